This design comes from an exercise in tuning for small area on the open sky130 flow, not from production work. RTL that was checked went through simulation tests only; none was proved equivalent to the original. Order is by start time. A run may have started before the one above it ended, and the first run may already hold edits. The series may have gaps, and a smaller design here may also do less where the tests do not look. No functional check of the RTL was part of run 1. Power and IR drop assume default switching activity.

### design.v
`timescale 1ns / 1ps
module ALU(
input [2:0]op,
input [31:0]data1,
input [31:0]data2,
output [31:0] result
);
wire [31:0]add_sub,AND_OR,slt;
wire [31:0]t,s,v;
assign s=data1^{32{op[0]}};
assign v=data2^{32{op[0]}};
assign t=(data2^{32{op[2]}});
assign add_sub=data1+t+op[2];
assign AND_OR=(s&v)^{32{op[0]}};
assign slt=(data1<data2)?1:0;
assign result=(op[1]&(~op[0]))?add_sub:((~op[2])&(~op[1])?AND_OR:(op[2]&op[1]&op[0]?slt:0));
endmodule
`timescale 1ns / 1ps
module ALU_control(
input [1:0]ALU_op,
input [5:0]func,
output [2:0]op
);
assign op[0]=(ALU_op[1]&(~ALU_op[0])&((func[3]&(~func[2])&func[1]&(~func[0]))|(func[2]&(~func[3])&func[0]&(~func[1]))));
assign op[1]=(~ALU_op[1])|((ALU_op[1]&(~ALU_op[0]))&(func[1]|(~func[3]))&((~func[2])&(~func[0])));
assign op[2]=((~ALU_op[1])&ALU_op[0])|((~ALU_op[0])&ALU_op[1]&(~func[2])&func[1]&(~func[0]));
endmodule
`timescale 1ns / 1ps
module control_id(
input [5:0]c_input,
output [1:0]ALU_op,
output reg_dst,
output jump,
output Mem_read,
output Mem_write,
output MemtoReg,
output ALU_src,
output Reg_Write,
output branch
    );
   assign jump=c_input[1]&(~c_input[0]);
   assign branch=c_input[2];
   assign Mem_read=c_input[0]&c_input[1]&(~c_input[3]);
   assign MemtoReg=Mem_read;
   assign Mem_write=c_input[0]&c_input[1]&c_input[3];
   assign ALU_op={((~c_input[5])&(~c_input[2])),c_input[2]};
   assign ALU_src=c_input[0]&c_input[1];
   assign Reg_Write=~((c_input[5]^c_input[1])|c_input[3]|c_input[2]);
   assign reg_dst=~c_input[1];
endmodule
`timescale 1ns / 1ps
module forwarding_unit(
input [4:0]ex_mem_rd,
input [4:0]mem_wb_rd,
input [4:0]id_ex_rt,
input [4:0]id_ex_rs,
input mem_wb_regwrite,
input ex_mem_regwrite,
output  [1:0]fa,
output  [1:0]fb
    );
 wire a,b,c,d;
 assign a=(ex_mem_rd==id_ex_rs)?1:0;
 assign b=(ex_mem_rd==id_ex_rt)?1:0;
 assign c=(mem_wb_rd==id_ex_rs)?1:0;
 assign d=(mem_wb_rd==id_ex_rt)?1:0;
 wire z_a,z_b;
 assign z_a=~(ex_mem_rd==0);
 assign z_b=~(mem_wb_rd==0);
 wire A,B,C,D;
 assign A=ex_mem_regwrite&(z_a)&a;
 assign B=ex_mem_regwrite&(z_a)&b;
 assign C=mem_wb_regwrite&(z_b)&c;
 assign D=mem_wb_regwrite&(z_b)&d;
 assign fa=(C)?2'b01:(A?2'b10:2'b00);
 assign fb=(D)?2'b01:(B?2'b10:2'b00);
endmodule
`timescale 1ns / 1ps
module hazard_detection_unit_id(
input id_ex_Mem_read,
input Mem_write,
input [4:0]id_ex_reg_rd,
input [4:0]id_ex_reg_rt,
input [4:0]if_id_reg_rt,
input [4:0]if_id_reg_rs,
output stall
    );
    wire s1,s2;
    assign s1=(id_ex_Mem_read&((id_ex_reg_rt==if_id_reg_rt)|(id_ex_reg_rt==if_id_reg_rs)));
    assign s2=(Mem_write&&((id_ex_reg_rd==if_id_reg_rt)||(id_ex_reg_rd==if_id_reg_rs)));
    assign stall=(s1|s2)?1:0;
endmodule
`timescale 1ns / 1ps
module register_file(
input clk,
input [4:0]r_reg1,
input [4:0]r_reg2,
input [4:0]w_reg,
input [31:0]w_data,
input Reg_Write,
output  [31:0]r_data1,
output  [31:0]r_data2
    );
    reg [31:0]mem[0:31];
    assign r_data1=(Reg_Write&&(w_reg==r_reg1))?w_data:mem[r_reg1];
    assign r_data2=(Reg_Write&&(w_reg==r_reg2))?w_data:mem[r_reg2];
    always@(posedge clk)
     if(Reg_Write) mem[w_reg]<=w_data;
endmodule
`timescale 1ns / 1ps
module info_fetch(
input stall,
input flush,
input PCsrc,
input clk,
input rst,
input [31:0]pc_b,
output reg[63:0]if_id,
output [31:0]imem_addr,
input [31:0]imem_data
    );
reg [31:0]pc,t_pc;
wire [31:0]ins;
assign imem_addr=t_pc;
assign ins=imem_data;
always@(posedge clk or posedge rst)
begin
  if(rst) begin if_id<=0; pc<=0;  end 
  else if(flush) begin if_id<={pc,32'h00000000}; pc<=t_pc; end
  else if(stall) begin if_id<=if_id; pc<=pc; end
  else begin  if_id<={t_pc,ins}; pc<=t_pc; end 
end 
always@(*)
begin
  if(rst) begin t_pc=0; end
  else if(PCsrc) begin t_pc=pc_b; end
  else begin t_pc=pc+1;  end
end 
endmodule
`timescale 1ns / 1ps
module info_decode(
input [63:0]if_id,
input id_ex_Mem_read,
input [4:0]id_ex_reg_rt,
input [4:0]id_ex_reg_rd,
input mem_wb_reg_write,
input [4:0]w_reg,
input [31:0]w_data,
output stall,
output flush,
output PCsrc,
output reg [129:0]id_ex,
input clk,
input rst,
output [31:0]pc_b
);
wire ALU_src;
wire Reg_Write;
wire branch;
wire reg_dst;
wire jump;
wire Mem_read;
wire Mem_write;
wire MemtoReg;
wire [1:0]ALU_op;
wire [5:0]c_input;
assign c_input=if_id[31:26];
control_id ci(.c_input(c_input),.ALU_op(ALU_op),.ALU_src(ALU_src),.Reg_Write(Reg_Write),
.jump(jump),.branch(branch),.reg_dst(reg_dst),.Mem_read(Mem_read),.Mem_write(Mem_write),.MemtoReg(MemtoReg));
wire [4:0]if_id_reg_rt,if_id_reg_rs;
assign if_id_reg_rt=if_id[20:16];
assign if_id_reg_rs=if_id[25:21];
hazard_detection_unit_id hdu(.id_ex_Mem_read(id_ex_Mem_read),.Mem_write(Mem_write),.id_ex_reg_rd(id_ex_reg_rd),.id_ex_reg_rt(id_ex_reg_rt),
.if_id_reg_rt(if_id_reg_rt),.if_id_reg_rs(if_id_reg_rs),
.stall(stall));
wire  [31:0]r_data1;
wire  [31:0]r_data2;
wire [31:0]sign_extend_offset;
register_file rf(.clk(clk),.r_reg1(if_id_reg_rs),.r_reg2(if_id_reg_rt),.w_reg(w_reg),.w_data(w_data),.Reg_Write(mem_wb_reg_write),
.r_data1(r_data1),.r_data2(r_data2));
assign sign_extend_offset={{16{if_id[15]}},if_id[15:0]};
always@(posedge clk or posedge rst)
begin
if(rst) begin id_ex<=0;  end 
else if(stall) begin id_ex<={{8{1'b0}},r_data1,r_data2,if_id[5:0],sign_extend_offset,if_id[25:21],if_id[20:16],if_id[20:16],if_id[15:11]}; end 
else  begin id_ex<={MemtoReg,Reg_Write,Mem_write,Mem_read,reg_dst,ALU_op,ALU_src,r_data1,r_data2,if_id[5:0],sign_extend_offset,if_id[25:21],if_id[20:16],if_id[20:16],if_id[15:11]}; end 
end 
assign pc_b=(branch)?(if_id[63:32]+(sign_extend_offset<<2)):((jump)?{if_id[63:60],(if_id[25:0]<<2)}:0);
assign flush=((r_data1==r_data2)&branch)?1:0;
assign PCsrc=(((r_data1==r_data2)&branch)|jump)?1:0;
endmodule
`timescale 1ns / 1ps
module execution(
input [129:0]id_ex,
output reg [72:0]ex_mem,
input [4:0]ex_mem_rd,
input [4:0]mem_wb_rd,
input mem_wb_regwrite,
input ex_mem_regwrite,
output id_ex_memread,
input [31:0]ex_mem_data,
input [31:0]mem_wb_data,
output [4:0]id_ex_reg_rt,
output [4:0]id_ex_reg_rd,
input clk,
input rst
);
assign id_ex_reg_rt=id_ex[9:5];
assign id_ex_reg_rd=id_ex[4:0];
wire [2:0]op;
wire [4:0]t_id_ex_rs,t_id_ex_rt;
wire [31:0] result;
wire [31:0]data1,data2p,data2;
wire [1:0]fa; 
wire [1:0]fb;
wire [4:0]dest;
wire [31:0]w_data;
assign t_id_ex_rs=id_ex[19:15];
assign t_id_ex_rt=id_ex[14:10];
ALU_control ac(.ALU_op(id_ex[124:123]),.func(id_ex[57:52]),.op(op));
forwarding_unit fu(.ex_mem_rd(ex_mem_rd),.mem_wb_rd(mem_wb_rd),.id_ex_rs(t_id_ex_rs),
.id_ex_rt(t_id_ex_rt),.mem_wb_regwrite(mem_wb_regwrite),.ex_mem_regwrite(ex_mem_regwrite),
.fa(fa),.fb(fb)
);
assign id_ex_memread=id_ex[126];
assign data1=(fa==2)?ex_mem_data:((fa==1)?mem_wb_data:id_ex[121:90]);
assign data2p=(fb==2)?ex_mem_data:((fb==1)?mem_wb_data:id_ex[89:58]);
assign data2=id_ex[122]?id_ex[51:20]:data2p;
ALU a(.op(op),.data1(data1),.data2(data2),.result(result));
assign dest=id_ex[125]?id_ex[4:0]:id_ex[9:5];
assign w_data=((t_id_ex_rt==mem_wb_rd)&id_ex[127])?mem_wb_data:id_ex[89:58];
always@(posedge clk or posedge rst)
begin
if(rst) ex_mem<=0;
else ex_mem<={id_ex[129:126],result,w_data,dest};
end
endmodule
`timescale 1ns / 1ps
module memory(
input [72:0]ex_mem,
output reg [70:0]mem_wb,
output [4:0]ex_mem_rd,
output [31:0]ex_mem_data,
output ex_mem_regwrite,
output [31:0]dmem_addr,
output [31:0]dmem_wdata,
output dmem_we,
output dmem_re,
input [31:0]dmem_rdata,
input clk,
input rst
    );
assign ex_mem_rd=ex_mem[4:0];
assign ex_mem_data=ex_mem[68:37];
assign ex_mem_regwrite=ex_mem[71];
wire [31:0]t_data1,t_data2,rd_data;
assign t_data1=ex_mem[68:37];
assign t_data2=ex_mem[36:5];
wire write,read;
assign write=ex_mem[70];
assign read=ex_mem[69];
assign dmem_addr=t_data1;
assign dmem_wdata=t_data2;
assign dmem_we=write;
assign dmem_re=read;
assign rd_data=read?dmem_rdata:0;
always@(posedge clk or posedge rst)
begin
if(rst) mem_wb<=0;
else mem_wb<={ex_mem[72:71],rd_data,t_data1,ex_mem_rd};
end   
endmodule
`timescale 1ns / 1ps
module write_back(
input [70:0]mem_wb,
output [4:0]w_reg,
output [31:0]w_data,
output reg_write,
output [31:0]mem_wb_data,
output [4:0]mem_wb_rd
    );
wire [31:0]data1,data2;
assign w_reg=mem_wb[4:0];
assign data1=mem_wb[36:5];
assign data2=mem_wb[68:37];
assign w_data=mem_wb[70]?data2:data1;
assign reg_write=mem_wb[69];
assign mem_wb_data=w_data;  
assign mem_wb_rd=mem_wb[4:0];  
endmodule
`timescale 1ns / 1ps
module risc_cpu(
input clk,
input rst,
output [31:0]imem_addr,
input [31:0]imem_data,
output [31:0]dmem_addr,
output [31:0]dmem_wdata,
output dmem_we,
output dmem_re,
input [31:0]dmem_rdata
);
wire stall,flush,PCsrc;
wire [31:0]pc_b;
wire [63:0]if_id;
wire [129:0]id_ex;
wire [72:0]ex_mem;
wire [70:0]mem_wb;
wire id_ex_memread;
wire [4:0]id_ex_reg_rt,id_ex_reg_rd;
wire [4:0]ex_mem_rd,mem_wb_rd,w_reg;
wire [31:0]ex_mem_data,mem_wb_data,w_data;
wire ex_mem_regwrite,reg_write;
info_fetch f(.stall(stall),.flush(flush),.PCsrc(PCsrc),.clk(clk),.rst(rst),.pc_b(pc_b),
.if_id(if_id),.imem_addr(imem_addr),.imem_data(imem_data));
info_decode d(.if_id(if_id),.id_ex_Mem_read(id_ex_memread),.id_ex_reg_rt(id_ex_reg_rt),
.id_ex_reg_rd(id_ex_reg_rd),.mem_wb_reg_write(reg_write),.w_reg(w_reg),.w_data(w_data),
.stall(stall),.flush(flush),.PCsrc(PCsrc),.id_ex(id_ex),.clk(clk),.rst(rst),.pc_b(pc_b));
execution e(.id_ex(id_ex),.ex_mem(ex_mem),.ex_mem_rd(ex_mem_rd),.mem_wb_rd(mem_wb_rd),
.mem_wb_regwrite(reg_write),.ex_mem_regwrite(ex_mem_regwrite),.id_ex_memread(id_ex_memread),
.ex_mem_data(ex_mem_data),.mem_wb_data(mem_wb_data),.id_ex_reg_rt(id_ex_reg_rt),
.id_ex_reg_rd(id_ex_reg_rd),.clk(clk),.rst(rst));
memory m(.ex_mem(ex_mem),.mem_wb(mem_wb),.ex_mem_rd(ex_mem_rd),.ex_mem_data(ex_mem_data),
.ex_mem_regwrite(ex_mem_regwrite),.dmem_addr(dmem_addr),.dmem_wdata(dmem_wdata),
.dmem_we(dmem_we),.dmem_re(dmem_re),.dmem_rdata(dmem_rdata),.clk(clk),.rst(rst));
write_back w(.mem_wb(mem_wb),.w_reg(w_reg),.w_data(w_data),.reg_write(reg_write),
.mem_wb_data(mem_wb_data),.mem_wb_rd(mem_wb_rd));
endmodule
### run.sh
#!/bin/bash
# synth_recipe.tcl (not shown) runs the flow's synth.tcl, then flattens the netlist and writes it again
# the make line also repeats each setting of config.mk as NAME=value (left out here)
make -C /OpenROAD-flow-scripts/flow DESIGN_CONFIG=/design/flow/config.mk WORK_HOME=/design/flow/orfs CLKGATE_MAP_FILE= SYNTH_SCRIPT=/design/flow/synth_recipe.tcl finish
### config.mk
export PLATFORM = sky130hd
export DESIGN_NAME = risc_cpu
export DESIGN_NICKNAME = risc_cpu
export VERILOG_FILES = /design/flow/design.v
export SDC_FILE = /design/flow/constraint.sdc
export NUM_CORES = 4
export LEC_CHECK = 0
export CAP_MARGIN = 20
export CORE_MARGIN = 2
export CORE_UTILIZATION = 40
export PLACE_DENSITY = 0.6
export SLEW_MARGIN = 20
### constraint.sdc
create_clock -name core_clock -period 10.0 [get_ports {clk}]
set_input_delay 2.0000 -clock core_clock [delete_from_list [all_inputs] [get_ports {clk}]]
set_output_delay 2.0000 -clock core_clock [all_outputs]
set_load 0.01 [all_outputs]
==> results.cfg, run 1 <==
[status]
status = complete, no violations

[routing]
drtPass1Iterations = 7
dr_total_vias = 42880
via_per_inst = 6.225
drt_iter0_markers = 5137
wirelength_um = 223400
drc = 0
ant_nets = 0
wl_per_cell_um = 32.43

[clock_network]
clock_sinks = 1359
numCtsBuffers = 144
cts_root_buffer = clkbuf_16
cts_tree = built
post_cts_buffers = 0
cts_max_level = 4
path_clk_slew_ns = 0.06
cts_buffer_depth = 3
hold_buffers = 0
clk-insertion-delay-late_ns = 0.83
ctsResizeCount = 0

[hold_path]
whs_path_depth = 0
min-delay-path-class = register to register

[placement]
dp_cells = 6621
routabilityCongestion = 0.9316
port_buffers = 162
dpl.hpwl_um = 136700
postPlaceCellArea_um2 = 72150

[sta]
worst_slew_pin_slew_ns = 1.130
skew_ns = 0.05537
fmax_ghz = 0.1088
setup_violations = 0
fin_crit_sh = 0.9194
fin_setup_tns_ns = 0
rsz0062_at_grt = no
period_minus_slack_ns = 9.194
relSlewSlack = 0.2447
slew_violations = 0
hold_viol_final = 0

[setup_path]
slowest_delay_ns = 0.94
cp-start-kind = register
cp_slowest_cell = dfrtp_4
required_ns = 8.00
crit_chain = buf_12 -> buf_4 -> mux4_2 -> mux2i_1 -> a22oi_1 -> a31oi_1 -> xor2_1 -> nor4_1 -> buf_4 -> o2111a_1 -> nand3_4 -> and2_4 -> nand2b_1 -> o21ai_1 -> and2_1 -> clkdlybuf4s50_1
worstPathBufferInverterCount = 4
crit_arrival_ns = 7.19
cp.depth = 16
end_kind = output pin
rr_startpoint = m.mem_wb[2]$_DFF_PP0_
cp_max_fo = 49
ff2ff_path_depth = 22
cp-startpoint = f.if_id[16]$_DFFE_PP0P_
critPathCapture = imem_addr[23]
timing.critical_path.mode_cell = buf_4
r2r-end = e.ex_mem[68]$_DFF_PP0_
r2r_slack_ns = 2.55
critical-path-top-delay-family = simple AND/OR/NAND/NOR gates
crit_type = register to output pin

[power]
power.density_nw_per_um2 = 212.0
p_sw_frac = 0.3074
comb_power_share = 0.217
pwr-share-seq = 0.448
power.switching_mw = 5.021
clockPowerShare = 0.335
p_int_mw = 11.31
power_mw = 16.33
leakagePower_nw = 26.86
peakVddDrop_mv = 0.2297

[die]
core_um2 = 168900
die_h_um = 416.0
rows = 151
dieArea_um2 = 173000
initial_core_util = 0.4019
fp.dieW_um = 416.0
pin_count = 164

[finish]
fin_area_um2 = 77040
drive_gt1_frac = 0.2197
syn_to_final_growth_pct = 13.47
fin_nets = 4711
final_cells = 6888
post-route-util = 0.4561

[synthesis]
synth_nets = 4627
yosys_warnings = 5
synthMuxAreaShare = 0.2220
synthCells = 4468
synth_xor_xnor_area_share = 0.02490
synth_top_family_by_area = multiplexers
synth-async-reset-ratio = 0.2465
synth_seq_area_share = 0.5764
synth_cell_type_count = 82
synth.avg_cell_area_um2 = 15.19
synth-compound-area-share = 0.06900
synth_edf_count = 1024
ys.flop_type = edfxtp_1
yosysMostFrequentCell = edfxtp_1
synthSimpleGateAreaFrac = 0.05123
synthTopCellsByArea = edfxtp_1 (45%), mux4_2 (18%), dfrtp_1 (12%), mux2i_1 (4.2%), ha_1 (1.7%)
yosys-top-cells-count = edfxtp_1 (1024), mux4_2 (528), dfrtp_1 (335), nand2_1 (286), mux2i_1 (284)
yosys.area.top_type_share = 0.4529
syn_area_um2 = 67890
ys_ff_latch = 1359
yosys.area.top_type = edfxtp_1
synth-adder-area-share = 0.02164

[global_route]
grt_max_degree = 98
grt_use_met3 = 0.04039
grt_pass1_vias = 42580
grt_overflow = 0
antenna_found_initial = 5
grtUsageMet2 = 0.4197
grt.busiest_layer = met2
grt_pass1_wl_um = 315500
grtUsageTotal = 0.2568
grtUsageMet1 = 0.3392

[flow_run]
cap_violations = 0
==> stage by stage <==
| stage | hold WS [ns] | setup WS, ns |
|---|---|---|
| after floorplan | 0.3312 | 1.294 |
| after global placement | 0.3366 | 1.774 |
| after detailed placement | 0.3469 | 1.710 |
| after CTS | 0.3562 | 0.7894 |
| after global routing | 0.3651 | 0.4983 |
| final | 0.3584 | 0.8063 |
==> area by class of cell <==
type	instances	area (µm²)
timing repair buffer	310	3038
inverter	120	471.7
sequential	1359	39160
fill	14660	91870
clock buffer	175	3810
tap	2218	2775
multi-input combinational	2617	26780
antenna	1	2.502
clock inverter	88	1002
==> state kept, by name, indices dropped and copies added, names as in the netlist <==
signal and flops:
d.rf.mem 1024, d.id_ex 97, e.ex_mem 72, m.mem_wb 71, f.if_id 63, f.pc 32
==> kinds of logic (layout without fill, tap and decap cells) <==
family                     count (synthesis)  after routing
DFF                                     1359           1359
muxes                                    842            842
and+or+nand+nor                          763            763
AOI/OAI and AO/OA                        697            697
buffers and inverters                    492            693
xor gates and xnor gates                 193            193
adders and majority gates                122            122
other                                      0              1
==> power by group through the flow <==
| stage | clock, mW | combinational [mW] | sequential (mW) |
|---|---|---|---|
| finish | 5.48 | 3.55 | 7.31 |
| global route | 5.77 | 3.78 | 7.33 |
| CTS | 5.55 | 3.49 | 7.31 |
| detailed placement | 0 | 3.47 | 7.43 |
| global placement | 0 | 3.45 | 7.42 |
| floorplan | 0 | 2.32 | 7.17 |
==> how the worst min path moves through the flow <==
stage	startpoint	endpoint	slack [ns]
2_1_floorplan	d.id_ex[128]$_DFF_PP0_	e.ex_mem[71]$_DFF_PP0_	0.33
3_3_place_gp	d.id_ex[128]$_DFF_PP0_	e.ex_mem[71]$_DFF_PP0_	0.34
3_5_place_dp	d.id_ex[128]$_DFF_PP0_	e.ex_mem[71]$_DFF_PP0_	0.35
4_1_cts	d.id_ex[128]$_DFF_PP0_	e.ex_mem[71]$_DFF_PP0_	0.36
5_1_grt	d.id_ex[128]$_DFF_PP0_	e.ex_mem[71]$_DFF_PP0_	0.37
6_report	d.id_ex[128]$_DFF_PP0_	e.ex_mem[71]$_DFF_PP0_	0.36
==> per-layer routing <==
layer	wire length, µm	part of all wire	up-vias
met3	18300	0.082	422
met1	86000	0.38	22600
met2	108100	0.48	2123
met5	13	0.000058	-
met4	10960	0.049	2
li1	-	-	17730
==> layout by cell type (no fill, tap or decap), types with 19 or more instances in the layout <==
| master | count |
|---|---|
| nor2_4 | 35 |
| xor2_1 | 64 |
| inv_1 | 114 |
| o22ai_1 | 27 |
| nor3_1 | 80 |
| a22oi_1 | 62 |
| a21oi_1 | 193 |
| o21ai_0 | 72 |
| nand2_1 | 284 |
| nor2_1 | 160 |
| nand3_1 | 33 |
| a32oi_1 | 56 |
| xnor2_1 | 129 |
| edfxtp_1 | 1024 |
| maj3_1 | 29 |
| clkbuf_16 | 144 |
| nand4_1 | 23 |
| buf_4 | 125 |
| mux2i_1 | 284 |
| mux2_2 | 29 |
| ha_1 | 91 |
| clkinv_1 | 25 |
| a21o_1 | 37 |
| a211oi_1 | 21 |
| clkinv_2 | 27 |
| a21boi_0 | 31 |
| o21a_1 | 42 |
| clkbuf_1 | 22 |
| a31oi_1 | 47 |
| and2_1 | 47 |
| dfrtp_1 | 327 |
| mux4_2 | 528 |
| clkdlybuf4s50_1 | 162 |
| buf_12 | 19 |
==> inputs of run 2 (changes only) <==
==> design.v (replaced) <==
module alu_dp(
input [31:0]an,
input [31:0]b,
input sub,
input s_a,input s_a_n,
input s_l,input s_l_n,
input s_or,input s_or_n,
output [31:0]r,
output co
);
wire [32:0]c;             
assign c[0]=sub;
genvar i;
generate for(i=0;i<32;i=i+1) begin:bt
  wire xn;                
  g_xnor2 ux(.a(b[i]),.b(sub),.y(xn));
  if(i%2==0) begin:e
    wire p,g,sn,ln;
    g_xor2 up(.a(an[i]),.b(xn),.y(p));
    g_nor2 ug(.a(an[i]),.b(xn),.y(g));
    g_a21oi uc(.a1(p),.a2(c[i]),.b1(g),.y(c[i+1]));
    g_xnor2 us(.a(p),.b(c[i]),.y(sn));
    g_a21oi ul(.a1(p),.a2(s_or),.b1(g),.y(ln));
    g_o22ai ur(.a1(sn),.a2(s_a_n),.b1(ln),.b2(s_l_n),.y(r[i]));
  end else begin:o
    wire pn,gn,s,l;
    g_xnor2 up(.a(an[i]),.b(xn),.y(pn));
    g_or2 ug(.a(an[i]),.b(xn),.y(gn));
    g_o21ai uc(.a1(pn),.a2(c[i]),.b1(gn),.y(c[i+1]));
    g_xor2 us(.a(pn),.b(c[i]),.y(s));
    g_o21ai ul(.a1(pn),.a2(s_or_n),.b1(gn),.y(l));
    g_ao22 ur(.a(s),.sa(s_a),.b(l),.sb(s_l),.y(r[i]));
  end
end endgenerate
assign co=c[32];
endmodule
module add30(
input [29:0]a,
input [15:0]imm,
output [29:0]s
);
wire [29:0]bb={{14{imm[15]}},imm};
wire [30:0]c;             
g_ha u0(.a(a[0]),.b(bb[0]),.s(s[0]),.co(c[1]));
genvar i;
generate for(i=1;i<30;i=i+1) begin:b
  if(i%2==1) begin:t
    wire p,gn;
    g_xor2 up(.a(a[i]),.b(bb[i]),.y(p));
    g_nand2 ug(.a(a[i]),.b(bb[i]),.y(gn));
    g_a21boi uc(.a1(p),.a2(c[i]),.b1n(gn),.y(c[i+1]));
    g_xor2 us(.a(p),.b(c[i]),.y(s[i]));
  end else begin:n
    wire pn,gn;
    g_xnor2 up(.a(a[i]),.b(bb[i]),.y(pn));
    g_nand2 ug(.a(a[i]),.b(bb[i]),.y(gn));
    g_o21ai uc(.a1(pn),.a2(c[i]),.b1(gn),.y(c[i+1]));
    g_xor2 us(.a(pn),.b(c[i]),.y(s[i]));
  end
end endgenerate
endmodule
module inc32(
input [31:0]a,
output [31:0]s
);
wire [31:0]c;
assign s[0]=~a[0];
assign c[1]=a[0];
genvar i;
generate for(i=1;i<31;i=i+1) begin:b
  g_ha u(.a(a[i]),.b(c[i]),.s(s[i]),.co(c[i+1]));
end endgenerate
g_xor2 ut(.a(a[31]),.b(c[31]),.y(s[31]));
endmodule
module g_ao22(input a,input sa,input b,input sb,output y);
assign y=(a&sa)|(b&sb);
endmodule
module g_aoi222(input a,input sa,input b,input sb,input c,input sc,output y);
assign y=~((a&sa)|(b&sb)|(c&sc));
endmodule
module g_a21boi(input a1,input a2,input b1n,output y);
assign y=~((a1&a2)|~b1n);
endmodule
module g_a21oi(input a1,input a2,input b1,output y);
assign y=~((a1&a2)|b1);
endmodule
module g_o21ai(input a1,input a2,input b1,output y);
assign y=~((a1|a2)&b1);
endmodule
module g_o22ai(input a1,input a2,input b1,input b2,output y);
assign y=~((a1|a2)&(b1|b2));
endmodule
module g_xor2(input a,input b,output y);
assign y=a^b;
endmodule
module g_xnor2(input a,input b,output y);
assign y=~(a^b);
endmodule
module g_nor2(input a,input b,output y);
assign y=~(a|b);
endmodule
module g_nand2(input a,input b,output y);
assign y=~(a&b);
endmodule
module g_or2(input a,input b,output y);
assign y=a|b;
endmodule
module g_inv(input a,output y);
assign y=~a;
endmodule
module g_ha(input a,input b,output s,output co);
assign s=a^b;
assign co=a&b;
endmodule
module rf_wmux(input s,input sn,input a,input b,output y);
assign y=(s&a)|(sn&b);
endmodule
module rf_aoi222(input a0,input s0,input a1,input s1,input a2,input s2,output y);
assign y=~((a0&s0)|(a1&s1)|(a2&s2));
endmodule
module rf_or11n(input [10:0]n,output y);
assign y=~&n;
endmodule
module rf_rd33(input [32:0]x,input [32:0]s,output y);
wire [10:0]n;
genvar k;
generate for(k=0;k<11;k=k+1) begin:g
  rf_aoi222 a(.a0(x[3*k]),.s0(s[3*k]),.a1(x[3*k+1]),.s1(s[3*k+1]),.a2(x[3*k+2]),.s2(s[3*k+2]),.y(n[k]));
end endgenerate
rf_or11n o(.n(n),.y(y));
endmodule
module risc_cpu(
input clk,
input rst,
output [31:0]imem_addr,
input [31:0]imem_data,
output [31:0]dmem_addr,
output [31:0]dmem_wdata,
output dmem_we,
output dmem_re,
input [31:0]dmem_rdata
);
reg [31:0]pc;             
reg [31:0]ir;             
reg e_regwrite,e_memwrite,e_memread,e_regdst,e_alusrc;
reg e_fa_m,e_fa_x,e_fa_r,e_sb_m,e_sb_x,e_sb_r,e_sfw;  
reg [2:0]e_op;
reg [31:0]e_a,e_b;
reg [15:0]e_imm;
reg [4:0]e_rt;
reg x_regwrite,x_memwrite,x_memread;
reg [31:0]x_res,x_wd;
reg [4:0]x_rd;
reg m_regwrite;
reg [31:0]m_data;
reg [4:0]m_rd;
wire c0=ir[26],c1=ir[27],c2=ir[28],c3=ir[29],c5=ir[31];
wire d_jump=c1&~c0;
wire d_memread=c0&c1&~c3;
wire d_memwrite=c0&c1&c3;
wire d_alusrc=c0&c1;
wire d_regwrite=~((c5^c1)|c3|c2);
wire d_regdst=~c1;
wire [1:0]aluop={~c5&~c2,c2};
wire [5:0]fn=ir[5:0];
wire [2:0]d_op;
assign d_op[0]=aluop[1]&~aluop[0]&((fn[3]&~fn[2]&fn[1]&~fn[0])|(fn[2]&~fn[3]&fn[0]&~fn[1]));
assign d_op[1]=~aluop[1]|(aluop[1]&~aluop[0]&(fn[1]|~fn[3])&~fn[2]&~fn[0]);
assign d_op[2]=(~aluop[1]&aluop[0])|(~aluop[0]&aluop[1]&~fn[2]&fn[1]&~fn[0]);
wire [4:0]rs=ir[25:21],rt=ir[20:16];
wire [4:0]e_rd=e_imm[15:11];
wire stall=(e_memread&((e_rt==rt)|(e_rt==rs)))|(d_memwrite&((e_rd==rt)|(e_rd==rs)));
wire rf_we=m_regwrite&~rst;
wire [31:0]rd1,rd2;
wire [31:0]q[0:31];
wire [31:0]s1,s2;
wire byp1=m_regwrite&(m_rd==rs);    
wire byp2=m_regwrite&(m_rd==rt);
genvar i,j;
generate for(i=0;i<32;i=i+1) begin:r
  reg [31:0]v;
  wire wen=rf_we&(m_rd==i);
  wire wn=~wen;
  wire [31:0]d;
  for(j=0;j<32;j=j+1) begin:b
    rf_wmux m(.s(wen),.sn(wn),.a(m_data[j]),.b(v[j]),.y(d[j]));
  end
  always@(posedge clk) v<=d;
  assign q[i]=v;
  assign s1[i]=~byp1&(rs==i);
  assign s2[i]=~byp2&(rt==i);
end endgenerate
generate for(j=0;j<32;j=j+1) begin:c
  wire [32:0]x;
  for(i=0;i<32;i=i+1) begin:e
    assign x[i]=q[i][j];
  end
  assign x[32]=m_data[j];
  rf_rd33 p1(.x(x),.s({byp1,s1}),.y(rd1[j]));
  rf_rd33 p2(.x(x),.s({byp2,s2}),.y(rd2[j]));
end endgenerate
wire flush=(rd1==rd2)&c2;
wire pcsrc=flush|d_jump;
wire [31:0]inc,npc;
wire [29:0]pcb;
inc32 ui(.a(pc),.s(inc));
add30 ub(.a(pc[31:2]),.imm(ir[15:0]),.s(pcb));
wire s_inc=~pcsrc;
wire s_br=pcsrc&c2;
wire s_j=pcsrc&~c2;
wire [31:0]jt={2'b00,pc[31:28],ir[23:0],2'b00};
genvar k;
generate for(k=0;k<32;k=k+1) begin:n
  if(k<2) begin:lo
    g_ao22 u(.a(inc[k]),.sa(s_inc),.b(pc[k]),.sb(s_br),.y(npc[k]));
  end else if(k>=30) begin:hi
    g_ao22 u(.a(inc[k]),.sa(s_inc),.b(pcb[k-2]),.sb(s_br),.y(npc[k]));
  end else begin:mid
    wire nn;
    g_aoi222 u(.a(inc[k]),.sa(s_inc),.b(pcb[k-2]),.sb(s_br),.c(jt[k]),.sc(s_j),.y(nn));
    g_inv v(.a(nn),.y(npc[k]));
  end
end endgenerate
assign imem_addr=npc;
wire f_hold=~rst&stall&~flush;
wire f_ldpc=~rst&~(stall&~flush);
wire f_ldir=~rst&~stall&~flush;
wire [31:0]pc_d,ir_d;
generate for(k=0;k<32;k=k+1) begin:f
  g_ao22 up(.a(pc[k]),.sa(f_hold),.b(npc[k]),.sb(f_ldpc),.y(pc_d[k]));
  g_ao22 ui(.a(ir[k]),.sa(f_hold),.b(imem_data[k]),.sb(f_ldir),.y(ir_d[k]));
end endgenerate
always@(posedge clk) begin pc<=pc_d; ir<=ir_d; end
always@(posedge clk)
  if(rst) begin
    e_regwrite<=0; e_memwrite<=0; e_memread<=0; e_regdst<=0; e_rt<=0;
  end else begin
    e_regwrite<=d_regwrite&~stall;
    e_memwrite<=d_memwrite&~stall;
    e_memread<=d_memread&~stall;
    e_regdst<=d_regdst&~stall;
    e_rt<=rt;
  end
always@(posedge clk) begin
  e_alusrc<=alusrc_d;
  e_op<=stall?3'b010:d_op;
  e_a<=rd1;
  e_b<=rd2;
  e_imm<=ir[15:0];
end
wire [4:0]dest=e_regdst?e_rd:e_rt;
wire fa_m_d=x_regwrite&(x_rd!=0)&(x_rd==rs);
wire fa_x_d=~fa_m_d&e_regwrite&(dest!=0)&(dest==rs);
wire fb_m_d=x_regwrite&(x_rd!=0)&(x_rd==rt);
wire fb_x_d=~fb_m_d&e_regwrite&(dest!=0)&(dest==rt);
wire alusrc_d=d_alusrc&~stall;
always@(posedge clk) begin
  e_fa_m<=fa_m_d;
  e_fa_x<=fa_x_d;
  e_fa_r<=~fa_m_d&~fa_x_d;
  e_sb_m<=fb_m_d&~alusrc_d;
  e_sb_x<=fb_x_d&~alusrc_d;
  e_sb_r<=~fb_m_d&~fb_x_d&~alusrc_d;
  e_sfw<=(rt==x_rd);
end
wire [31:0]da_n,db;
wire kn=~(e_imm[15]&e_alusrc);
generate for(k=0;k<32;k=k+1) begin:x
  wire t,u;
  g_aoi222 ua(.a(m_data[k]),.sa(e_fa_m),.b(x_res[k]),.sb(e_fa_x),.c(e_a[k]),.sc(e_fa_r),.y(da_n[k]));
  g_aoi222 ub(.a(m_data[k]),.sa(e_sb_m),.b(x_res[k]),.sb(e_sb_x),.c(e_b[k]),.sc(e_sb_r),.y(t));
  if(k<16) begin:lo
    g_nand2 uc(.a(e_imm[k]),.b(e_alusrc),.y(u));
  end else begin:hi
    assign u=kn;
  end
  g_nand2 ud(.a(t),.b(u),.y(db[k]));
end endgenerate
wire sub=e_op[2];
wire s_a=e_op[1]&~e_op[0];
wire s_l=~e_op[2]&~e_op[1];
wire s_or=~e_op[2]&~e_op[1]&e_op[0];
wire s_slt=&e_op;
wire [31:0]ar;
wire co;
alu_dp ua(.an(da_n),.b(db),.sub(sub),.s_a(s_a),.s_a_n(~s_a),.s_l(s_l),.s_l_n(~s_l),
  .s_or(s_or),.s_or_n(~s_or),.r(ar),.co(co));
wire [31:0]result={ar[31:1],ar[0]|(s_slt&~co)};
wire [31:0]wdata;
generate for(k=0;k<32;k=k+1) begin:w
  g_ao22 u(.a(m_data[k]),.sa(e_sfw),.b(e_b[k]),.sb(~e_sfw),.y(wdata[k]));
end endgenerate
always@(posedge clk)
  if(rst) begin x_regwrite<=0; x_memwrite<=0; x_memread<=0; end
  else begin x_regwrite<=e_regwrite; x_memwrite<=e_memwrite; x_memread<=e_memread; end
always@(posedge clk) begin
  x_res<=result;
  x_wd<=wdata;
  x_rd<=dest;
end
assign dmem_addr=x_res;
assign dmem_wdata=x_wd;
assign dmem_we=x_memwrite;
assign dmem_re=x_memread;
always@(posedge clk)
  if(rst) m_regwrite<=0;
  else m_regwrite<=x_regwrite;
wire [31:0]m_data_d;
generate for(k=0;k<32;k=k+1) begin:m
  g_ao22 u(.a(dmem_rdata[k]),.sa(x_memread),.b(x_res[k]),.sb(~x_memread),.y(m_data_d[k]));
end endgenerate
always@(posedge clk) begin
  m_data<=m_data_d;
  m_rd<=x_rd;
end
endmodule
==> flow/run.sh (new file) <==
#!/bin/bash
# Layout: the standard flow (standard.sh) unchanged, except that
#  - the port buffers are sky130_fd_sc_hd__buf_1 (buffer_ports -buffer_cell);
#  - clock tree synthesis inserts no dummy loads (-dont_use_dummy_load).
# Each step's output goes to its own log file here.
set -euo pipefail
bash standard.sh synth > run_synth.log 2>&1
cat >> config.mk <<'CFG'
export BUFFER_PORTS_ARGS = -buffer_cell sky130_fd_sc_hd__buf_1
export CTS_ARGS = -sink_clustering_enable -repair_clock_nets -buf_list sky130_fd_sc_hd__clkbuf_8 -sink_clustering_size 14 -sink_clustering_max_diameter 60 -dont_use_dummy_load
CFG
bash standard.sh finish > run_layout.log 2>&1
==> standard.sh (new file) <==
#!/bin/bash
# synth_recipe.tcl (not shown) runs the flow's synth.tcl, then flattens the netlist and writes it again
# the make line also repeats each setting of config.mk as NAME=value (left out here)
make -C /OpenROAD-flow-scripts/flow DESIGN_CONFIG=/design/flow/config.mk WORK_HOME=/design/flow/orfs CLKGATE_MAP_FILE= SYNTH_SCRIPT=/design/flow/synth_recipe.tcl "${@:-finish}"
--- a/config.mk
+++ b/config.mk
@@ -10,3 +10,9 @@
 export CORE_UTILIZATION = 40
+export CTS_BUF_LIST = sky130_fd_sc_hd__clkbuf_8
+export CTS_CLUSTER_DIAMETER = 60
+export CTS_CLUSTER_SIZE = 14
 export PLACE_DENSITY = 0.6
 export SLEW_MARGIN = 20
+export SYNTH_HIERARCHICAL = 1
+export BUFFER_PORTS_ARGS = -buffer_cell sky130_fd_sc_hd__buf_1
+export CTS_ARGS = -sink_clustering_enable -repair_clock_nets -buf_list sky130_fd_sc_hd__clkbuf_8 -sink_clustering_size 14 -sink_clustering_max_diameter 60 -dont_use_dummy_load
removed: run.sh
==> results.cfg, run 2 <==
[placement]
port_buffers = 162
dp_cells = 6350
routabilityCongestion = 1.012
dpl.hpwl_um = 146500

[clock_network]
numCtsBuffers = 113
clk-insertion-delay-late_ns = 0.92
cts_max_level = 3
path_clk_slew_ns = 0.09
hold_buffers = 0
cts_root_buffer = clkbuf_8
post_cts_buffers = 0
clock_sinks = 1297
ctsResizeCount = 0
cts_tree = built
cts_buffer_depth = 3

[power]
p_int_mw = 7.471
power.density_nw_per_um2 = 208.2
pwr-share-seq = 0.501
clockPowerShare = 0.233
comb_power_share = 0.265
peakVddDrop_mv = 0.1501
leakagePower_nw = 21.43
p_sw_frac = 0.3745
power.switching_mw = 4.474

[synthesis]
synth_nets = 4431
synthTopCellsByArea = dfxtp_1 (51%), a22o_1 (20%), a222oi_1 (16%), xor2_1 (2.3%), xnor2_1 (1.8%)
syn_area_um2 = 51070
ys.flop_type = dfxtp_1
yosys.area.top_type = dfxtp_1
synth-async-reset-ratio = 0
yosysMostFrequentCell = dfxtp_1
yosys_warnings = 7
yosys-top-cells-count = dfxtp_1 (1297), a22o_1 (1171), a222oi_1 (796), xor2_1 (135), nand4_1 (130)
ys_ff_latch = 1297
synth_edf_count = 0
synth_cell_type_count = 49
yosys.area.top_type_share = 0.5084
synth.avg_cell_area_um2 = 11.78
synth_seq_area_share = 0.5084
synthCells = 4334

[finish]
seqCellArea_um2 = 25970
drive_gt1_frac = 0.1035
syn_to_final_growth_pct = 12.35
regMostFlops = r.v
largest_reg_flops = 1024
final_cells = 6482
fin_nets = 4900
fill_cells = 11820
final_cell_mix = dfxtp_1 (1290), a22o_1 (1171), a222oi_1 (796), buf_4 (214), buf_1 (162)
multi_input_area_um2 = 25160
final_common_cell = dfxtp_1

[die]
pin_count = 164
dieArea_um2 = 130500
core_um2 = 127200
rows = 131
initial_core_util = 0.4015
fp.dieW_um = 361.3
die_h_um = 361.3

[sta]
slew_violations = 0
fmax_ghz = 0.1027
rsz0062_at_grt = no
relSlewSlack = 0.1692
worst_slew_pin_slew_ns = 1.244
hold_viol_final = 0
setup_violations = 0
skew_ns = 0.1209
fin_setup_tns_ns = 0
period_minus_slack_ns = 9.733
fin_crit_sh = 0.9733

[setup_path]
cp_max_fo = 26
required_ns = 8.00
cp-start-kind = register
crit_type = register to output pin
crit_arrival_ns = 7.73
end_kind = output pin
ff2ff_path_depth = 40
r2r_slack_ns = 0.51

[global_route]
grt_pass1_vias = 46840
antenna_found_initial = 18
grt_max_degree = 64
grt_overflow = 0
grtUsageTotal = 0.3522
grt_pass1_wl_um = 338300

[routing]
via_per_inst = 7.698
dr_total_vias = 49900
drtPass1Iterations = 17
wirelength_um = 242600
wl_per_cell_um = 37.43
drt_iter0_markers = 11550
ant_nets = 0
drc = 0

[flow_run]
cap_violations = 0

[hold_path]
min-delay-path-class = register to register
whs_path_depth = 0

[status]
status = complete, no violations
-- run 2: modules after synthesis, one instance, submodules excluded, excerpt --
module / copies in the design / cells inside / flops+latches / area, µm²
risc_cpu: 1 / 1680 / 1297 / 28250
g_ha: 31 / 1 / 0 / 12.51
g_xor2: 77 / 1 / 0 / 8.758
g_nor2: 16 / 1 / 0 / 3.754
rf_aoi222: 704 / 1 / 0 / 10.01
g_a21boi: 14 / 1 / 0 / 11.26
g_o21ai: 46 / 1 / 0 / 5.005
g_ao22: 147 / 1 / 0 / 8.758
g_or2: 16 / 1 / 0 / 6.256
g_xnor2: 78 / 1 / 0 / 8.758
inc32: 1 / 1 / 0 / 3.754
rf_wmux: 1024 / 1 / 0 / 8.758
-- run 2: metrics by stage --
step           utilization  instance area, µm²  hold WS (ns)  setup slack, ns  power, mW
6_report            0.4511               57380        0.3720           0.2667      11.95
5_1_grt             0.4510               57360        0.3893         0.004794      12.22
4_1_cts             0.4506               57310        0.3785           0.2128      11.75
3_5_place_dp        0.4383               55750        0.3959            1.186      9.062
3_3_place_gp        0.4383               55750        0.3976            1.179      9.022
2_1_floorplan            -               51070        0.3801            2.111      7.636
-- run 2: logic make-up after synthesis --
family,Yosys count,share of synthesized area
compound gates,2089,0.3748
xor+xnor,238,0.04082
fa+ha+maj,31,0.007595
buf+inv,101,0.008110
flops,1297,0.5084
mux,5,0.001225
simple gates,573,0.05902
-- run 2: worst max-delay path, stage by stage (launching register included) --
cell	delay, ns
dfxtp_1	0.54
xor2_1	0.13
nor4_1	0.31
nand3_1	0.24
inv_2	0.50
or3_2	0.55
nor2_4	0.29
buf_4	0.29
a222oi_1	0.33
nand4_1	0.51
or3_1	0.56
xor2_1	0.27
nor3_1	0.58
nand3_1	0.23
nor3_2	0.16
buf_4	0.24
a21oi_2	0.14
buf_4	0.29
a222oi_1	0.40
inv_1	0.13
buf_1	0.15
-- run 2: metal layers --
layer  share of wire  wire (µm)  up-vias  track usage
li1                -          -    20160            -
met1            0.38      91640    24340       0.4568
met2            0.39      95000     4517       0.4793
met3            0.16      38470      864       0.1457
met4           0.072      17430       10       0.2196
met5         0.00027         66        -      0.01147
-- run 2: power by group through the flow --
| stage | clock network [mW] | registers (mW) | logic [mW] |
|---|---|---|---|
| 6_report | 2.79 | 5.99 | 3.17 |
| 5_1_grt | 2.96 | 6.02 | 3.24 |
| 4_1_cts | 2.79 | 5.96 | 2.99 |
| 3_5_place_dp | 0 | 6.08 | 2.99 |
| 3_3_place_gp | 0 | 6.07 | 2.95 |
| 2_1_floorplan | 0 | 6.30 | 1.34 |
-- run 2: worst paths after layout --
check / from / to
worst min-delay path: ir[7]$_DFF_P_ / e_imm[7]$_DFF_P_
worst max register to register: e_sb_r$_DFF_P_ / x_res[0]$_DFF_P_
worst max-delay path: m_rd[3]$_DFF_P_ / imem_addr[6]
worst min register to register: ir[7]$_DFF_P_ / e_imm[7]$_DFF_P_
-- run 2: layout make-up --
cell class | count | area share
repair buffers | 379 | 0.03965
diodes | 19 | 0.0008287
flip-flops and latches | 1297 | 0.4527
well taps | 1662 | 0.03624
clock buffers | 113 | 0.02711
multi-input cells | 2936 | 0.4385
inverters | 76 | 0.004972
==> inputs of run 3 (changes only) <==
--- a/design.v
+++ b/design.v
@@ -10,4 +10,7 @@
 );
-wire [32:0]c;             
+wire [32:0]c;
+wire [31:0]pq,gq,gx;
+wire [8:0]cl;             
 assign c[0]=sub;
+assign cl[0]=sub;
 genvar i;
@@ -17,16 +20,24 @@
   if(i%2==0) begin:e
-    wire p,g,sn,ln;
-    g_xor2 up(.a(an[i]),.b(xn),.y(p));
-    g_nor2 ug(.a(an[i]),.b(xn),.y(g));
-    g_a21oi uc(.a1(p),.a2(c[i]),.b1(g),.y(c[i+1]));
-    g_xnor2 us(.a(p),.b(c[i]),.y(sn));
-    g_a21oi ul(.a1(p),.a2(s_or),.b1(g),.y(ln));
+    wire sn,ln;
+    g_xor2 up(.a(an[i]),.b(xn),.y(pq[i]));
+    g_nor2 ug(.a(an[i]),.b(xn),.y(gq[i]));
+    g_a21oi uc(.a1(pq[i]),.a2(c[i]),.b1(gq[i]),.y(c[i+1]));
+    g_xnor2 us(.a(pq[i]),.b(c[i]),.y(sn));
+    g_a21oi ul(.a1(pq[i]),.a2(s_or),.b1(gq[i]),.y(ln));
     g_o22ai ur(.a1(sn),.a2(s_a_n),.b1(ln),.b2(s_l_n),.y(r[i]));
+    if(i>=4) begin:k
+      g_or2 uh(.a(an[i]),.b(xn),.y(gx[i]));
+    end else begin:z
+      assign gx[i]=1'b0;
+    end
   end else begin:o
-    wire pn,gn,s,l;
-    g_xnor2 up(.a(an[i]),.b(xn),.y(pn));
-    g_or2 ug(.a(an[i]),.b(xn),.y(gn));
-    g_o21ai uc(.a1(pn),.a2(c[i]),.b1(gn),.y(c[i+1]));
-    g_xor2 us(.a(pn),.b(c[i]),.y(s));
-    g_o21ai ul(.a1(pn),.a2(s_or_n),.b1(gn),.y(l));
+    wire s,l;
+    g_xnor2 up(.a(an[i]),.b(xn),.y(pq[i]));
+    g_or2 ug(.a(an[i]),.b(xn),.y(gq[i]));
+    assign gx[i]=1'b0;
+    if(i%4!=3) begin:u
+      g_o21ai uc(.a1(pq[i]),.a2(c[i]),.b1(gq[i]),.y(c[i+1]));
+    end
+    g_xor2 us(.a(pq[i]),.b(c[i]),.y(s));
+    g_o21ai ul(.a1(pq[i]),.a2(s_or_n),.b1(gq[i]),.y(l));
     g_ao22 ur(.a(s),.sa(s_a),.b(l),.sb(s_l),.y(r[i]));
@@ -34,3 +45,18 @@
 end endgenerate
-assign co=c[32];
+g_o21ai ub0(.a1(pq[3]),.a2(c[3]),.b1(gq[3]),.y(cl[1]));
+genvar k;
+generate for(k=1;k<8;k=k+1) begin:la
+  wire g01,g23,p01,p23,gg,pp;
+  g_o21ai u1(.a1(pq[4*k+1]),.a2(gx[4*k]),.b1(gq[4*k+1]),.y(g01));
+  g_nor2b u2(.a(pq[4*k+1]),.bn(pq[4*k]),.y(p01));
+  g_o21ai u3(.a1(pq[4*k+3]),.a2(gx[4*k+2]),.b1(gq[4*k+3]),.y(g23));
+  g_nor2b u4(.a(pq[4*k+3]),.bn(pq[4*k+2]),.y(p23));
+  g_a21o u5(.a1(p23),.a2(g01),.b1(g23),.y(gg));
+  g_and2 u6(.a(p23),.b(p01),.y(pp));
+  g_a21o u7(.a1(pp),.a2(cl[k]),.b1(gg),.y(cl[k+1]));
+end endgenerate
+generate for(k=1;k<=8;k=k+1) begin:cb
+  assign c[4*k]=cl[k];
+end endgenerate
+assign co=cl[8];
 endmodule
@@ -114,2 +140,11 @@
 endmodule
+module g_a21o(input a1,input a2,input b1,output y);
+assign y=(a1&a2)|b1;
+endmodule
+module g_and2(input a,input b,output y);
+assign y=a&b;
+endmodule
+module g_nor2b(input a,input bn,output y);
+assign y=~(a|~bn);
+endmodule
 module rf_wmux(input s,input sn,input a,input b,output y);
@@ -176,4 +211,8 @@
 wire [31:0]s1,s2;
-wire byp1=m_regwrite&(m_rd==rs);    
-wire byp2=m_regwrite&(m_rd==rt);
+reg byp1,byp2;
+wire [31:0]ir_d;
+always@(posedge clk) begin
+  byp1<=~rst&x_regwrite&(x_rd==ir_d[25:21]);
+  byp2<=~rst&x_regwrite&(x_rd==ir_d[20:16]);
+end
 genvar i,j;
@@ -227,3 +266,3 @@
 wire f_ldir=~rst&~stall&~flush;
-wire [31:0]pc_d,ir_d;
+wire [31:0]pc_d;
 generate for(k=0;k<32;k=k+1) begin:f
==> results.cfg, run 3 <==
[clock_network]
hold_buffers = 0
clock_sinks = 1299
post_cts_buffers = 0
cts_max_level = 3
cts_root_buffer = clkbuf_8
path_clk_slew_ns = 0.09
cts_buffer_depth = 3
clk-insertion-delay-late_ns = 0.91
numCtsBuffers = 116
ctsResizeCount = 0
cts_tree = built

[synthesis]
synth-adder-area-share = 0.007521
synth_top_family_by_area = compound AO/OA/AOI/OAI gates
synthCells = 4412
yosys_warnings = 7
synth_cell_type_count = 51
ys_ff_latch = 1299
synthSimpleGateAreaFrac = 0.06570
synth_seq_area_share = 0.5042
synth_xor_xnor_area_share = 0.04042
yosys.area.top_type = dfxtp_1
synthTopCellsByArea = dfxtp_1 (50%), a22o_1 (20%), a222oi_1 (15%), xor2_1 (2.2%), xnor2_1 (1.8%)
ys.flop_type = dfxtp_1
yosys.area.top_type_share = 0.5042
synth-compound-area-share = 0.3728
synth.avg_cell_area_um2 = 11.69
syn_area_um2 = 51570
synthMuxAreaShare = 0.0009704
synth_edf_count = 0
yosys-top-cells-count = dfxtp_1 (1299), a22o_1 (1171), a222oi_1 (796), nand4_1 (135), xor2_1 (132)
synth-async-reset-ratio = 0
synth_nets = 4509
yosysMostFrequentCell = dfxtp_1

[sta]
period_minus_slack_ns = 9.416
rsz0062_at_grt = no
skew_ns = 0.1009
fmax_ghz = 0.1062
setup_violations = 0
fin_setup_tns_ns = 0
hold_viol_final = 0
fin_crit_sh = 0.9416
slew_violations = 0
relSlewSlack = 0.2370
worst_slew_pin_slew_ns = 1.143

[setup_path]
cp_max_fo = 4
required_ns = 8.00
slowest_delay_ns = 0.34
critical-path-top-delay-family = adder cells
r2r_slack_ns = 3.09
ff2ff_path_depth = 16
worstPathBufferInverterCount = 1
end_kind = output pin
crit_type = register to output pin
cp.depth = 33
crit_arrival_ns = 7.42
timing.critical_path.mode_cell = ha_1
cp_slowest_cell = dfxtp_1
cp-start-kind = register

[hold_path]
whs_path_depth = 0
min-delay-path-class = register to register

[global_route]
grt_pass1_vias = 45780
grt_overflow = 0
antenna_found_initial = 28
grtUsageTotal = 0.3396
grt_pass1_wl_um = 331200
grt_max_degree = 38

[placement]
routabilityCongestion = 0.9559
port_buffers = 162
dpl.hpwl_um = 143800

[power]
power.density_nw_per_um2 = 209.0
power_mw = 12.07
peakVddDrop_mv = 0.1874
leakagePower_nw = 21.61

[routing]
dr_total_vias = 49130
wl_per_cell_um = 36.17
drt_iter0_markers = 11490
ant_nets = 0
wirelength_um = 236200
drc = 0
via_per_inst = 7.522
drtPass1Iterations = 14

[finish]
drive_gt1_frac = 0.09879
final_common_cell = dfxtp_1
fin_nets = 4958
largest_reg_flops = 1024
regMostFlops = r.v
final_cell_mix = dfxtp_1 (1277), a22o_1 (1171), a222oi_1 (796), buf_4 (197), buf_1 (162)
fill_cells = 11870
syn_to_final_growth_pct = 11.93

[die]
core_um2 = 127700
pin_count = 164
dieArea_um2 = 131800
fp.dieW_um = 363.1
rows = 131
die_h_um = 363.1
initial_core_util = 0.4039

[flow_run]
cap_violations = 0

[status]
status = complete, no violations
run 3: changes by cell type after synthesis, moves of 8 or more:
cell      change
nand2b_1      +8
or2_1        +14
nor3_1       +10
buf_2        -10
a21o_1       +14
clkbuf_1      +8
nor2b_4      +14
run 3: kinds of logic after synthesis:
kind of cell    count (synthesis)
compound gates               2109
flops                        1299
simple gates                  626
xor+xnor                      238
buf+inv                       104
fa+ha+maj                      31
mux                             5
run 3: power by group:
| part | switching, mW | internal [mW] | leakage [nW] |
|---|---|---|---|
| clock | 1.78 | 1.02 | 0.834 |
| sequential | 0.455 | 5.59 | 10.5 |
| combinational | 2.33 | 0.879 | 10.3 |
run 3: Yosys stat by module (local to each module, per instance), excerpt:
module    area, µm²  times used  cells inside
inc32         3.754           1             1
rf_wmux       8.758        1024             1
g_xor2        8.758          77             1
g_nand2       3.754          76             1
g_ao22        8.758         147             1
risc_cpu      28300           1          1702
g_aoi222      10.01          92             1
g_and2        6.256           7             1
g_a21oi       8.758          32             1
g_a21boi      11.26          14             1
g_inv         3.754          28             1
g_o21ai       5.005          53             1
run 3: worst register-to-register path, stage by stage, from the launching register on:
cell and delay (ns):
dfxtp_1 0.92, nand2b_1 0.82, nor2_4 0.36, buf_4 0.34, a222oi_1 0.35, nand4_1 0.43, or3_1 0.52, xor2_1 0.17
nor4_1 0.66, nand4_1 0.31, nor3_1 0.61, nor3_2 0.12, buf_4 0.27, a22o_1 0.30, xnor2_1 0.19, nand4_1 0.13
nor3_1 0.32
run 3: worst paths after layout:
check | start | endpoint
min reg2reg | ir[8]$_DFF_P_ | e_imm[8]$_DFF_P_
min | ir[8]$_DFF_P_ | e_imm[8]$_DFF_P_
max reg2reg | ir[22]$_DFF_P_ | byp2$_DFF_P_
max | pc[0]$_DFF_P_ | imem_addr[31]
run 3: final cells by class:
cell class / count / area, µm² / share of cell area
antenna: 11 / 27.53 / 0.0004769
clock buffer: 116 / 1597 / 0.02766
inverter: 75 / 281.5 / 0.004877
multi-input combinational: 3009 / 25590 / 0.4434
sequential: 1299 / 26030 / 0.4510
tap: 1662 / 2079 / 0.03602
timing repair buffer: 360 / 2115 / 0.03663
run 3: per-stage QoR:
step	cells	hold slack [ns]	setup slack (ns)	utilization	area, µm²
final	6532	0.4190	0.5843	0.4521	57730
after global routing	6525	0.4334	0.1542	0.4520	57710
after CTS	6520	0.4281	0.5829	0.4517	57670
after detailed placement	6404	0.4071	1.630	0.4392	56070
after global placement	6404	0.4020	1.567	0.4392	56070
after floorplan	4412	0.3290	2.111	-	51570
run 3: layer usage:
metal | track usage | wire, µm
met3 | 0.1107 | 32760
met1 | 0.4294 | 87390
met5 | 0.005084 | 173
met4 | 0.2162 | 16970
met2 | 0.4965 | 98940
==> inputs of run 4 (changes only) <==
--- a/flow/run.sh
+++ b/flow/run.sh
@@ -9,3 +9,3 @@
 export BUFFER_PORTS_ARGS = -buffer_cell sky130_fd_sc_hd__buf_1
-export CTS_ARGS = -sink_clustering_enable -repair_clock_nets -buf_list sky130_fd_sc_hd__clkbuf_8 -sink_clustering_size 14 -sink_clustering_max_diameter 60 -dont_use_dummy_load
+export CTS_ARGS = -sink_clustering_enable -repair_clock_nets -buf_list sky130_fd_sc_hd__clkbuf_8 -sink_clustering_size 18 -sink_clustering_max_diameter 70 -dont_use_dummy_load
 CFG
--- a/config.mk
+++ b/config.mk
@@ -11,4 +11,4 @@
 export CTS_BUF_LIST = sky130_fd_sc_hd__clkbuf_8
-export CTS_CLUSTER_DIAMETER = 60
-export CTS_CLUSTER_SIZE = 14
+export CTS_CLUSTER_DIAMETER = 70
+export CTS_CLUSTER_SIZE = 18
 export PLACE_DENSITY = 0.6
@@ -17,2 +17,2 @@
 export BUFFER_PORTS_ARGS = -buffer_cell sky130_fd_sc_hd__buf_1
-export CTS_ARGS = -sink_clustering_enable -repair_clock_nets -buf_list sky130_fd_sc_hd__clkbuf_8 -sink_clustering_size 14 -sink_clustering_max_diameter 60 -dont_use_dummy_load
+export CTS_ARGS = -sink_clustering_enable -repair_clock_nets -buf_list sky130_fd_sc_hd__clkbuf_8 -sink_clustering_size 18 -sink_clustering_max_diameter 70 -dont_use_dummy_load
==> results.cfg, run 4 <==
[finish]
regMostFlops = r.v
largest_reg_flops = 1024
final_cell_mix = dfxtp_1 (1277), a22o_1 (1171), a222oi_1 (796), buf_4 (197), buf_1 (162)
fin_nets = 4934
drive_gt1_frac = 0.09431
syn_to_final_growth_pct = 11.29
final_common_cell = dfxtp_1
final_cells = 6509
fill_cells = 11890
post-route-util = 0.4495

[synthesis]
synth-async-reset-ratio = 0
synth_nets = 4509
synth_cell_type_count = 51
synthSimpleGateAreaFrac = 0.06570
synthCells = 4412
synth-compound-area-share = 0.3728
yosysMostFrequentCell = dfxtp_1
synth_edf_count = 0
ys_ff_latch = 1299
yosys-top-cells-count = dfxtp_1 (1299), a22o_1 (1171), a222oi_1 (796), nand4_1 (135), xor2_1 (132)
synth_xor_xnor_area_share = 0.04042
synth_top_family_by_area = compound AO/OA/AOI/OAI gates
yosys.area.top_type = dfxtp_1
synth.avg_cell_area_um2 = 11.69
synth-adder-area-share = 0.007521
synth_seq_area_share = 0.5042
yosys.area.top_type_share = 0.5042
synthMuxAreaShare = 0.0009704
ys.flop_type = dfxtp_1
syn_area_um2 = 51570
synthTopCellsByArea = dfxtp_1 (50%), a22o_1 (20%), a222oi_1 (15%), xor2_1 (2.2%), xnor2_1 (1.8%)
yosys_warnings = 7

[status]
status = complete, no violations

[setup_path]
crit_chain = nand2b_1 -> nor2_4 -> buf_4 -> a222oi_1 -> nand4_1 -> or3_1 -> xor2_1 -> nor4_1 -> nand4_1 -> nor3_1 -> o21a_1 -> buf_4 -> a222oi_1 -> inv_1 -> buf_1
worstPathBufferInverterCount = 4
slowest_delay_ns = 0.99
critical-path-top-delay-family = simple AND/OR/NAND/NOR gates
crit_arrival_ns = 7.44
cp-start-kind = register
cp_max_fo = 32
required_ns = 8.00
crit_type = register to output pin
end_kind = output pin
cp_slowest_cell = dfxtp_1

[clock_network]
numCtsBuffers = 92
cts_root_buffer = clkbuf_8
hold_buffers = 0
path_clk_slew_ns = 0.11
post_cts_buffers = 0
clock_sinks = 1299
clk-insertion-delay-late_ns = 0.87
ctsResizeCount = 0
cts_max_level = 3
cts_tree = built
cts_buffer_depth = 3

[global_route]
grt_overflow = 0
grtUsageTotal = 0.3394
grt_max_degree = 38
antenna_found_initial = 30
grt_pass1_wl_um = 331000
grt_pass1_vias = 45720

[sta]
skew_ns = 0.1031
fmax_ghz = 0.1060
rsz0062_at_grt = no
slew_violations = 0
fin_crit_sh = 0.9436
relSlewSlack = 0.2226
worst_slew_pin_slew_ns = 1.165
setup_violations = 0
period_minus_slack_ns = 9.436
fin_setup_tns_ns = 0
hold_viol_final = 0

[routing]
wl_met3_um = 32050
dr_total_vias = 49110
drt_iter0_markers = 11660
ant_nets = 0
wl_per_cell_um = 36.32
wirelength_um = 236400
dr.max_layer_used = met5
drc = 0
met1_length_um = 87580
drtPass1Iterations = 13
wl_met2_um = 99900
via_per_inst = 7.545

[power]
leakagePower_nw = 21.43
power.density_nw_per_um2 = 205.8
peakVddDrop_mv = 0.1824
power_mw = 11.81

[die]
core_um2 = 127700
pin_count = 164
fp.dieW_um = 363.1
dieArea_um2 = 131800
initial_core_util = 0.4039
rows = 131
die_h_um = 363.1

[hold_path]
min-delay-path-class = register to register

[placement]
dpl.hpwl_um = 143800
dp_cells = 6404
port_buffers = 162
routabilityCongestion = 0.9559

[flow_run]
cap_violations = 0
run 4: cell counts after synthesis:
No cell type changed its count.
run 4: Yosys stat by module, one instance, submodules excluded, a selection:
module | flip-flops and latches | copies in the design | cell area (µm²) | cells inside
g_and2 | 0 | 7 | 6.256 | 1
g_ao22 | 0 | 147 | 8.758 | 1
g_xnor2 | 0 | 78 | 8.758 | 1
g_a21oi | 0 | 32 | 8.758 | 1
rf_or11n | 0 | 64 | 23.77 | 4
g_aoi222 | 0 | 92 | 10.01 | 1
rf_wmux | 0 | 1024 | 8.758 | 1
g_o21ai | 0 | 53 | 5.005 | 1
inc32 | 0 | 1 | 3.754 | 1
g_nor2b | 0 | 14 | 13.76 | 1
run 4: cell type report:
cell class                      count  area (µm²)  area share
Tap cell                         1662        2079     0.03623
Clock buffer                       92        1266     0.02206
Multi-Input combinational cell   3009       25590      0.4459
Antenna cell                       12       30.03   0.0005232
Timing Repair Buffer              360        2115     0.03684
Inverter                           75       281.5    0.004905
Sequential cell                  1299       26030      0.4535
run 4: cells by family (layout without fill, tap and decap cells):
| group | Yosys count | in the layout |
|---|---|---|
| AOI/OAI and AO/OA | 2109 | 2109 |
| xor gates and xnor gates | 238 | 238 |
| adders and majority gates | 31 | 31 |
| buffers and inverters | 104 | 527 |
| DFF | 1299 | 1299 |
| muxes | 5 | 5 |
| other | 0 | 12 |
| and+or+nand+nor | 626 | 626 |
run 4: path summary, 6_finish.rpt:
check / from / to / slack (ns) / depth (start not counted)
setup / recovery: ir[22]$_DFF_P_ / imem_addr[23] / 0.56 / 15
hold / removal: ir[11]$_DFF_P_ / e_imm[11]$_DFF_P_ / 0.41 / 0
setup reg to reg: ir[22]$_DFF_P_ / byp2$_DFF_P_ / 2.98 / 16
hold reg to reg: ir[11]$_DFF_P_ / e_imm[11]$_DFF_P_ / 0.41 / 0
run 4: through the flow:
| stage | hold WS, ns | worst slack [ns] | area [µm²] |
|---|---|---|---|
| global placement | 0.4020 | 1.567 | 56070 |
| detailed placement | 0.4071 | 1.630 | 56070 |
| floorplan | 0.3290 | 2.111 | 51570 |
| CTS | 0.4095 | 0.6227 | 57340 |
| global route | 0.4162 | 0.2224 | 57380 |
| finish | 0.4104 | 0.5639 | 57400 |
run 4: metal layers:
| metal | vias up | GRT usage |
|---|---|---|
| met4 | 24 | 0.2122 |
| met5 | - | 0.005084 |
| met3 | 742 | 0.1099 |
| li1 | 20290 | - |
| met1 | 24200 | 0.4280 |
| met2 | 3851 | 0.5000 |
run 4: power by group:
| part | internal (mW) | switching (mW) |
|---|---|---|
| clock network | 0.825 | 1.72 |
| registers | 5.59 | 0.458 |
| logic | 0.879 | 2.34 |
| total | 7.29 | 4.52 |
==> inputs of run 5 (changes only) <==
--- a/flow/run.sh
+++ b/flow/run.sh
@@ -3,3 +3,4 @@
 #  - the port buffers are sky130_fd_sc_hd__buf_1 (buffer_ports -buffer_cell);
-#  - clock tree synthesis inserts no dummy loads (-dont_use_dummy_load).
+#  - clock tree synthesis inserts no dummy loads (-dont_use_dummy_load);
+#  - the resizer may change a cell's footprint when it sizes it (MATCH_CELL_FOOTPRINT 0).
 # Each step's output goes to its own log file here.
@@ -11,2 +12,2 @@
 CFG
-bash standard.sh finish > run_layout.log 2>&1
+bash standard.sh MATCH_CELL_FOOTPRINT=0 finish > run_layout.log 2>&1
==> results.cfg, run 5 <==
[flow_run]
cap_violations = 0

[synthesis]
ys.flop_type = dfxtp_1
syn_area_um2 = 51570
synth-async-reset-ratio = 0
yosys_warnings = 7
yosys-top-cells-count = dfxtp_1 (1299), a22o_1 (1171), a222oi_1 (796), nand4_1 (135), xor2_1 (132)
synth_cell_type_count = 51
yosys.area.top_type = dfxtp_1
yosys.area.top_type_share = 0.5042
synth_edf_count = 0
yosysMostFrequentCell = dfxtp_1
ys_ff_latch = 1299
synth_seq_area_share = 0.5042
synthCells = 4412
synth.avg_cell_area_um2 = 11.69
synthTopCellsByArea = dfxtp_1 (50%), a22o_1 (20%), a222oi_1 (15%), xor2_1 (2.2%), xnor2_1 (1.8%)
synth_nets = 4509

[routing]
wirelength_um = 236700
ant_nets = 0
via_per_inst = 7.557
drc = 0
drtPass1Iterations = 15
dr_total_vias = 49200
drt_iter0_markers = 11800
wl_per_cell_um = 36.36

[sta]
fin_crit_sh = 0.9360
relSlewSlack = 0.2293
skew_ns = 0.09706
fmax_ghz = 0.1068
hold_viol_final = 0
setup_violations = 0
fin_setup_tns_ns = 0
rsz0062_at_grt = no
period_minus_slack_ns = 9.360
slew_violations = 0
worst_slew_pin_slew_ns = 1.154

[setup_path]
cp-start-kind = register
timing.critical_path.mode_cell = ha_1
slowest_delay_ns = 0.35
required_ns = 8.00
crit_arrival_ns = 7.36
end_kind = output pin
cp_slowest_cell = dfxtp_1
crit_type = register to output pin
cp-startpoint = pc[0]$_DFF_P_
cp_max_fo = 4
rr_startpoint = ir[22]$_DFF_P_

[finish]
syn_to_final_growth_pct = 11.32
fin_nets = 4935
final_cell_mix = dfxtp_1 (1277), a22o_1 (1171), a222oi_1 (796), buf_4 (197), buf_1 (162)
largest_reg_flops = 1024
final_common_cell = dfxtp_1
post-route-util = 0.4496
drive_gt1_frac = 0.09429
regMostFlops = r.v

[die]
rows = 131
pin_count = 164
dieArea_um2 = 131800
initial_core_util = 0.4039
core_um2 = 127700
fp.dieW_um = 363.1
die_h_um = 363.1

[global_route]
grt_pass1_vias = 45720
antenna_found_initial = 30
grt_pass1_wl_um = 331000
grtUsageTotal = 0.3394
grt_max_degree = 38
grt_overflow = 0

[hold_path]
min_from = ir[11]$_DFF_P_
min-delay-path-class = register to register

[placement]
routabilityCongestion = 0.9559
dpl.hpwl_um = 143800
port_buffers = 162

[clock_network]
cts_max_level = 3
clk-insertion-delay-late_ns = 0.86
numCtsBuffers = 92
ctsResizeCount = 0
cts_root_buffer = clkbuf_8
post_cts_buffers = 0
cts_buffer_depth = 3
clock_sinks = 1299
cts_tree = built
path_clk_slew_ns = 0.11
hold_buffers = 0

[power]
leakagePower_nw = 21.44
power.density_nw_per_um2 = 205.8
peakVddDrop_mv = 0.1821

[status]
status = complete, no violations
## run 5: cell counts after synthesis
Identical to the previous run, type by type.
## run 5: stage by stage
step	total power [mW]	instance area, µm²	hold slack (ns)	setup WS, ns	std cells
floorplan	7.690	51570	0.3290	2.111	4412
global placement	9.188	56070	0.4020	1.567	6404
detailed placement	9.219	56070	0.4071	1.630	6404
CTS	11.66	57340	0.4095	0.6227	6496
global route	12.11	57400	0.4162	0.2224	6504
finish	11.82	57410	0.4110	0.6399	6510
## run 5: critical path, delay by kind of cell (launching register included)
family / cells / cell delay, ns
fa+ha+maj: 30 / 5.64
buf+inv: 1 / 0.13
flops: 1 / 0.35
xor+xnor: 1 / 0.16
compound gates: 1 / 0.25
## run 5: modules after synthesis, one instance, submodules excluded, excerpt
module / flops+latches / cells
rf_aoi222: 0 / 1
rf_or11n: 0 / 4
g_ao22: 0 / 1
g_nor2: 0 / 1
g_nand2: 0 / 1
inc32: 0 / 1
g_and2: 0 / 1
g_inv: 0 / 1
g_a21o: 0 / 1
g_nor2b: 0 / 1
g_o22ai: 0 / 1
g_a21oi: 0 / 1
g_a21boi: 0 / 1
g_aoi222: 0 / 1
g_or2: 0 / 1
g_xor2: 0 / 1
## run 5: final cells by class
class / count / area (µm²)
well taps: 1662 / 2079
fillers: 11890 / 70270
repair buffers: 361 / 2130
flip-flops and latches: 1299 / 26030
multi-input cells: 3009 / 25590
inverters: 75 / 281.5
clock buffers: 92 / 1266
diodes: 12 / 30.03
## run 5: cell families (layout without fill, tap and decap cells)
family / Yosys count / count (layout) / share of synthesized area
AO/OA/AOI/OAI: 2109 / 2109 / 0.3728
XOR/XNOR: 238 / 238 / 0.04042
adder cells (fa/ha/maj): 31 / 31 / 0.007521
buffers and inverters: 104 / 528 / 0.008370
flip-flops: 1299 / 1299 / 0.5042
multiplexers: 5 / 5 / 0.0009705
other: 0 / 12 / 0
AND/OR/NAND/NOR: 626 / 626 / 0.06570
## run 5: worst paths after layout
kind                  endpoint  slack [ns]  cells past startpoint
min reg2reg  e_imm[11]$_DFF_P_        0.41                      0
max reg2reg       byp2$_DFF_P_        3.11                     16
max              imem_addr[31]        0.64                     33
min          e_imm[11]$_DFF_P_        0.41                      0
## run 5: routing by layer
layer / vias to the layer above / global-route usage / wire (µm)
met3: 753 / 0.1099 / 31990
met5: - / 0.005084 / 305
met2: 3947 / 0.5000 / 100100
met1: 24180 / 0.4280 / 87760
li1: 20300 / - / -
met4: 24 / 0.2122 / 16520
## run 5: power by group
group,leakage (nW),total (mW),switching [mW],internal (mW)
Combinational,10.3,3.22,2.34,0.879
Sequential,10.5,6.05,0.458,5.59
Clock,0.662,2.55,1.72,0.825
==> inputs of run 6 (changes only) <==
--- a/design.v
+++ b/design.v
@@ -10,7 +10,4 @@
 );
-wire [32:0]c;
-wire [31:0]pq,gq,gx;
-wire [8:0]cl;             
+wire [32:0]c;             
 assign c[0]=sub;
-assign cl[0]=sub;
 genvar i;
@@ -20,24 +17,16 @@
   if(i%2==0) begin:e
-    wire sn,ln;
-    g_xor2 up(.a(an[i]),.b(xn),.y(pq[i]));
-    g_nor2 ug(.a(an[i]),.b(xn),.y(gq[i]));
-    g_a21oi uc(.a1(pq[i]),.a2(c[i]),.b1(gq[i]),.y(c[i+1]));
-    g_xnor2 us(.a(pq[i]),.b(c[i]),.y(sn));
-    g_a21oi ul(.a1(pq[i]),.a2(s_or),.b1(gq[i]),.y(ln));
+    wire p,g,sn,ln;
+    g_xor2 up(.a(an[i]),.b(xn),.y(p));
+    g_nor2 ug(.a(an[i]),.b(xn),.y(g));
+    g_a21oi uc(.a1(p),.a2(c[i]),.b1(g),.y(c[i+1]));
+    g_xnor2 us(.a(p),.b(c[i]),.y(sn));
+    g_a21oi ul(.a1(p),.a2(s_or),.b1(g),.y(ln));
     g_o22ai ur(.a1(sn),.a2(s_a_n),.b1(ln),.b2(s_l_n),.y(r[i]));
-    if(i>=4) begin:k
-      g_or2 uh(.a(an[i]),.b(xn),.y(gx[i]));
-    end else begin:z
-      assign gx[i]=1'b0;
-    end
   end else begin:o
-    wire s,l;
-    g_xnor2 up(.a(an[i]),.b(xn),.y(pq[i]));
-    g_or2 ug(.a(an[i]),.b(xn),.y(gq[i]));
-    assign gx[i]=1'b0;
-    if(i%4!=3) begin:u
-      g_o21ai uc(.a1(pq[i]),.a2(c[i]),.b1(gq[i]),.y(c[i+1]));
-    end
-    g_xor2 us(.a(pq[i]),.b(c[i]),.y(s));
-    g_o21ai ul(.a1(pq[i]),.a2(s_or_n),.b1(gq[i]),.y(l));
+    wire pn,gn,s,l;
+    g_xnor2 up(.a(an[i]),.b(xn),.y(pn));
+    g_or2 ug(.a(an[i]),.b(xn),.y(gn));
+    g_o21ai uc(.a1(pn),.a2(c[i]),.b1(gn),.y(c[i+1]));
+    g_xor2 us(.a(pn),.b(c[i]),.y(s));
+    g_o21ai ul(.a1(pn),.a2(s_or_n),.b1(gn),.y(l));
     g_ao22 ur(.a(s),.sa(s_a),.b(l),.sb(s_l),.y(r[i]));
@@ -45,18 +34,3 @@
 end endgenerate
-g_o21ai ub0(.a1(pq[3]),.a2(c[3]),.b1(gq[3]),.y(cl[1]));
-genvar k;
-generate for(k=1;k<8;k=k+1) begin:la
-  wire g01,g23,p01,p23,gg,pp;
-  g_o21ai u1(.a1(pq[4*k+1]),.a2(gx[4*k]),.b1(gq[4*k+1]),.y(g01));
-  g_nor2b u2(.a(pq[4*k+1]),.bn(pq[4*k]),.y(p01));
-  g_o21ai u3(.a1(pq[4*k+3]),.a2(gx[4*k+2]),.b1(gq[4*k+3]),.y(g23));
-  g_nor2b u4(.a(pq[4*k+3]),.bn(pq[4*k+2]),.y(p23));
-  g_a21o u5(.a1(p23),.a2(g01),.b1(g23),.y(gg));
-  g_and2 u6(.a(p23),.b(p01),.y(pp));
-  g_a21o u7(.a1(pp),.a2(cl[k]),.b1(gg),.y(cl[k+1]));
-end endgenerate
-generate for(k=1;k<=8;k=k+1) begin:cb
-  assign c[4*k]=cl[k];
-end endgenerate
-assign co=cl[8];
+assign co=c[32];
 endmodule
@@ -140,11 +114,2 @@
 endmodule
-module g_a21o(input a1,input a2,input b1,output y);
-assign y=(a1&a2)|b1;
-endmodule
-module g_and2(input a,input b,output y);
-assign y=a&b;
-endmodule
-module g_nor2b(input a,input bn,output y);
-assign y=~(a|~bn);
-endmodule
 module rf_wmux(input s,input sn,input a,input b,output y);
==> flow/run.sh (replaced) <==
#!/bin/bash
# Layout: the standard flow (standard.sh) unchanged, except that
#  - the port buffers are sky130_fd_sc_hd__buf_1 (buffer_ports -buffer_cell);
#  - clock tree synthesis inserts no dummy loads (-dont_use_dummy_load).
# Each step's output goes to its own log file here.
set -euo pipefail
bash standard.sh synth > run_synth.log 2>&1
cat >> config.mk <<'CFG'
export BUFFER_PORTS_ARGS = -buffer_cell sky130_fd_sc_hd__buf_1
export CTS_ARGS = -sink_clustering_enable -repair_clock_nets -buf_list sky130_fd_sc_hd__clkbuf_8 -sink_clustering_size 16 -sink_clustering_max_diameter 65 -dont_use_dummy_load
CFG
bash standard.sh finish > run_layout.log 2>&1
--- a/config.mk
+++ b/config.mk
@@ -11,4 +11,4 @@
 export CTS_BUF_LIST = sky130_fd_sc_hd__clkbuf_8
-export CTS_CLUSTER_DIAMETER = 70
-export CTS_CLUSTER_SIZE = 18
+export CTS_CLUSTER_DIAMETER = 65
+export CTS_CLUSTER_SIZE = 16
 export PLACE_DENSITY = 0.6
@@ -17,2 +17,2 @@
 export BUFFER_PORTS_ARGS = -buffer_cell sky130_fd_sc_hd__buf_1
-export CTS_ARGS = -sink_clustering_enable -repair_clock_nets -buf_list sky130_fd_sc_hd__clkbuf_8 -sink_clustering_size 18 -sink_clustering_max_diameter 70 -dont_use_dummy_load
+export CTS_ARGS = -sink_clustering_enable -repair_clock_nets -buf_list sky130_fd_sc_hd__clkbuf_8 -sink_clustering_size 16 -sink_clustering_max_diameter 65 -dont_use_dummy_load
==> results.cfg, run 6 <==
[placement]
dp_cells = 6353
dp_slack_ns = 1.475
dpl.hpwl_um = 141400
port_buffers = 162
postPlaceCellArea_um2 = 55690
routabilityCongestion = 0.9483

[sta]
setup_violations = 0
fin_setup_tns_ns = 0
hold_viol_final = 0
fin_ws_ns = 0.4306
period_minus_slack_ns = 9.569
relSlewSlack = 0.1985
rsz0062_at_grt = no
fmax_ghz = 0.1045
worst_slew_pin_slew_ns = 1.199
skew_ns = 0.1216
timing.hold.ws_ns = 0.4213
slew_violations = 0
fin_crit_sh = 0.9569

[synthesis]
yosys.area.top_type_share = 0.5088
synth_cell_type_count = 49
synthTopCellsByArea = dfxtp_1 (51%), a22o_1 (20%), a222oi_1 (16%), xor2_1 (2.3%), xnor2_1 (1.8%)
ys_ff_latch = 1299
ys.flop_type = dfxtp_1
synth.avg_cell_area_um2 = 11.73
synth-async-reset-ratio = 0
yosys_warnings = 7
synthCells = 4356
synth_nets = 4453
yosys.area.top_type = dfxtp_1
synth_edf_count = 0
yosysMostFrequentCell = dfxtp_1
yosys-top-cells-count = dfxtp_1 (1299), a22o_1 (1171), a222oi_1 (796), nand4_1 (135), xor2_1 (132)
syn_area_um2 = 51110
synth_seq_area_share = 0.5088

[global_route]
grt_max_degree = 64
grtUsageMet1 = 0.4526
grtUsageMet2 = 0.4713
grt_overflow = 0
grt.busiest_layer = met2
grt_pass1_vias = 45720
antenna_found_initial = 14
grtUsageTotal = 0.3355
grt_pass1_wl_um = 326100
grt_use_met3 = 0.09909

[die]
dieArea_um2 = 130600
initial_core_util = 0.4018
fp.dieW_um = 361.5
rows = 131
pin_count = 164
core_um2 = 127200
die_h_um = 361.5

[hold_path]
min_to = e_imm[14]$_DFF_P_
min-delay-path-class = register to register
whs_path_depth = 0
min_from = ir[14]$_DFF_P_

[setup_path]
r2r-end = x_res[0]$_DFF_P_
end_kind = output pin
required_ns = 8.00
crit_type = register to output pin
timing.critical_path.mode_cell = buf_4
rr_startpoint = e_sb_m$_DFF_P_
r2r_slack_ns = 0.95
slowest_delay_ns = 0.91
worstPathBufferInverterCount = 5
crit_arrival_ns = 7.57
cp_slowest_cell = nor4_1
cp-start-kind = register
ff2ff_path_depth = 38
cp_max_fo = 18
crit_chain = nand2b_1 -> nor2_4 -> buf_4 -> a222oi_1 -> nand4_1 -> or3_1 -> xor2_1 -> nor4_1 -> nand4_1 -> nor3_1 -> buf_4 -> nor2_2 -> buf_4 -> a222oi_1 -> inv_1 -> buf_1
critical-path-top-delay-family = simple AND/OR/NAND/NOR gates

[clock_network]
cts_max_level = 3
ctsResizeCount = 0
hold_buffers = 0
cts_tree = built
clk-insertion-delay-late_ns = 0.83
cts_root_buffer = clkbuf_8
clock_sinks = 1299
numCtsBuffers = 107
path_clk_slew_ns = 0.10
cts_buffer_depth = 3
post_cts_buffers = 0

[routing]
ant_nets = 0
drc = 0
via_per_inst = 7.543
drtPass1Iterations = 12
dr_total_vias = 48780
drt_iter0_markers = 11210
wirelength_um = 232000
wl_per_cell_um = 35.87

[finish]
fin_nets = 4897
drive_gt1_frac = 0.09650
fin_area_um2 = 57190
final_cells = 6467
syn_to_final_growth_pct = 11.89
largest_reg_flops = 1024
final_common_cell = dfxtp_1
final_cell_mix = dfxtp_1 (1290), a22o_1 (1171), a222oi_1 (796), buf_4 (199), buf_1 (162)
fill_cells = 11790
regMostFlops = r.v

[power]
peakVddDrop_mv = 0.1967
power.density_nw_per_um2 = 206.8
leakagePower_nw = 21.31

[status]
status = complete, no violations

[flow_run]
cap_violations = 0
==> run 6: where the power goes <==
part / internal (mW) / total, mW / switching (mW)
clock network: 0.950 / 2.71 / 1.76
logic: 0.849 / 2.93 / 2.08
registers: 5.58 / 6.19 / 0.611
==> run 6: modules after synthesis (local to each module, per instance), excerpt <==
module,cells inside,flops+latches,copies in the design
g_nor2,1,0,16
rf_or11n,4,0,64
g_o22ai,1,0,16
g_aoi222,1,0,92
g_nand2,1,0,76
g_o21ai,1,0,46
g_xor2,1,0,77
rf_wmux,1,0,1024
==> run 6: metrics by stage <==
stage / util / power, mW
detailed placement: 0.4379 / 9.059
global placement: 0.4379 / 9.037
global route: 0.4495 / 12.13
CTS: 0.4495 / 11.67
finish: 0.4496 / 11.83
floorplan: - / 7.604
==> run 6: routing by layer <==
layer,wire length (µm),part of all wire,up-vias
li1,-,-,20160
met1,89650,0.39,23860
met2,94160,0.41,4047
met3,32660,0.14,700
met4,15430,0.067,10
met5,69,0.00030,-
==> run 6: worst reg2reg max path, delay by kind of cell (launching register included) <==
kind | cells | cell delay, ns
AO/OA/AOI/OAI | 34 | 7.57
XOR/XNOR | 2 | 0.57
buffers and inverters | 1 | 0.22
flip-flops | 1 | 0.48
AND/OR/NAND/NOR | 1 | 0.11
==> run 6: cell type report <==
type                            count  area (µm²)  share of cell area
Sequential cell                  1299       26020              0.4549
Multi-Input combinational cell   2953       25160              0.4399
Timing Repair Buffer              364        2162             0.03781
Tap cell                         1662        2079             0.03636
Clock buffer                      107        1473             0.02575
Inverter                           75       281.5            0.004923
Antenna cell                        7       17.52           0.0003063
==> run 6: worst max path at each step <==
| stage | from | endpoint | cells past startpoint |
|---|---|---|---|
| after global routing | ir[1]$_DFF_P_ | imem_addr[31] | 32 |
| after global placement | e_sb_m$_DFF_P_ | x_res[0]$_DFF_P_ | 38 |
| after detailed placement | e_sb_m$_DFF_P_ | x_res[0]$_DFF_P_ | 38 |
| after CTS | pc[1]$_DFF_P_ | imem_addr[31] | 33 |
| final | ir[22]$_DFF_P_ | imem_addr[15] | 16 |
| after floorplan | pc[1]$_DFF_P_ | imem_addr[31] | 32 |
==> run 6: cells by family (layout without fill, tap and decap cells) <==
group,count (synthesis),in the layout,share of synthesized area
AO/OA/AOI/OAI,2088,2088,0.3734
flip-flops,1299,1299,0.5088
AND/OR/NAND/NOR,591,591,0.05995
XOR/XNOR,238,238,0.04079
buffers and inverters,104,546,0.008446
adder cells (fa/ha/maj),31,31,0.007589
multiplexers,5,5,0.0009793
other,0,7,0
==> inputs of run 7 (changes only) <==
--- a/config.mk
+++ b/config.mk
@@ -13,3 +13,3 @@
 export CTS_CLUSTER_SIZE = 16
-export PLACE_DENSITY = 0.6
+export PLACE_DENSITY = 0.75
 export SLEW_MARGIN = 20
==> results.cfg, run 7 <==
[global_route]
grt_overflow = 0
grtUsageTotal = 0.3234
antenna_found_initial = 26
grt_pass1_wl_um = 319100
grt_max_degree = 64
grt_pass1_vias = 47630

[finish]
fin_nets = 4875
fill_cells = 11690
post-route-util = 0.4466
largest_reg_flops = 1024
regMostFlops = r.v
syn_to_final_growth_pct = 11.14
fin_area_um2 = 56800
final_cell_mix = dfxtp_1 (1296), a22o_1 (1171), a222oi_1 (796), buf_4 (194), buf_1 (162)
final_common_cell = dfxtp_1
final_cells = 6450
drive_gt1_frac = 0.08815

[sta]
fin_crit_sh = 0.9678
fmax_ghz = 0.1033
worst_slew_pin_slew_ns = 1.243
slew_violations = 0
relSlewSlack = 0.1661
period_minus_slack_ns = 9.678
fin_ws_ns = 0.3222
hold_viol_final = 0
fin_setup_tns_ns = 0
rsz0062_at_grt = no
setup_violations = 0
skew_ns = 0.09403

[setup_path]
crit_chain = nor2_1 -> nand2_1 -> nor2_4 -> buf_4 -> a222oi_1 -> nand4_1 -> or3_1 -> xor2_1 -> nor4_2 -> nand4_1 -> nor3_1 -> nor2_2 -> buf_4 -> a222oi_1 -> inv_1 -> buf_1
worstPathBufferInverterCount = 4
cp.depth = 16
slowest_delay_ns = 0.96
cp-start-kind = register
critical-path-top-delay-family = simple AND/OR/NAND/NOR gates
crit_arrival_ns = 7.68
end_kind = output pin
required_ns = 8.00
cp_slowest_cell = nor4_2
crit_type = register to output pin
ff2ff_path_depth = 37
cp_max_fo = 32

[clock_network]
clock_sinks = 1299
clk-insertion-delay-late_ns = 0.81
hold_buffers = 0
cts_buffer_depth = 3
cts_tree = built
cts_max_level = 3
numCtsBuffers = 93
ctsResizeCount = 0
path_clk_slew_ns = 0.10
post_cts_buffers = 0
cts_root_buffer = clkbuf_8

[synthesis]
yosys.area.top_type = dfxtp_1
yosys-top-cells-count = dfxtp_1 (1299), a22o_1 (1171), a222oi_1 (796), nand4_1 (135), xor2_1 (132)
synthMuxAreaShare = 0.0009792
synthSimpleGateAreaFrac = 0.05995
synth_nets = 4453
synth_xor_xnor_area_share = 0.04079
synth_edf_count = 0
yosys.area.top_type_share = 0.5088
yosysMostFrequentCell = dfxtp_1
synth_top_family_by_area = compound AO/OA/AOI/OAI gates
synth_seq_area_share = 0.5088
synth_cell_type_count = 49
ys.flop_type = dfxtp_1
synthCells = 4356
yosys_warnings = 7
ys_ff_latch = 1299
syn_area_um2 = 51110
synth-adder-area-share = 0.007589
synth-async-reset-ratio = 0
synthTopCellsByArea = dfxtp_1 (51%), a22o_1 (20%), a222oi_1 (16%), xor2_1 (2.3%), xnor2_1 (1.8%)
synth.avg_cell_area_um2 = 11.73
synth-compound-area-share = 0.3734

[routing]
dr_total_vias = 50100
wl_per_cell_um = 34.90
met1_length_um = 77180
wl_met2_um = 90120
drt_iter0_markers = 12350
dr.max_layer_used = met5
wirelength_um = 225100
via_per_inst = 7.767
wl_met3_um = 37720
drtPass1Iterations = 15
drc = 0
ant_nets = 0

[status]
status = complete, no violations

[placement]
port_buffers = 162
postPlaceCellArea_um2 = 55490
routabilityCongestion = 1.060
dpl.hpwl_um = 132700
dp_slack_ns = 1.474
dp_cells = 6345

[flow_run]
cap_violations = 0

[hold_path]
whs_path_depth = 0
min-delay-path-class = register to register

[power]
peakVddDrop_mv = 0.1926
power.density_nw_per_um2 = 204.9
leakagePower_nw = 21.13

[die]
rows = 131
fp.dieW_um = 361.5
pin_count = 164
dieArea_um2 = 130600
die_h_um = 361.5
initial_core_util = 0.4018
core_um2 = 127200
-- run 7: cell counts after synthesis --
No cell type changed its count.
-- run 7: cells by family after synthesis --
logic type,count (synthesis)
compound gates,2088
flops,1299
simple gates,591
xor+xnor,238
buf+inv,104
fa+ha+maj,31
mux,5
-- run 7: layer usage --
metal | global-route usage | vias up
met2 | 0.4511 | 4976
met3 | 0.1401 | 1116
met1 | 0.3879 | 23860
li1 | - | 20110
met5 | 0.002960 | -
met4 | 0.2511 | 38
-- run 7: path summary, 6_finish.rpt --
path	end	from	slack (ns)
worst max register to register	x_res[0]$_DFF_P_	m_data[0]$_DFF_P_	0.87
worst min-delay path	e_imm[5]$_DFF_P_	ir[5]$_DFF_P_	0.43
worst min register to register	e_imm[5]$_DFF_P_	ir[5]$_DFF_P_	0.43
worst max-delay path	imem_addr[14]	ir[23]$_DFF_P_	0.32
-- run 7: worst reg2reg max path, delay by kind of cell (launching register included) --
family	cells	cell delay, ns
compound gates	34	7.33
flops	1	0.82
buf+inv	2	0.57
xor+xnor	1	0.38
-- run 7: through the flow --
step	total power [mW]	hold slack, ns
2_1_floorplan	7.604	0.3290
3_3_place_gp	8.922	0.4079
6_report	11.64	0.4252
5_1_grt	11.85	0.4276
4_1_cts	11.36	0.4227
3_5_place_dp	8.978	0.4096
-- run 7: area by class of cell --
class | instances | area (µm²) | area share
well taps | 1662 | 2079 | 0.03661
clock buffers | 93 | 1280 | 0.02253
multi-input cells | 2953 | 25060 | 0.4411
diodes | 12 | 30.03 | 0.0005287
flip-flops and latches | 1299 | 26010 | 0.4579
inverters | 75 | 281.5 | 0.004956
repair buffers | 356 | 2064 | 0.03635
-- run 7: report_power, final --
| part | internal [mW] | switching (mW) |
|---|---|---|
| Combinational | 0.837 | 2.18 |
| Clock | 0.833 | 1.68 |
| Sequential | 5.58 | 0.523 |
| Total | 7.25 | 4.39 |
-- run 7: per-module statistics from Yosys (local to each module, per instance), a selection --
| module | cell area, µm² | flip-flops and latches | cells inside | copies in the design |
|---|---|---|---|---|
| g_o22ai | 6.256 | 0 | 1 | 16 |
| inc32 | 3.754 | 0 | 1 | 1 |
| rf_or11n | 23.77 | 0 | 4 | 64 |
| rf_wmux | 8.758 | 0 | 1 | 1024 |
| g_ha | 12.51 | 0 | 1 | 31 |
| g_a21boi | 11.26 | 0 | 1 | 14 |
| g_o21ai | 5.005 | 0 | 1 | 46 |
| g_or2 | 6.256 | 0 | 1 | 16 |
| g_a21oi | 8.758 | 0 | 1 | 32 |
| g_nand2 | 3.754 | 0 | 1 | 76 |
| g_aoi222 | 10.01 | 0 | 1 | 92 |
| g_xnor2 | 8.758 | 0 | 1 | 78 |
==> inputs of run 8 (changes only) <==
--- a/config.mk
+++ b/config.mk
@@ -13,3 +13,3 @@
 export CTS_CLUSTER_SIZE = 16
-export PLACE_DENSITY = 0.75
+export PLACE_DENSITY = 0.8
 export SLEW_MARGIN = 20
==> results.cfg, run 8 <==
[finish]
largest_reg_flops = 1024
final_cell_mix = dfxtp_1 (1297), a22o_1 (1171), a222oi_1 (796), buf_4 (184), buf_1 (162)
regMostFlops = r.v
fin_nets = 4870
drive_gt1_frac = 0.08761
final_common_cell = dfxtp_1
final_cells = 6437
syn_to_final_growth_pct = 11.04
fin_area_um2 = 56750

[placement]
routabilityCongestion = 1.037
dpl.hpwl_um = 130300
dp_cells = 6335
port_buffers = 162
postPlaceCellArea_um2 = 55360

[routing]
drc = 0
via_per_inst = 7.779
dr_total_vias = 50070
drtPass1Iterations = 17
ant_nets = 0
drt_iter0_markers = 12800
wl_per_cell_um = 34.38
wirelength_um = 221300

[clock_network]
ctsResizeCount = 0
clock_sinks = 1299
cts_buffer_depth = 3
path_clk_slew_ns = 0.11
hold_buffers = 0
cts_max_level = 3
clk-insertion-delay-late_ns = 0.83
cts_root_buffer = clkbuf_8
post_cts_buffers = 0
numCtsBuffers = 96
cts_tree = built

[synthesis]
yosys.area.top_type_share = 0.5088
synth_nets = 4453
synthCells = 4356
synth_cell_type_count = 49
synth.avg_cell_area_um2 = 11.73
ys.flop_type = dfxtp_1
syn_area_um2 = 51110
synth-async-reset-ratio = 0
yosys_warnings = 7
yosys-top-cells-count = dfxtp_1 (1299), a22o_1 (1171), a222oi_1 (796), nand4_1 (135), xor2_1 (132)
yosys.area.top_type = dfxtp_1
synth_edf_count = 0
synthTopCellsByArea = dfxtp_1 (51%), a22o_1 (20%), a222oi_1 (16%), xor2_1 (2.3%), xnor2_1 (1.8%)
ys_ff_latch = 1299
synth_seq_area_share = 0.5088
yosysMostFrequentCell = dfxtp_1

[sta]
setup_violations = 0
slew_violations = 0
rsz0062_at_grt = no
fin_crit_sh = 0.9380
worst_slew_pin_slew_ns = 1.234
fmax_ghz = 0.1066
period_minus_slack_ns = 9.380
relSlewSlack = 0.1752
hold_viol_final = 0
skew_ns = 0.1148
fin_setup_tns_ns = 0
timing.hold.ws_ns = 0.4243

[setup_path]
crit_arrival_ns = 7.38
crit_type = register to output pin
rr_startpoint = e_sb_m$_DFF_P_
required_ns = 8.00
slowest_delay_ns = 0.34
critical-path-top-delay-family = adder cells
cp-start-kind = register
cp_max_fo = 3
r2r-end = x_res[0]$_DFF_P_
ff2ff_path_depth = 39
timing.critical_path.mode_cell = ha_1
cp_slowest_cell = dfxtp_1
worstPathBufferInverterCount = 1
r2r_slack_ns = 1.09
end_kind = output pin

[hold_path]
min_to = e_imm[14]$_DFF_P_
whs_path_depth = 0
min-delay-path-class = register to register
min_from = ir[14]$_DFF_P_

[die]
core_um2 = 127200
dieArea_um2 = 130600
die_h_um = 361.5
pin_count = 164
initial_core_util = 0.4018
rows = 131
fp.dieW_um = 361.5

[power]
power.density_nw_per_um2 = 204.7
peakVddDrop_mv = 0.2041
leakagePower_nw = 21.10

[flow_run]
cap_violations = 0

[global_route]
antenna_found_initial = 7
grt_max_degree = 64
grt_pass1_vias = 47780
grt_overflow = 0
grt_pass1_wl_um = 315100
grtUsageTotal = 0.3176

[status]
status = complete, no violations
## run 8: cell count changes in the layout (fill, tap and decap cells not counted), moves of 2 or more
cell and change:
buf_16 +2, buf_4 -10, clkbuf_8 +3, clkinv_1 +2, diode_2 -8, inv_1 -5
inv_2 +3, nor2_2 +10, nor2_4 -10
## run 8: Yosys stat by module (local to each module, per instance), excerpt
module    area [µm²]  times used  flops+latches  cells inside
risc_cpu       28300           1           1299          1702
g_a21boi       11.26          14              0             1
g_aoi222       10.01          92              0             1
g_a21oi        8.758          32              0             1
rf_wmux        8.758        1024              0             1
g_xnor2        8.758          78              0             1
g_xor2         8.758          77              0             1
g_ao22         8.758         147              0             1
g_or2          6.256          16              0             1
g_o22ai        6.256          16              0             1
g_nor2         3.754          16              0             1
g_nand2        3.754          76              0             1
## run 8: kinds of logic (layout without fill, tap and decap cells)
logic type | count (synthesis) | after routing | share of synthesized area
compound gates | 2088 | 2088 | 0.3734
xor+xnor | 238 | 238 | 0.04079
other cells | 0 | 4 | 0
mux | 5 | 5 | 0.0009793
simple gates | 591 | 591 | 0.05995
buf+inv | 104 | 519 | 0.008446
fa+ha+maj | 31 | 31 | 0.007589
flops | 1299 | 1299 | 0.5088
## run 8: final cells by class
class	count	area [µm²]
Multi-Input combinational cell	2953	25010
Antenna cell	4	10.01
Inverter	75	281.5
Sequential cell	1299	26010
Clock buffer	96	1321
Fill cell	11590	70440
Timing Repair Buffer	348	2044
Tap cell	1662	2079
## run 8: where the power goes
part           switching, mW  total (mW)  internal (mW)  leakage, nW
Clock                   1.69        2.55          0.859        0.690
Sequential             0.543        6.12           5.58         10.5
Combinational           2.11        2.95          0.837         9.89
## run 8: worst max-delay path by stage
| stage | from | end | slack [ns] | cells after the start |
|---|---|---|---|---|
| final | pc[1]$_DFF_P_ | imem_addr[31] | 0.62 | 33 |
| after global routing | ir[1]$_DFF_P_ | imem_addr[31] | 0.22 | 32 |
| after CTS | pc[1]$_DFF_P_ | imem_addr[31] | 0.64 | 33 |
| after detailed placement | pc[0]$_DFF_P_ | imem_addr[31] | 1.51 | 33 |
| after global placement | pc[1]$_DFF_P_ | imem_addr[31] | 1.53 | 33 |
| after floorplan | pc[1]$_DFF_P_ | imem_addr[31] | 2.11 | 32 |
## run 8: per-layer routing
metal | part of all wire | up-vias | GRT usage | routed length, µm
met2 | 0.40 | 5093 | 0.4428 | 87760
met3 | 0.17 | 995 | 0.1265 | 37350
met5 | 0.00098 | - | 0.01147 | 216
met4 | 0.085 | 8 | 0.2370 | 18710
li1 | - | 20090 | - | -
met1 | 0.35 | 23890 | 0.3907 | 77240
## run 8: worst register-to-register path, delay by kind of cell (launching register included)
kind,cells,cell delay (ns)
DFF,1,0.31
AOI/OAI and AO/OA,34,7.25
xor gates and xnor gates,2,0.63
and+or+nand+nor,1,0.12
buffers and inverters,2,0.54
## run 8: metrics by stage
stage / total power, mW / util / setup slack [ns]
6_report: 11.62 / 0.4462 / 0.6201
4_1_cts: 11.39 / 0.4456 / 0.6392
5_1_grt: 11.86 / 0.4461 / 0.2192
2_1_floorplan: 7.604 / - / 2.111
3_5_place_dp: 8.970 / 0.4352 / 1.510
3_3_place_gp: 8.894 / 0.4352 / 1.525
==> inputs of run 9 (changes only) <==
--- a/config.mk
+++ b/config.mk
@@ -7,3 +7,3 @@
 export LEC_CHECK = 0
-export CAP_MARGIN = 20
+export CAP_MARGIN = 5
 export CORE_MARGIN = 2
@@ -13,4 +13,4 @@
 export CTS_CLUSTER_SIZE = 16
-export PLACE_DENSITY = 0.8
-export SLEW_MARGIN = 20
+export PLACE_DENSITY = 0.75
+export SLEW_MARGIN = 5
 export SYNTH_HIERARCHICAL = 1
==> results.cfg, run 9 <==
[power]
pwr-share-seq = 0.525
clockPowerShare = 0.215
comb_power_share = 0.260
p_sw_frac = 0.3764
power.density_nw_per_um2 = 204.7
leakagePower_nw = 21.14
power.switching_mw = 4.376
power_mw = 11.63
peakVddDrop_mv = 0.1926
p_int_mw = 7.250

[hold_path]
whs_path_depth = 0
min-delay-path-class = register to register

[setup_path]
crit_chain = nand2b_1 -> nor2_4 -> buf_4 -> a222oi_1 -> nand4_1 -> or3_1 -> xor2_1 -> nor4_1 -> nand3_1 -> nor3_1 -> nor2_2 -> buf_4 -> a222oi_1 -> inv_1 -> buf_1
cp_max_fo = 32
crit_type = register to output pin
slowest_delay_ns = 0.93
ff2ff_path_depth = 37
cp_slowest_cell = nor2_4
cp-start-kind = register
required_ns = 8.00
crit_arrival_ns = 7.67
end_kind = output pin

[routing]
drt_iter0_markers = 12310
via_per_inst = 7.771
wirelength_um = 225100
drc = 0
drtPass1Iterations = 13
ant_nets = 0
dr_total_vias = 50120
wl_per_cell_um = 34.91

[clock_network]
hold_buffers = 0
path_clk_slew_ns = 0.10
cts_max_level = 3
cts_root_buffer = clkbuf_8
cts_buffer_depth = 3
ctsResizeCount = 0
post_cts_buffers = 0
clk-insertion-delay-late_ns = 0.81
clock_sinks = 1299
cts_tree = built
numCtsBuffers = 93

[finish]
largest_reg_flops = 1024
syn_to_final_growth_pct = 11.13
final_common_cell = dfxtp_1
fin_nets = 4875
regMostFlops = r.v
final_cells = 6449
seqCellArea_um2 = 26010
multi_input_area_um2 = 25060
post-route-util = 0.4466
fill_cells = 11690
drive_gt1_frac = 0.08815
final_cell_mix = dfxtp_1 (1296), a22o_1 (1171), a222oi_1 (796), buf_4 (194), buf_1 (162)

[synthesis]
ys_ff_latch = 1299
syn_area_um2 = 51110
synth_seq_area_share = 0.5088
synth_cell_type_count = 49
yosys.area.top_type = dfxtp_1
yosysMostFrequentCell = dfxtp_1
synth-async-reset-ratio = 0
synthTopCellsByArea = dfxtp_1 (51%), a22o_1 (20%), a222oi_1 (16%), xor2_1 (2.3%), xnor2_1 (1.8%)
synth_edf_count = 0
synth.avg_cell_area_um2 = 11.73
yosys.area.top_type_share = 0.5088
ys.flop_type = dfxtp_1
synthCells = 4356
yosys-top-cells-count = dfxtp_1 (1299), a22o_1 (1171), a222oi_1 (796), nand4_1 (135), xor2_1 (132)
synth_nets = 4453
yosys_warnings = 7

[placement]
routabilityCongestion = 1.060
port_buffers = 162
dpl.hpwl_um = 132700
dp_cells = 6345

[sta]
period_minus_slack_ns = 9.669
fin_setup_tns_ns = 0
setup_violations = 0
fmax_ghz = 0.1034
skew_ns = 0.09015
slew_violations = 0
rsz0062_at_grt = no
fin_crit_sh = 0.9669
relSlewSlack = 0.1132
worst_slew_pin_slew_ns = 1.329
hold_viol_final = 0

[global_route]
grt_pass1_vias = 47630
grt_pass1_wl_um = 319100
grt_max_degree = 64
grtUsageTotal = 0.3234
antenna_found_initial = 26
grt_overflow = 0

[die]
dieArea_um2 = 130600
core_um2 = 127200
rows = 131
die_h_um = 361.5
fp.dieW_um = 361.5
pin_count = 164
initial_core_util = 0.4018

[status]
status = complete, no violations

[flow_run]
cap_violations = 0
[run 9: logic make-up (layout without fill, tap and decap cells)]
| family | after synthesis | count (layout) | synth area share |
|---|---|---|---|
| AO/OA/AOI/OAI | 2088 | 2088 | 0.3734 |
| flip-flops | 1299 | 1299 | 0.5088 |
| AND/OR/NAND/NOR | 591 | 591 | 0.05995 |
| XOR/XNOR | 238 | 238 | 0.04079 |
| buffers and inverters | 104 | 524 | 0.008446 |
| adder cells (fa/ha/maj) | 31 | 31 | 0.007589 |
| multiplexers | 5 | 5 | 0.0009793 |
| other | 0 | 11 | 0 |
[run 9: routing by layer]
layer	global-route usage	routed length [µm]	vias to the layer above
met4	0.2511	19610	28
met3	0.1401	38480	1098
met2	0.4511	89930	5050
met1	0.3879	76880	23830
met5	0.002960	211	-
li1	-	-	20110
[run 9: final timing paths]
path | startpoint | to | slack (ns)
setup / recovery | ir[21]$_DFF_P_ | imem_addr[14] | 0.33
hold reg to reg | ir[9]$_DFF_P_ | e_imm[9]$_DFF_P_ | 0.43
hold / removal | ir[9]$_DFF_P_ | e_imm[9]$_DFF_P_ | 0.43
setup reg to reg | m_data[0]$_DFF_P_ | x_res[0]$_DFF_P_ | 0.89
[run 9: metrics by stage]
| step | cell area, µm² | hold slack (ns) | worst slack, ns |
|---|---|---|---|
| 2_1_floorplan | 51110 | 0.3290 | 2.111 |
| 3_3_place_gp | 55490 | 0.4079 | 1.483 |
| 3_5_place_dp | 55490 | 0.4096 | 1.474 |
| 4_1_cts | 56770 | 0.4227 | 0.5985 |
| 5_1_grt | 56780 | 0.4276 | 0.2461 |
| 6_report | 56800 | 0.4285 | 0.3306 |
[run 9: layout make-up]
class / instances / share of cell area
flip-flops and latches: 1299 / 0.4579
multi-input cells: 2953 / 0.4412
well taps: 1662 / 0.03661
repair buffers: 356 / 0.03635
clock buffers: 93 / 0.02254
inverters: 75 / 0.004956
diodes: 11 / 0.0004846
[run 9: power by group through the flow]
stage                     Combinational, mW  Sequential (mW)  Clock [mW]
after floorplan                        1.19             6.42           0
after global placement                 2.75             6.17           0
after detailed placement               2.80             6.18           0
after CTS                              2.81             6.07        2.49
after global routing                   3.05             6.13        2.67
final                                  3.02             6.10        2.50
[run 9: per-module statistics from Yosys, one instance, submodules excluded, excerpt]
module     cell area [µm²]  flops+latches  times used  cells
g_a21boi             11.26              0          14      1
g_aoi222             10.01              0          92      1
g_ha                 12.51              0          31      1
g_inv                3.754              0          28      1
g_nand2              3.754              0          76      1
g_nor2               3.754              0          16      1
g_o21ai              5.005              0          46      1
g_o22ai              6.256              0          16      1
g_or2                6.256              0          16      1
g_xnor2              8.758              0          78      1
g_xor2               8.758              0          77      1
inc32                3.754              0           1      1
rf_aoi222            10.01              0         704      1
rf_wmux              8.758              0        1024      1
risc_cpu             28300           1299           1   1702
[run 9: critical path, delay by kind of cell (launching register included)]
family | cells | cell delay (ns)
AOI/OAI and AO/OA | 2 | 0.57
and+or+nand+nor | 8 | 4.42
DFF | 1 | 0.75
xor gates and xnor gates | 1 | 0.20
buffers and inverters | 4 | 0.93
==> inputs of run 10 (changes only) <==
--- a/config.mk
+++ b/config.mk
@@ -7,3 +7,3 @@
 export LEC_CHECK = 0
-export CAP_MARGIN = 5
+export CAP_MARGIN = 20
 export CORE_MARGIN = 2
@@ -13,4 +13,4 @@
 export CTS_CLUSTER_SIZE = 16
-export PLACE_DENSITY = 0.75
-export SLEW_MARGIN = 5
+export PLACE_DENSITY = 0.9
+export SLEW_MARGIN = 20
 export SYNTH_HIERARCHICAL = 1
==> results.cfg, run 10 <==
[routing]
drtPass1Iterations = 17
drc = 0
drt_iter0_markers = 14960
dr_total_vias = 51710
via_per_inst = 8.033
wirelength_um = 226200
ant_nets = 0
wl_per_cell_um = 35.14

[die]
die_h_um = 361.5
fp.dieW_um = 361.5
core_um2 = 127200
initial_core_util = 0.4018
pin_count = 164
dieArea_um2 = 130600
rows = 131

[finish]
drive_gt1_frac = 0.08618
final_cell_mix = dfxtp_1 (1296), a22o_1 (1171), a222oi_1 (796), buf_4 (187), buf_1 (162)
fin_nets = 4868
regMostFlops = r.v
largest_reg_flops = 1024
syn_to_final_growth_pct = 10.65
final_cells = 6438
final_common_cell = dfxtp_1
fill_cells = 11600

[synthesis]
synth-adder-area-share = 0.007589
yosys_warnings = 7
yosysMostFrequentCell = dfxtp_1
syn_area_um2 = 51110
synth_top_family_by_area = compound AO/OA/AOI/OAI gates
synthTopCellsByArea = dfxtp_1 (51%), a22o_1 (20%), a222oi_1 (16%), xor2_1 (2.3%), xnor2_1 (1.8%)
synth_edf_count = 0
synth_seq_area_share = 0.5088
synth.avg_cell_area_um2 = 11.73
yosys.area.top_type_share = 0.5088
ys_ff_latch = 1299
yosys.area.top_type = dfxtp_1
yosys-top-cells-count = dfxtp_1 (1299), a22o_1 (1171), a222oi_1 (796), nand4_1 (135), xor2_1 (132)
synth-async-reset-ratio = 0
synth_cell_type_count = 49
synth_nets = 4453
synthSimpleGateAreaFrac = 0.05995
ys.flop_type = dfxtp_1
synth_xor_xnor_area_share = 0.04079
synthCells = 4356
synth-compound-area-share = 0.3734
synthMuxAreaShare = 0.0009792

[sta]
rsz0062_at_grt = no
setup_violations = 0
fin_crit_sh = 0.9537
fmax_ghz = 0.1049
worst_slew_pin_slew_ns = 1.166
fin_ws_ns = 0.4627
slew_violations = 0
hold_viol_final = 0
relSlewSlack = 0.2216
skew_ns = 0.1690
period_minus_slack_ns = 9.537
fin_setup_tns_ns = 0

[placement]
port_buffers = 162
dpl.hpwl_um = 131800
routabilityCongestion = 1.031
dp_cells = 6339
dp_slack_ns = 1.057

[hold_path]
min-delay-path-class = register to register

[status]
status = complete, no violations

[clock_network]
cts_max_level = 3
clock_sinks = 1299
clk-insertion-delay-late_ns = 0.86
ctsResizeCount = 0
post_cts_buffers = 0
cts_root_buffer = clkbuf_8
cts_tree = built
numCtsBuffers = 92
hold_buffers = 0
cts_buffer_depth = 3
path_clk_slew_ns = 0.10

[global_route]
grt_pass1_wl_um = 321900
antenna_found_initial = 19
grt_max_degree = 64
grtUsageTotal = 0.3232
grt_overflow = 0
grt_pass1_vias = 48970

[setup_path]
crit_arrival_ns = 7.54
timing.critical_path.mode_cell = ha_1
slowest_delay_ns = 0.34
required_ns = 8.00
cp_slowest_cell = dfxtp_1
cp_max_fo = 3
end_kind = output pin
crit_type = register to output pin
cp-start-kind = register

[power]
peakVddDrop_mv = 0.2045
leakagePower_nw = 21.03
power_mw = 11.62
power.density_nw_per_um2 = 205.4

[flow_run]
cap_violations = 0
-- run 10: layout make-up --
| cell class | count | area, µm² | area share |
|---|---|---|---|
| Tap cell | 1662 | 2079 | 0.03677 |
| Inverter | 75 | 281.5 | 0.004978 |
| Multi-Input combinational cell | 2953 | 24870 | 0.4397 |
| Clock buffer | 92 | 1266 | 0.02239 |
| Antenna cell | 7 | 17.52 | 0.0003097 |
| Timing Repair Buffer | 350 | 2032 | 0.03593 |
| Sequential cell | 1299 | 26010 | 0.4599 |
-- run 10: where the power goes --
| part | internal [mW] | leakage (nW) | total [mW] | switching, mW |
|---|---|---|---|---|
| Combinational | 0.834 | 9.86 | 3.03 | 2.19 |
| Sequential | 5.58 | 10.5 | 6.09 | 0.510 |
| Clock | 0.825 | 0.661 | 2.50 | 1.67 |
-- run 10: cells by family (layout without fill, tap and decap cells) --
logic type / after synthesis / in the layout
and+or+nand+nor: 591 / 591
muxes: 5 / 5
other: 0 / 7
xor gates and xnor gates: 238 / 238
DFF: 1299 / 1299
AOI/OAI and AO/OA: 2088 / 2088
buffers and inverters: 104 / 517
adders and majority gates: 31 / 31
-- run 10: final timing paths --
path / start / cells after the start / slack (ns) / to
worst max-delay path: pc[1]$_DFF_P_ / 33 / 0.46 / imem_addr[31]
worst min-delay path: ir[4]$_DFF_P_ / 0 / 0.43 / e_imm[4]$_DFF_P_
worst max register to register: m_data[0]$_DFF_P_ / 38 / 0.46 / x_res[0]$_DFF_P_
worst min register to register: ir[4]$_DFF_P_ / 0 / 0.43 / e_imm[4]$_DFF_P_
-- run 10: Yosys stat by module (local to each module, per instance), a selection --
module    cells inside  flops+latches  cell area [µm²]
g_xnor2              1              0            8.758
g_a21boi             1              0            11.26
rf_or11n             4              0            23.77
g_ha                 1              0            12.51
g_ao22               1              0            8.758
g_inv                1              0            3.754
inc32                1              0            3.754
g_nand2              1              0            3.754
g_or2                1              0            6.256
-- run 10: through the flow --
step | area, µm² | utilization | hold WS, ns
6_report | 56550 | 0.4446 | 0.4305
5_1_grt | 56540 | 0.4445 | 0.4308
4_1_cts | 56530 | 0.4445 | 0.4130
3_5_place_dp | 55260 | 0.4345 | 0.4046
3_3_place_gp | 55260 | 0.4345 | 0.4049
2_1_floorplan | 51110 | - | 0.3290
-- run 10: critical path, delay by kind of cell, from the launching register on --
kind | cells | cell delay [ns]
AOI/OAI and AO/OA | 1 | 0.26
adders and majority gates | 30 | 5.85
DFF | 1 | 0.34
xor gates and xnor gates | 1 | 0.16
buffers and inverters | 1 | 0.16
-- run 10: per-layer routing --
layer	vias up	routed length [µm]	track usage	share of wire
met5	-	204	0.008509	0.00090
met4	24	21080	0.2348	0.093
met3	1487	42580	0.1509	0.19
met2	5790	88650	0.4476	0.39
met1	24310	73720	0.3890	0.33
li1	20100	-	-	-
==> inputs of run 11 (changes only) <==
--- a/design.v
+++ b/design.v
@@ -17,3 +17,3 @@
   if(i%2==0) begin:e
-    wire p,g,sn,ln;
+    wire p,g,s,rn;
     g_xor2 up(.a(an[i]),.b(xn),.y(p));
@@ -21,5 +21,5 @@
     g_a21oi uc(.a1(p),.a2(c[i]),.b1(g),.y(c[i+1]));
-    g_xnor2 us(.a(p),.b(c[i]),.y(sn));
-    g_a21oi ul(.a1(p),.a2(s_or),.b1(g),.y(ln));
-    g_o22ai ur(.a1(sn),.a2(s_a_n),.b1(ln),.b2(s_l_n),.y(r[i]));
+    g_xor2 us(.a(p),.b(c[i]),.y(s));
+    g_aoi222 ur(.a(s),.sa(s_a),.b(g),.sb(s_l),.c(p),.sc(s_or),.y(rn));
+    g_inv ui(.a(rn),.y(r[i]));
   end else begin:o
--- a/config.mk
+++ b/config.mk
@@ -13,3 +13,3 @@
 export CTS_CLUSTER_SIZE = 16
-export PLACE_DENSITY = 0.9
+export PLACE_DENSITY = 0.8
 export SLEW_MARGIN = 20
==> results.cfg, run 11 <==
[sta]
fin_crit_sh = 0.9350
worst_slew_pin_slew_ns = 1.220
fin_ws_ns = 0.6498
skew_ns = 0.1511
rsz0062_at_grt = no
period_minus_slack_ns = 9.350
hold_viol_final = 0
setup_violations = 0
relSlewSlack = 0.1849
fmax_ghz = 0.1070
slew_violations = 0
fin_setup_tns_ns = 0

[routing]
wirelength_um = 216700
wl_per_cell_um = 33.64
drc = 0
drt_iter0_markers = 12950
dr_total_vias = 50410
via_per_inst = 7.826
drtPass1Iterations = 15
ant_nets = 0

[die]
fp.dieW_um = 361.4
rows = 131
initial_core_util = 0.4016
die_h_um = 361.4
pin_count = 164
dieArea_um2 = 130600
core_um2 = 127200

[synthesis]
synth_nets = 4452
synthCells = 4355
yosys_warnings = 7
synth.avg_cell_area_um2 = 11.73
syn_area_um2 = 51090

[finish]
regMostFlops = r.v
final_common_cell = dfxtp_1
final_cell_mix = dfxtp_1 (1296), a22o_1 (1171), a222oi_1 (812), buf_4 (186), buf_1 (162)
fin_nets = 4867
syn_to_final_growth_pct = 10.76
drive_gt1_frac = 0.08326
largest_reg_flops = 1024

[clock_network]
post_cts_buffers = 0
cts_buffer_depth = 3
ctsResizeCount = 0
numCtsBuffers = 94
cts_root_buffer = clkbuf_8
path_clk_slew_ns = 0.10
clock_sinks = 1299
cts_tree = built
hold_buffers = 0
clk-insertion-delay-late_ns = 0.86
cts_max_level = 3

[hold_path]
min_from = ir[4]$_DFF_P_
min-delay-path-class = register to register

[setup_path]
crit_arrival_ns = 7.35
timing.critical_path.mode_cell = ha_1
cp-start-kind = register
cp_slowest_cell = dfxtp_1
cp_max_fo = 3
required_ns = 8.00
end_kind = output pin
cp-startpoint = pc[1]$_DFF_P_
rr_startpoint = e_sb_m$_DFF_P_
crit_type = register to output pin
slowest_delay_ns = 0.34

[power]
power.density_nw_per_um2 = 203.0
peakVddDrop_mv = 0.1780
leakagePower_nw = 21.26

[global_route]
grtUsageTotal = 0.3107
grt_max_degree = 64
grt_pass1_vias = 48380
grt_overflow = 0
grt_pass1_wl_um = 310900
antenna_found_initial = 21

[placement]
dp_slack_ns = 1.477
dpl.hpwl_um = 124200
port_buffers = 162
routabilityCongestion = 1.074

[flow_run]
cap_violations = 0

[status]
status = complete, no violations
run 11: changes by cell type in the layout (fill, tap and decap cells not counted), sizes merged:
cell | previous run | this run
inv | 65 | 82
a21oi | 33 | 17
a222oi | 796 | 812
o22ai | 16 | 0
xnor2 | 106 | 90
xor2 | 132 | 148
diode | 7 | 11
buf | 350 | 348
clkbuf | 92 | 94
clkinv | 10 | 8
run 11: per-layer routing:
layer,GRT usage,vias up,share of wire
met1,0.3747,24020,0.34
met4,0.2407,22,0.089
met2,0.4242,5168,0.39
li1,-,20090,-
met5,0.002960,-,0.00089
met3,0.1434,1111,0.18
run 11: layout make-up:
cell class                      count  area [µm²]
Fill cell                       11600       70610
Sequential cell                  1299       26010
Multi-Input combinational cell   2937       24830
Tap cell                         1662        2079
Timing Repair Buffer              348        2004
Clock buffer                       94        1294
Inverter                           90       337.8
Antenna cell                       11       27.53
run 11: path summary, 6_finish.rpt:
kind / cells past startpoint / slack (ns) / to
hold reg to reg: 0 / 0.41 / e_imm[4]$_DFF_P_
setup reg to reg: 39 / 0.76 / x_res[0]$_DFF_P_
setup / recovery: 33 / 0.65 / imem_addr[31]
hold / removal: 0 / 0.41 / e_imm[4]$_DFF_P_
run 11: per-stage QoR:
step | utilization | std cells | hold WS [ns] | power, mW | cell area (µm²)
final | 0.4448 | 6441 | 0.4115 | 11.48 | 56580
after global routing | 0.4447 | 6434 | 0.4222 | 11.71 | 56560
after CTS | 0.4446 | 6430 | 0.4092 | 11.22 | 56550
after detailed placement | 0.4344 | 6336 | 0.4156 | 8.836 | 55260
after global placement | 0.4344 | 6336 | 0.4112 | 8.740 | 55250
after floorplan | - | 4355 | 0.3290 | 7.572 | 51090
run 11: power by group:
| part | internal, mW | total (mW) | switching, mW |
|---|---|---|---|
| combinational | 0.856 | 2.96 | 2.10 |
| clock | 0.841 | 2.53 | 1.69 |
| sequential | 5.56 | 6.00 | 0.438 |
| total | 7.26 | 11.5 | 4.22 |
run 11: critical path: cells and delay by family, from the launching register on:
family,cells,cell delay (ns)
adders and majority gates,30,5.69
xor gates and xnor gates,1,0.16
buffers and inverters,1,0.14
AOI/OAI and AO/OA,1,0.25
DFF,1,0.34

re-timing with driven ports:
Ports are ideal in the flow. The routed layouts listed here were re-timed in OpenROAD.
Step 1 (the two cells are an assumption about what drives the block):
set clk [get_ports {clk}]
set_driving_cell -lib_cell sky130_fd_sc_hd__clkbuf_16 $clk
set_driving_cell -lib_cell sky130_fd_sc_hd__buf_2 [delete_from_list [all_inputs] $clk]
Step 2 times the ports against the registers' clock, not the clock port: input delays grow and output delays shrink by t, the midpoint of the rising clock arrivals with the driver on.
a / b / c = no drivers / after step 1 / after step 2; a / b = the first two.
run	t (ns)	setup slack, ns	hold slack, ns	slew at the worst register clock pin (ns)	worst slew at a driven data input, ns
run 1	0.890	0.806 / 0.723 / 1.613	0.358 / 0.358 / 0.358	0.07 / 0.07	0.06
run 2	0.938	0.267 / 0.188 / 0.514	0.372 / 0.372 / 0.372	0.10 / 0.10	0.06
run 3	0.938	0.584 / 0.512 / 1.450	0.419 / 0.419 / 0.419	0.10 / 0.10	0.09
run 4	0.903	0.564 / 0.479 / 1.382	0.410 / 0.410 / 0.410	0.12 / 0.12	0.08
run 5	0.906	0.640 / 0.554 / 1.461	0.411 / 0.411 / 0.411	0.12 / 0.12	0.08
run 6	0.872	0.431 / 0.346 / 0.948	0.421 / 0.421 / 0.421	0.11 / 0.11	0.08
run 7	0.833	0.322 / 0.250 / 0.874	0.425 / 0.425 / 0.425	0.12 / 0.12	0.06
run 8	0.842	0.620 / 0.551 / 1.090	0.424 / 0.424 / 0.424	0.11 / 0.11	0.07
run 9	0.834	0.331 / 0.259 / 0.891	0.429 / 0.429 / 0.429	0.11 / 0.11	0.06
run 10	0.849	0.463 / 0.392 / 0.464	0.430 / 0.430 / 0.430	0.12 / 0.12	0.08
run 11	0.850	0.650 / 0.578 / 0.757	0.411 / 0.411 / 0.411	0.11 / 0.11	0.07
After both steps setup and hold are still met in every run listed.
